From an optimization exercise on the open Yosys and OpenROAD flow, aimed at small area and a short achievable clock period; shortcuts taken in it are not production practice.
Only simulation tests tie the RTL to the original design; equivalence was not proved.
The runs stand in the order in which they began. Some may have run side by side, so a run need not build on the results above it, and the first need not be the original design.
Some runs may be left out. An edit can pass the tests and still lose a function that they never use.
Power figures rest on the tool's default switching activity, not on a simulated workload.

==> flow/design.v <==
module processor_arm #(parameter N = 64)
					  (input logic CLOCK_50, reset,
					   input logic ExtIRQ,
					   output logic [N-1:0] IM_addr,
					   input logic [31:0] IM_readData,
					   input logic [N-1:0] DM_readData,
					   output logic [N-1:0] DM_writeData, DM_addr,
					   output logic DM_writeEnable, DM_readEnable,
					   output logic ExtIAck);
	logic [31:0] I;
	logic [10:0] op;
	assign I  = IM_readData;
	assign op = I[31:21];
	logic isLDUR, isSTUR, isADD, isSUB, isAND, isORR, isCBZ, isMRS, isERET, isBR;
	assign isLDUR = (op == 11'b11111000010);
	assign isSTUR = (op == 11'b11111000000);
	assign isADD  = (op == 11'b10001011000);
	assign isSUB  = (op == 11'b11001011000);
	assign isAND  = (op == 11'b10001010000);
	assign isORR  = (op == 11'b10101010000);
	assign isCBZ  = (op[10:3] == 8'b10110100);
	assign isMRS  = (op == 11'b11010101001);
	assign isERET = (op == 11'b11010110100);
	assign isBR   = (op == 11'b11010110000);
	logic valid, nai, regWrite, branch;
	assign valid    = isLDUR | isSTUR | isADD | isSUB | isAND | isORR | isCBZ | isMRS | isERET | isBR;
	assign nai      = ~valid;
	assign regWrite = (isLDUR | isADD | isSUB | isAND | isORR | isMRS) & ~reset;
	assign branch   = isCBZ | isERET | isBR;
	assign DM_readEnable  = isLDUR & ~reset;
	assign DM_writeEnable = isSTUR & ~reset;
	logic [63:0] X [0:30];
	logic [4:0] ra1, ra2, wa;
	assign ra1 = I[9:5];
	assign ra2 = I[25] ? I[20:16] : I[4:0];
	assign wa  = I[4:0];
	logic [63:0] wd, rd1, rd2;
	genvar gi;
	generate
		for (gi = 0; gi < 31; gi++) begin : g_reg
			always_ff @(posedge CLOCK_50)
				if (regWrite && wa == gi) X[gi] <= wd;
		end
	endgenerate
	logic [30:0] sel1, sel2;
	onehot31 D1 (.a(ra1), .y(sel1));
	onehot31 D2 (.a(ra2), .y(sel2));
	generate
		for (gi = 0; gi < 64; gi++) begin : g_rd
			logic [30:0] col;
			for (genvar r = 0; r < 31; r++) begin : g_c
				assign col[r] = X[r][gi];
			end
			rmux31 M1 (.d(col), .s(sel1), .y(rd1[gi]));
			rmux31 M2 (.d(col), .s(sel2), .y(rd2[gi]));
		end
	endgenerate
	addr_gen AG (.a(rd1), .imm(I[20:12]), .y(DM_addr));
	assign DM_writeData = rd2;
	logic [63:0] sum;
	alu_addsub AS (.a(rd1), .b(rd2), .sub(I[30]), .y(sum));
	logic [63:2] PC, ERR, ELR;
	logic [1:0]  ESR;
	logic [63:0] excData;
	always_comb
		case (I[13:12])
			2'b00: excData = {ERR, 2'b00};
			2'b01: excData = {ELR, 2'b00};
			2'b10: excData = {62'b0, ESR};
			default: excData = '0;
		endcase
	always_comb
		if (isLDUR)          wd = DM_readData;
		else if (isMRS)      wd = excData;
		else if (isAND)      wd = rd1 & rd2;
		else if (isORR)      wd = rd1 | rd2;
		else                 wd = sum;
	logic zero, taken, EProc;
	logic [63:2] pcPlus4, nextPC;
	assign zero     = ~|rd2;
	assign taken    = branch & zero;
	logic [63:2] pcBranch;
	assign pcPlus4  = PC + 62'd1;
	assign pcBranch = PC + (isCBZ ? {{43{I[23]}}, I[23:5]} : 62'd0);
	assign nextPC   = taken ? (isERET ? ERR : pcBranch) : pcPlus4;
	assign EProc    = (ExtIRQ | nai) & ~reset;
	always_ff @(posedge CLOCK_50, posedge reset)
		if (reset) PC <= '0;
		else if (EProc) PC <= 62'd54;    
		else PC <= nextPC;
	always_ff @(posedge CLOCK_50, posedge reset)
		if (reset) begin
			ERR <= '0;
			ELR <= '0;
			ESR <= '0;
		end else if (EProc) begin
			ERR <= nextPC;
			ELR <= PC;
			ESR <= nai ? 2'b10 : 2'b01;
		end
	assign IM_addr = {PC, 2'b00};
	assign ExtIAck = ExtIRQ & (PC == 62'd54);
endmodule
module onehot31 (input logic [4:0] a,
				 output logic [30:0] y);
	always_comb
		for (int i = 0; i < 31; i++) y[i] = (a == i);
endmodule
module rmux31 (input logic [30:0] d, s,
			   output logic y);
	logic [10:0] g;
	logic [2:0]  h;
	for (genvar k = 0; k < 10; k++) begin : g_aoi
		aoi222 A (.a1(d[3*k]), .a2(s[3*k]), .b1(d[3*k+1]), .b2(s[3*k+1]),
				  .c1(d[3*k+2]), .c2(s[3*k+2]), .y(g[k]));
	end
	nand2g N0 (.a(d[30]), .b(s[30]), .y(g[10]));
	nand4g N1 (.a(g[0]), .b(g[1]), .c(g[2]), .d(g[3]), .y(h[0]));
	nand4g N2 (.a(g[4]), .b(g[5]), .c(g[6]), .d(g[7]), .y(h[1]));
	nand3g N3 (.a(g[8]), .b(g[9]), .c(g[10]), .y(h[2]));
	or3g   O1 (.a(h[0]), .b(h[1]), .c(h[2]), .y(y));
endmodule
module aoi222 (input logic a1, a2, b1, b2, c1, c2, output logic y);
	assign y = ~((a1 & a2) | (b1 & b2) | (c1 & c2));
endmodule
module nand2g (input logic a, b, output logic y);
	assign y = ~(a & b);
endmodule
module nand3g (input logic a, b, c, output logic y);
	assign y = ~(a & b & c);
endmodule
module nand4g (input logic a, b, c, d, output logic y);
	assign y = ~(a & b & c & d);
endmodule
module or3g (input logic a, b, c, output logic y);
	assign y = a | b | c;
endmodule
module addr_gen (input logic [63:0] a,
				 input logic [8:0] imm,
				 output logic [63:0] y);
	logic [9:0] lo;
	logic inc, dec;
	logic [54:0] ones, zeros;    
	add9 L (.a(a[8:0]), .b(imm), .s(lo));
	assign inc = ~imm[8] & lo[9];
	assign dec = imm[8] & ~lo[9];
	prefix_and54 PA (.x(a[62:9]), .y(ones[54:1]));
	prefix_nor54 PZ (.x(a[62:9]), .y(zeros[54:1]));
	assign ones[0]  = 1'b1;
	assign zeros[0] = 1'b1;
	assign y[8:0] = lo[8:0];
	for (genvar j = 0; j < 55; j++) begin : g_hi
		addr_bit B (.a(a[9+j]), .p(ones[j]), .z(zeros[j]), .inc(inc), .dec(dec), .y(y[9+j]));
	end
endmodule
module add9 (input logic [8:0] a, b, output logic [9:0] s);
	assign s = {1'b0, a} + {1'b0, b};
endmodule
module addr_bit (input logic a, p, z, inc, dec, output logic y);
	assign y = a ^ ((inc & p) | (dec & z));
endmodule
module prefix_and54 (input logic [53:0] x, output logic [53:0] y);
	logic [53:0] t [0:6];
	assign t[0] = x;
	for (genvar lv = 0; lv < 6; lv++) begin : g_lv
		for (genvar i = 0; i < 54; i++) begin : g_i
			if ((i >> lv) & 1)
				assign t[lv+1][i] = t[lv][i] & t[lv][((i >> lv) << lv) - 1];
			else
				assign t[lv+1][i] = t[lv][i];
		end
	end
	assign y = t[6];
endmodule
module prefix_nor54 (input logic [53:0] x, output logic [53:0] y);
	logic [53:0] t [0:6];
	assign t[0] = ~x;
	for (genvar lv = 0; lv < 6; lv++) begin : g_lv
		for (genvar i = 0; i < 54; i++) begin : g_i
			if ((i >> lv) & 1)
				assign t[lv+1][i] = t[lv][i] & t[lv][((i >> lv) << lv) - 1];
			else
				assign t[lv+1][i] = t[lv][i];
		end
	end
	assign y = t[6];
endmodule
module alu_addsub (input logic [63:0] a, b,
				   input logic sub,
				   output logic [63:0] y);
	logic [64:0] t;
	assign t = {a, 1'b1} + {(sub ? ~b : b), sub};
	assign y = t[64:1];
endmodule
==> flow/run.sh <==
#!/bin/bash
# synth_recipe.tcl (not shown) runs the flow's synth.tcl, then flattens the netlist and writes it again
# the make line also repeats each setting of config.mk as NAME=value (left out here)
make -C /OpenROAD-flow-scripts/flow DESIGN_CONFIG=/design/flow/config.mk WORK_HOME=/design/flow/orfs CLKGATE_MAP_FILE= SYNTH_SCRIPT=/design/flow/synth_recipe.tcl finish
==> flow/config.mk <==
export PLATFORM = sky130hd
export DESIGN_NAME = processor_arm
export DESIGN_NICKNAME = processor_arm
export VERILOG_FILES = /design/flow/design.v
export SDC_FILE = /design/flow/constraint.sdc
export NUM_CORES = 4
export LEC_CHECK = 0
export CAP_MARGIN = 20
export CORE_MARGIN = 2
export CORE_UTILIZATION = 70
export PLACE_DENSITY = 0.85
export SETUP_SLACK_MARGIN = 5
export SLEW_MARGIN = 20
export SYNTH_HIERARCHICAL = 1
==> flow/constraint.sdc <==
create_clock -name core_clock -period 14.5 [get_ports {CLOCK_50}]
set_input_delay 2.9000 -clock core_clock [delete_from_list [all_inputs] [get_ports {CLOCK_50}]]
set_output_delay 2.9000 -clock core_clock [all_outputs]
set_load 0.01 [all_outputs]
==> run notes, run 1 <==
outcome stopped before the end; CTS buffer count 206; Die Y 383.7 µm; Compound-Gate Fraction of Synth Area 0.1884; Ports 294; GRT Resource Usage Total 0.8313; Mean Syn Cell Area 13.39 µm²; Clock Path Buffers 3; routability cong. 1.073; Port Buffers 291; clock sinks 2,172; Synth Flop Type edfxtp_1; number of core rows 139; DP Worst Slack 1604 ps; register area share after synthesis 0.6368; area share of fa/ha/maj cells after synthesis 0.01264; Die X 383.7 µm; Syn Inst Count 7,537; Yosys warning total 13; Max H-tree Level 4; Stopped at global routing (5_1_grt); Hold-fix buffers, CTS 0; Yosys cell types 117; XOR/XNOR share of the synthesized area 0.02429; Post-Synth Simple-Gate Area 0.1159; Clk Tree Root Cell clkbuf_16; mux share of post-synthesis cell area 0.009929; total grt overflow 269; fraction of registers with async set/reset 0.08656; flops & latches, synth 2,172; post-synthesis cell area 0.1009 mm²; placed cells 9,764; number of flops mapped to enable cells by yosys 1,984; main combinational cell family by area after synthesis compound AO/OA/AOI/OAI gates; largest net degree at the start of global routing 153; HPWL Detailed 294,100 µm; Initial Utilization 0.7044; GR repair worst EP DM_addr[63]; error message [ERROR GRT-0232] Routing congestion too high. Check the congestion heatmap in the GUI.; worst_ep kind top-level output
==> routing by layer <==
metal,track usage,GRT overflow
met5,0.5621,4
met2,0.9440,103
met1,0.8355,19
met4,0.8058,129
met3,0.7288,14
==> power by group through the flow <==
stage / Clock, µW / Sequential [µW] / Combinational (µW)
3_3_place_gp: 0 / 8600 / 4350
4_1_cts: 5400 / 8470 / 5060
2_1_floorplan: 0 / 8640 / 2250
3_5_place_dp: 0 / 8610 / 4540
==> metrics by stage <==
step	cell area, µm²	hold slack (ps)
detailed placement	109100	463.5
global placement	109000	457.7
CTS	119900	477.9
floorplan	102000	445.9
==> how the worst min path moves through the flow <==
stage | from | end | slack, ps | depth (start not counted)
floorplan | ELR[7]$_DFFE_PP0N_ | ELR[7]$_DFFE_PP0N_ | 450 | 2
global placement | ELR[54]$_DFFE_PP0N_ | ELR[54]$_DFFE_PP0N_ | 460 | 2
detailed placement | ELR[58]$_DFFE_PP0N_ | ELR[58]$_DFFE_PP0N_ | 460 | 2
CTS | ELR[58]$_DFFE_PP0N_ | ELR[58]$_DFFE_PP0N_ | 480 | 2
==> modules after synthesis, one instance, submodules excluded, excerpt <==
module | flops+latches | cells | area (µm²) | times used
addr_gen | 0 | 3 | 18.77 | 1
prefix_nor54 | 0 | 88 | 514.2 | 1
addr_bit | 0 | 2 | 21.27 | 55
nand2g | 0 | 1 | 3.754 | 128
processor_arm | 2172 | 4526 | 76930 | 1
alu_addsub | 0 | 646 | 4603 | 1
==> Yosys cell counts, drive strengths merged (60+ instances only) <==
cell,n,area (µm²)
xnor2,149,1305
nor2,586,2205
dfrtp,188,4705
nand2,552,2072
nor3,168,867.1
or3,164,1033
a222oi,1280,12810
nor4,107,703.2
and3,60,375.4
edfxtp,1984,59580
a21oi,436,2197
nand4,349,2190
nand3,221,1106
xor2,131,1147
o21ai,125,633.1
ha,98,1226
clkbuf,200,750.7
mux2i,84,844.6
==> cells by family after synthesis <==
group | Yosys count
AND/OR/NAND/NOR | 2358
AO/OA/AOI/OAI | 2223
buffers and inverters | 303
other | 2
adder cells (fa/ha/maj) | 101
XOR/XNOR | 280
flip-flops | 2172
multiplexers | 98
==> what timing repair did <==
action	4_1_cts
pin swaps	199
gates cloned	42
endpoints found under the setup margin	1757
buffers inserted	220
resized for setup	607
==> inputs of run 2 (changes only) <==
--- a/flow/design.v
+++ b/flow/design.v
@@ -36,3 +36,5 @@
 	assign wa  = I[4:0];
-	logic [63:0] wd, rd1, rd2;
+	logic [63:0] wd, rd1, rd2, rd1n, rd2n;
+	assign rd1 = ~rd1n;
+	assign rd2 = ~rd2n;
 	genvar gi;
@@ -53,10 +55,10 @@
 			end
-			rmux31 M1 (.d(col), .s(sel1), .y(rd1[gi]));
-			rmux31 M2 (.d(col), .s(sel2), .y(rd2[gi]));
+			rmux31 M1 (.d(col), .s(sel1), .yn(rd1n[gi]));
+			rmux31 M2 (.d(col), .s(sel2), .yn(rd2n[gi]));
 		end
 	endgenerate
-	addr_gen AG (.a(rd1), .imm(I[20:12]), .y(DM_addr));
+	addr_gen AG (.an(rd1n), .imm(I[20:12]), .y(DM_addr));
 	assign DM_writeData = rd2;
 	logic [63:0] sum;
-	alu_addsub AS (.a(rd1), .b(rd2), .sub(I[30]), .y(sum));
+	alu_addsub AS (.an(rd1n), .bn(rd2n), .sub(I[30]), .y(sum));
 	logic [63:2] PC, ERR, ELR;
@@ -109,3 +111,3 @@
 module rmux31 (input logic [30:0] d, s,
-			   output logic y);
+			   output logic yn);
 	logic [10:0] g;
@@ -120,3 +122,3 @@
 	nand3g N3 (.a(g[8]), .b(g[9]), .c(g[10]), .y(h[2]));
-	or3g   O1 (.a(h[0]), .b(h[1]), .c(h[2]), .y(y));
+	nor3g  O1 (.a(h[0]), .b(h[1]), .c(h[2]), .y(yn));
 endmodule
@@ -134,6 +136,46 @@
 endmodule
-module or3g (input logic a, b, c, output logic y);
-	assign y = a | b | c;
+module nor3g (input logic a, b, c, output logic y);
+	assign y = ~(a | b | c);
 endmodule
-module addr_gen (input logic [63:0] a,
+module alu_addsub (input logic [63:0] an, bn,
+				   input logic sub,
+				   output logic [63:0] y);
+	logic [63:0] a, b;
+	assign a = ~an;
+	assign b = ~bn;
+	logic [63:0] bb, g, p;
+	assign bb = b ^ {64{sub}};
+	assign g = a & bb;
+	assign p = a ^ bb;
+	logic [63:0] G [0:12];
+	logic [63:0] P [0:12];
+	logic [64:0] c;
+	logic [63:0] g0;
+	assign g0 = {g[63:1], g[0] | (p[0] & sub)};
+	assign G[0] = g0; assign P[0] = p;
+	for (genvar l = 0; l < 6; l++) begin : up
+		for (genvar i = 0; i < 64; i++) begin : b
+			if ((i % (2 << l)) == (2 << l) - 1) begin
+				assign G[l+1][i] = G[l][i] | (P[l][i] & G[l][i - (1 << l)]);
+				assign P[l+1][i] = P[l][i] & P[l][i - (1 << l)];
+			end else begin
+				assign G[l+1][i] = G[l][i];
+				assign P[l+1][i] = P[l][i];
+			end
+		end
+	end
+	for (genvar l = 5; l > 0; l--) begin : dn
+		for (genvar i = 0; i < 64; i++) begin : b
+			if ((i % (1 << l)) == (1 << (l-1)) - 1 && i >= (1 << l)) begin
+				assign G[12-l][i] = G[11-l][i] | (P[11-l][i] & G[11-l][i - (1 << (l-1))]);
+				assign P[12-l][i] = P[11-l][i] & P[11-l][i - (1 << (l-1))];
+			end else begin
+				assign G[12-l][i] = G[11-l][i];
+				assign P[12-l][i] = P[11-l][i];
+			end
+		end
+	end
+	assign y = p ^ {G[11][62:0], sub};
+endmodule
+module addr_gen (input logic [63:0] an,
 				 input logic [8:0] imm,
@@ -142,53 +184,876 @@
 	logic inc, dec;
-	logic [54:0] ones, zeros;    
-	add9 L (.a(a[8:0]), .b(imm), .s(lo));
+	add9 L (.an(an[8:0]), .b(imm), .s(lo));
 	assign inc = ~imm[8] & lo[9];
 	assign dec = imm[8] & ~lo[9];
-	prefix_and54 PA (.x(a[62:9]), .y(ones[54:1]));
-	prefix_nor54 PZ (.x(a[62:9]), .y(zeros[54:1]));
-	assign ones[0]  = 1'b1;
-	assign zeros[0] = 1'b1;
 	assign y[8:0] = lo[8:0];
-	for (genvar j = 0; j < 55; j++) begin : g_hi
-		addr_bit B (.a(a[9+j]), .p(ones[j]), .z(zeros[j]), .inc(inc), .dec(dec), .y(y[9+j]));
-	end
+	logic n1;
+	nor2g G1 (.a(an[10]), .b(an[9]), .y(n1));
+	logic n2;
+	nor2g G2 (.a(an[12]), .b(an[11]), .y(n2));
+	logic n3;
+	nor2g G3 (.a(an[14]), .b(an[13]), .y(n3));
+	logic n4;
+	nor2g G4 (.a(an[16]), .b(an[15]), .y(n4));
+	logic n5;
+	nor2g G5 (.a(an[18]), .b(an[17]), .y(n5));
+	logic n6;
+	nor2g G6 (.a(an[20]), .b(an[19]), .y(n6));
+	logic n7;
+	nor2g G7 (.a(an[22]), .b(an[21]), .y(n7));
+	logic n8;
+	nor2g G8 (.a(an[24]), .b(an[23]), .y(n8));
+	logic n9;
+	nor2g G9 (.a(an[26]), .b(an[25]), .y(n9));
+	logic n10;
+	nor2g G10 (.a(an[28]), .b(an[27]), .y(n10));
+	logic n11;
+	nor2g G11 (.a(an[30]), .b(an[29]), .y(n11));
+	logic n12;
+	nor2g G12 (.a(an[32]), .b(an[31]), .y(n12));
+	logic n13;
+	nor2g G13 (.a(an[34]), .b(an[33]), .y(n13));
+	logic n14;
+	nor2g G14 (.a(an[36]), .b(an[35]), .y(n14));
+	logic n15;
+	nor2g G15 (.a(an[38]), .b(an[37]), .y(n15));
+	logic n16;
+	nor2g G16 (.a(an[40]), .b(an[39]), .y(n16));
+	logic n17;
+	nor2g G17 (.a(an[42]), .b(an[41]), .y(n17));
+	logic n18;
+	nor2g G18 (.a(an[44]), .b(an[43]), .y(n18));
+	logic n19;
+	nor2g G19 (.a(an[46]), .b(an[45]), .y(n19));
+	logic n20;
+	nor2g G20 (.a(an[48]), .b(an[47]), .y(n20));
+	logic n21;
+	nor2g G21 (.a(an[50]), .b(an[49]), .y(n21));
+	logic n22;
+	nor2g G22 (.a(an[52]), .b(an[51]), .y(n22));
+	logic n23;
+	nor2g G23 (.a(an[54]), .b(an[53]), .y(n23));
+	logic n24;
+	nor2g G24 (.a(an[56]), .b(an[55]), .y(n24));
+	logic n25;
+	nor2g G25 (.a(an[58]), .b(an[57]), .y(n25));
+	logic n26;
+	nor2g G26 (.a(an[60]), .b(an[59]), .y(n26));
+	logic n27;
+	nor2g G27 (.a(an[62]), .b(an[61]), .y(n27));
+	logic n28;
+	logic n28i;
+	invg I28 (.a(n1), .y(n28i));
+	nor2g G28 (.a(n28i), .b(an[11]), .y(n28));
+	logic n29;
+	nand2g G29 (.a(n2), .b(n1), .y(n29));
+	logic n30;
+	logic n30i;
+	invg I30 (.a(n3), .y(n30i));
+	nor2g G30 (.a(n30i), .b(an[15]), .y(n30));
+	logic n31;
+	nand2g G31 (.a(n4), .b(n3), .y(n31));
+	logic n32;
+	logic n32i;
+	invg I32 (.a(n5), .y(n32i));
+	nor2g G32 (.a(n32i), .b(an[19]), .y(n32));
+	logic n33;
+	nand2g G33 (.a(n6), .b(n5), .y(n33));
+	logic n34;
+	logic n34i;
+	invg I34 (.a(n7), .y(n34i));
+	nor2g G34 (.a(n34i), .b(an[23]), .y(n34));
+	logic n35;
+	nand2g G35 (.a(n8), .b(n7), .y(n35));
+	logic n36;
+	logic n36i;
+	invg I36 (.a(n9), .y(n36i));
+	nor2g G36 (.a(n36i), .b(an[27]), .y(n36));
+	logic n37;
+	nand2g G37 (.a(n10), .b(n9), .y(n37));
+	logic n38;
+	logic n38i;
+	invg I38 (.a(n11), .y(n38i));
+	nor2g G38 (.a(n38i), .b(an[31]), .y(n38));
+	logic n39;
+	nand2g G39 (.a(n12), .b(n11), .y(n39));
+	logic n40;
+	logic n40i;
+	invg I40 (.a(n13), .y(n40i));
+	nor2g G40 (.a(n40i), .b(an[35]), .y(n40));
+	logic n41;
+	nand2g G41 (.a(n14), .b(n13), .y(n41));
+	logic n42;
+	logic n42i;
+	invg I42 (.a(n15), .y(n42i));
+	nor2g G42 (.a(n42i), .b(an[39]), .y(n42));
+	logic n43;
+	nand2g G43 (.a(n16), .b(n15), .y(n43));
+	logic n44;
+	logic n44i;
+	invg I44 (.a(n17), .y(n44i));
+	nor2g G44 (.a(n44i), .b(an[43]), .y(n44));
+	logic n45;
+	nand2g G45 (.a(n18), .b(n17), .y(n45));
+	logic n46;
+	logic n46i;
+	invg I46 (.a(n19), .y(n46i));
+	nor2g G46 (.a(n46i), .b(an[47]), .y(n46));
+	logic n47;
+	nand2g G47 (.a(n20), .b(n19), .y(n47));
+	logic n48;
+	logic n48i;
+	invg I48 (.a(n21), .y(n48i));
+	nor2g G48 (.a(n48i), .b(an[51]), .y(n48));
+	logic n49;
+	nand2g G49 (.a(n22), .b(n21), .y(n49));
+	logic n50;
+	logic n50i;
+	invg I50 (.a(n23), .y(n50i));
+	nor2g G50 (.a(n50i), .b(an[55]), .y(n50));
+	logic n51;
+	nand2g G51 (.a(n24), .b(n23), .y(n51));
+	logic n52;
+	logic n52i;
+	invg I52 (.a(n25), .y(n52i));
+	nor2g G52 (.a(n52i), .b(an[59]), .y(n52));
+	logic n53;
+	nand2g G53 (.a(n26), .b(n25), .y(n53));
+	logic n54;
+	nor2g G54 (.a(an[13]), .b(n29), .y(n54));
+	logic n55;
+	logic n55i;
+	invg I55 (.a(n3), .y(n55i));
+	nor2g G55 (.a(n55i), .b(n29), .y(n55));
+	logic n56;
+	logic n56i;
+	invg I56 (.a(n30), .y(n56i));
+	nor2g G56 (.a(n56i), .b(n29), .y(n56));
+	logic n57;
+	nor2g G57 (.a(n31), .b(n29), .y(n57));
+	logic n58;
+	nor2g G58 (.a(an[21]), .b(n33), .y(n58));
+	logic n59;
+	logic n59i;
+	invg I59 (.a(n7), .y(n59i));
+	nor2g G59 (.a(n59i), .b(n33), .y(n59));
+	logic n60;
+	logic n60i;
+	invg I60 (.a(n34), .y(n60i));
+	nor2g G60 (.a(n60i), .b(n33), .y(n60));
+	logic n61;
+	nor2g G61 (.a(n35), .b(n33), .y(n61));
+	logic n62;
+	nor2g G62 (.a(an[29]), .b(n37), .y(n62));
+	logic n63;
+	logic n63i;
+	invg I63 (.a(n11), .y(n63i));
+	nor2g G63 (.a(n63i), .b(n37), .y(n63));
+	logic n64;
+	logic n64i;
+	invg I64 (.a(n38), .y(n64i));
+	nor2g G64 (.a(n64i), .b(n37), .y(n64));
+	logic n65;
+	nor2g G65 (.a(n39), .b(n37), .y(n65));
+	logic n66;
+	nor2g G66 (.a(an[37]), .b(n41), .y(n66));
+	logic n67;
+	logic n67i;
+	invg I67 (.a(n15), .y(n67i));
+	nor2g G67 (.a(n67i), .b(n41), .y(n67));
+	logic n68;
+	logic n68i;
+	invg I68 (.a(n42), .y(n68i));
+	nor2g G68 (.a(n68i), .b(n41), .y(n68));
+	logic n69;
+	nor2g G69 (.a(n43), .b(n41), .y(n69));
+	logic n70;
+	nor2g G70 (.a(an[45]), .b(n45), .y(n70));
+	logic n71;
+	logic n71i;
+	invg I71 (.a(n19), .y(n71i));
+	nor2g G71 (.a(n71i), .b(n45), .y(n71));
+	logic n72;
+	logic n72i;
+	invg I72 (.a(n46), .y(n72i));
+	nor2g G72 (.a(n72i), .b(n45), .y(n72));
+	logic n73;
+	nor2g G73 (.a(n47), .b(n45), .y(n73));
+	logic n74;
+	nor2g G74 (.a(an[53]), .b(n49), .y(n74));
+	logic n75;
+	logic n75i;
+	invg I75 (.a(n23), .y(n75i));
+	nor2g G75 (.a(n75i), .b(n49), .y(n75));
+	logic n76;
+	logic n76i;
+	invg I76 (.a(n50), .y(n76i));
+	nor2g G76 (.a(n76i), .b(n49), .y(n76));
+	logic n77;
+	nor2g G77 (.a(n51), .b(n49), .y(n77));
+	logic n78;
+	nor2g G78 (.a(an[61]), .b(n53), .y(n78));
+	logic n79;
+	logic n79i;
+	invg I79 (.a(n27), .y(n79i));
+	nor2g G79 (.a(n79i), .b(n53), .y(n79));
+	logic n80;
+	logic n80i;
+	invg I80 (.a(n57), .y(n80i));
+	nor2g G80 (.a(n80i), .b(an[17]), .y(n80));
+	logic n81;
+	nand2g G81 (.a(n5), .b(n57), .y(n81));
+	logic n82;
+	nand2g G82 (.a(n32), .b(n57), .y(n82));
+	logic n83;
+	logic n83i;
+	invg I83 (.a(n57), .y(n83i));
+	nor2g G83 (.a(n83i), .b(n33), .y(n83));
+	logic n84;
+	nand2g G84 (.a(n58), .b(n57), .y(n84));
+	logic n85;
+	nand2g G85 (.a(n59), .b(n57), .y(n85));
+	logic n86;
+	nand2g G86 (.a(n60), .b(n57), .y(n86));
+	logic n87;
+	nand2g G87 (.a(n61), .b(n57), .y(n87));
+	logic n88;
+	logic n88i;
+	invg I88 (.a(n65), .y(n88i));
+	nor2g G88 (.a(n88i), .b(an[33]), .y(n88));
+	logic n89;
+	nand2g G89 (.a(n13), .b(n65), .y(n89));
+	logic n90;
+	nand2g G90 (.a(n40), .b(n65), .y(n90));
+	logic n91;
+	logic n91i;
+	invg I91 (.a(n65), .y(n91i));
+	nor2g G91 (.a(n91i), .b(n41), .y(n91));
+	logic n92;
+	nand2g G92 (.a(n66), .b(n65), .y(n92));
+	logic n93;
+	nand2g G93 (.a(n67), .b(n65), .y(n93));
+	logic n94;
+	nand2g G94 (.a(n68), .b(n65), .y(n94));
+	logic n95;
+	nand2g G95 (.a(n69), .b(n65), .y(n95));
+	logic n96;
+	logic n96i;
+	invg I96 (.a(n73), .y(n96i));
+	nor2g G96 (.a(n96i), .b(an[49]), .y(n96));
+	logic n97;
+	nand2g G97 (.a(n21), .b(n73), .y(n97));
+	logic n98;
+	nand2g G98 (.a(n48), .b(n73), .y(n98));
+	logic n99;
+	logic n99i;
+	invg I99 (.a(n73), .y(n99i));
+	nor2g G99 (.a(n99i), .b(n49), .y(n99));
+	logic n100;
+	nand2g G100 (.a(n74), .b(n73), .y(n100));
+	logic n101;
+	nand2g G101 (.a(n75), .b(n73), .y(n101));
+	logic n102;
+	nand2g G102 (.a(n76), .b(n73), .y(n102));
+	logic n103;
+	nand2g G103 (.a(n77), .b(n73), .y(n103));
+	logic n104;
+	nor2g G104 (.a(an[25]), .b(n87), .y(n104));
+	logic n105;
+	logic n105i;
+	invg I105 (.a(n9), .y(n105i));
+	nor2g G105 (.a(n105i), .b(n87), .y(n105));
+	logic n106;
+	logic n106i;
+	invg I106 (.a(n36), .y(n106i));
+	nor2g G106 (.a(n106i), .b(n87), .y(n106));
+	logic n107;
+	nor2g G107 (.a(n37), .b(n87), .y(n107));
+	logic n108;
+	logic n108i;
+	invg I108 (.a(n62), .y(n108i));
+	nor2g G108 (.a(n108i), .b(n87), .y(n108));
+	logic n109;
+	logic n109i;
+	invg I109 (.a(n63), .y(n109i));
+	nor2g G109 (.a(n109i), .b(n87), .y(n109));
+	logic n110;
+	logic n110i;
+	invg I110 (.a(n64), .y(n110i));
+	nor2g G110 (.a(n110i), .b(n87), .y(n110));
+	logic n111;
+	logic n111i;
+	invg I111 (.a(n65), .y(n111i));
+	nor2g G111 (.a(n111i), .b(n87), .y(n111));
+	logic n112;
+	logic n112i;
+	invg I112 (.a(n88), .y(n112i));
+	nor2g G112 (.a(n112i), .b(n87), .y(n112));
+	logic n113;
+	nor2g G113 (.a(n89), .b(n87), .y(n113));
+	logic n114;
+	nor2g G114 (.a(n90), .b(n87), .y(n114));
+	logic n115;
+	logic n115i;
+	invg I115 (.a(n91), .y(n115i));
+	nor2g G115 (.a(n115i), .b(n87), .y(n115));
+	logic n116;
+	nor2g G116 (.a(n92), .b(n87), .y(n116));
+	logic n117;
+	nor2g G117 (.a(n93), .b(n87), .y(n117));
+	logic n118;
+	nor2g G118 (.a(n94), .b(n87), .y(n118));
+	logic n119;
+	nor2g G119 (.a(n95), .b(n87), .y(n119));
+	logic n120;
+	nor2g G120 (.a(an[57]), .b(n103), .y(n120));
+	logic n121;
+	logic n121i;
+	invg I121 (.a(n25), .y(n121i));
+	nor2g G121 (.a(n121i), .b(n103), .y(n121));
+	logic n122;
+	logic n122i;
+	invg I122 (.a(n52), .y(n122i));
+	nor2g G122 (.a(n122i), .b(n103), .y(n122));
+	logic n123;
+	nor2g G123 (.a(n53), .b(n103), .y(n123));
+	logic n124;
+	logic n124i;
+	invg I124 (.a(n78), .y(n124i));
+	nor2g G124 (.a(n124i), .b(n103), .y(n124));
+	logic n125;
+	logic n125i;
+	invg I125 (.a(n79), .y(n125i));
+	nor2g G125 (.a(n125i), .b(n103), .y(n125));
+	logic n126;
+	logic n126i;
+	invg I126 (.a(n119), .y(n126i));
+	nor2g G126 (.a(n126i), .b(an[41]), .y(n126));
+	logic n127;
+	nand2g G127 (.a(n17), .b(n119), .y(n127));
+	logic n128;
+	nand2g G128 (.a(n44), .b(n119), .y(n128));
+	logic n129;
+	logic n129i;
+	invg I129 (.a(n119), .y(n129i));
+	nor2g G129 (.a(n129i), .b(n45), .y(n129));
+	logic n130;
+	nand2g G130 (.a(n70), .b(n119), .y(n130));
+	logic n131;
+	nand2g G131 (.a(n71), .b(n119), .y(n131));
+	logic n132;
+	nand2g G132 (.a(n72), .b(n119), .y(n132));
+	logic n133;
+	nand2g G133 (.a(n73), .b(n119), .y(n133));
+	logic n134;
+	nand2g G134 (.a(n96), .b(n119), .y(n134));
+	logic n135;
+	logic n135i;
+	invg I135 (.a(n119), .y(n135i));
+	nor2g G135 (.a(n135i), .b(n97), .y(n135));
+	logic n136;
+	logic n136i;
+	invg I136 (.a(n119), .y(n136i));
+	nor2g G136 (.a(n136i), .b(n98), .y(n136));
+	logic n137;
+	nand2g G137 (.a(n99), .b(n119), .y(n137));
+	logic n138;
+	logic n138i;
+	invg I138 (.a(n119), .y(n138i));
+	nor2g G138 (.a(n138i), .b(n100), .y(n138));
+	logic n139;
+	logic n139i;
+	invg I139 (.a(n119), .y(n139i));
+	nor2g G139 (.a(n139i), .b(n101), .y(n139));
+	logic n140;
+	logic n140i;
+	invg I140 (.a(n119), .y(n140i));
+	nor2g G140 (.a(n140i), .b(n102), .y(n140));
+	logic n141;
+	logic n141i;
+	invg I141 (.a(n119), .y(n141i));
+	nor2g G141 (.a(n141i), .b(n103), .y(n141));
+	logic n142;
+	nand2g G142 (.a(n120), .b(n119), .y(n142));
+	logic n143;
+	nand2g G143 (.a(n121), .b(n119), .y(n143));
+	logic n144;
+	nand2g G144 (.a(n122), .b(n119), .y(n144));
+	logic n145;
+	nand2g G145 (.a(n123), .b(n119), .y(n145));
+	logic n146;
+	nand2g G146 (.a(n124), .b(n119), .y(n146));
+	logic n147;
+	nand2g G147 (.a(n125), .b(n119), .y(n147));
+	logic n148;
+	nand2g G148 (.a(an[10]), .b(an[9]), .y(n148));
+	logic n149;
+	nand2g G149 (.a(an[12]), .b(an[11]), .y(n149));
+	logic n150;
+	nand2g G150 (.a(an[14]), .b(an[13]), .y(n150));
+	logic n151;
+	nand2g G151 (.a(an[16]), .b(an[15]), .y(n151));
+	logic n152;
+	nand2g G152 (.a(an[18]), .b(an[17]), .y(n152));
+	logic n153;
+	nand2g G153 (.a(an[20]), .b(an[19]), .y(n153));
+	logic n154;
+	nand2g G154 (.a(an[22]), .b(an[21]), .y(n154));
+	logic n155;
+	nand2g G155 (.a(an[24]), .b(an[23]), .y(n155));
+	logic n156;
+	nand2g G156 (.a(an[26]), .b(an[25]), .y(n156));
+	logic n157;
+	nand2g G157 (.a(an[28]), .b(an[27]), .y(n157));
+	logic n158;
+	nand2g G158 (.a(an[30]), .b(an[29]), .y(n158));
+	logic n159;
+	nand2g G159 (.a(an[32]), .b(an[31]), .y(n159));
+	logic n160;
+	nand2g G160 (.a(an[34]), .b(an[33]), .y(n160));
+	logic n161;
+	nand2g G161 (.a(an[36]), .b(an[35]), .y(n161));
+	logic n162;
+	nand2g G162 (.a(an[38]), .b(an[37]), .y(n162));
+	logic n163;
+	nand2g G163 (.a(an[40]), .b(an[39]), .y(n163));
+	logic n164;
+	nand2g G164 (.a(an[42]), .b(an[41]), .y(n164));
+	logic n165;
+	nand2g G165 (.a(an[44]), .b(an[43]), .y(n165));
+	logic n166;
+	nand2g G166 (.a(an[46]), .b(an[45]), .y(n166));
+	logic n167;
+	nand2g G167 (.a(an[48]), .b(an[47]), .y(n167));
+	logic n168;
+	nand2g G168 (.a(an[50]), .b(an[49]), .y(n168));
+	logic n169;
+	nand2g G169 (.a(an[52]), .b(an[51]), .y(n169));
+	logic n170;
+	nand2g G170 (.a(an[54]), .b(an[53]), .y(n170));
+	logic n171;
+	nand2g G171 (.a(an[56]), .b(an[55]), .y(n171));
+	logic n172;
+	nand2g G172 (.a(an[58]), .b(an[57]), .y(n172));
+	logic n173;
+	nand2g G173 (.a(an[60]), .b(an[59]), .y(n173));
+	logic n174;
+	nand2g G174 (.a(an[62]), .b(an[61]), .y(n174));
+	logic n175;
+	logic n175i;
+	invg I175 (.a(an[11]), .y(n175i));
+	nor2g G175 (.a(n175i), .b(n148), .y(n175));
+	logic n176;
+	nor2g G176 (.a(n149), .b(n148), .y(n176));
+	logic n177;
+	logic n177i;
+	invg I177 (.a(an[15]), .y(n177i));
+	nor2g G177 (.a(n177i), .b(n150), .y(n177));
+	logic n178;
+	nor2g G178 (.a(n151), .b(n150), .y(n178));
+	logic n179;
+	logic n179i;
+	invg I179 (.a(an[19]), .y(n179i));
+	nor2g G179 (.a(n179i), .b(n152), .y(n179));
+	logic n180;
+	nor2g G180 (.a(n153), .b(n152), .y(n180));
+	logic n181;
+	logic n181i;
+	invg I181 (.a(an[23]), .y(n181i));
+	nor2g G181 (.a(n181i), .b(n154), .y(n181));
+	logic n182;
+	nor2g G182 (.a(n155), .b(n154), .y(n182));
+	logic n183;
+	logic n183i;
+	invg I183 (.a(an[27]), .y(n183i));
+	nor2g G183 (.a(n183i), .b(n156), .y(n183));
+	logic n184;
+	nor2g G184 (.a(n157), .b(n156), .y(n184));
+	logic n185;
+	logic n185i;
+	invg I185 (.a(an[31]), .y(n185i));
+	nor2g G185 (.a(n185i), .b(n158), .y(n185));
+	logic n186;
+	nor2g G186 (.a(n159), .b(n158), .y(n186));
+	logic n187;
+	logic n187i;
+	invg I187 (.a(an[35]), .y(n187i));
+	nor2g G187 (.a(n187i), .b(n160), .y(n187));
+	logic n188;
+	nor2g G188 (.a(n161), .b(n160), .y(n188));
+	logic n189;
+	logic n189i;
+	invg I189 (.a(an[39]), .y(n189i));
+	nor2g G189 (.a(n189i), .b(n162), .y(n189));
+	logic n190;
+	nor2g G190 (.a(n163), .b(n162), .y(n190));
+	logic n191;
+	logic n191i;
+	invg I191 (.a(an[43]), .y(n191i));
+	nor2g G191 (.a(n191i), .b(n164), .y(n191));
+	logic n192;
+	nor2g G192 (.a(n165), .b(n164), .y(n192));
+	logic n193;
+	logic n193i;
+	invg I193 (.a(an[47]), .y(n193i));
+	nor2g G193 (.a(n193i), .b(n166), .y(n193));
+	logic n194;
+	nor2g G194 (.a(n167), .b(n166), .y(n194));
+	logic n195;
+	logic n195i;
+	invg I195 (.a(an[51]), .y(n195i));
+	nor2g G195 (.a(n195i), .b(n168), .y(n195));
+	logic n196;
+	nor2g G196 (.a(n169), .b(n168), .y(n196));
+	logic n197;
+	logic n197i;
+	invg I197 (.a(an[55]), .y(n197i));
+	nor2g G197 (.a(n197i), .b(n170), .y(n197));
+	logic n198;
+	nor2g G198 (.a(n171), .b(n170), .y(n198));
+	logic n199;
+	logic n199i;
+	invg I199 (.a(an[59]), .y(n199i));
+	nor2g G199 (.a(n199i), .b(n172), .y(n199));
+	logic n200;
+	nor2g G200 (.a(n173), .b(n172), .y(n200));
+	logic n201;
+	nand2g G201 (.a(an[13]), .b(n176), .y(n201));
+	logic n202;
+	logic n202i;
+	invg I202 (.a(n176), .y(n202i));
+	nor2g G202 (.a(n202i), .b(n150), .y(n202));
+	logic n203;
+	nand2g G203 (.a(n177), .b(n176), .y(n203));
+	logic n204;
+	nand2g G204 (.a(n178), .b(n176), .y(n204));
+	logic n205;
+	nand2g G205 (.a(an[21]), .b(n180), .y(n205));
+	logic n206;
+	logic n206i;
+	invg I206 (.a(n180), .y(n206i));
+	nor2g G206 (.a(n206i), .b(n154), .y(n206));
+	logic n207;
+	nand2g G207 (.a(n181), .b(n180), .y(n207));
+	logic n208;
+	nand2g G208 (.a(n182), .b(n180), .y(n208));
+	logic n209;
+	nand2g G209 (.a(an[29]), .b(n184), .y(n209));
+	logic n210;
+	logic n210i;
+	invg I210 (.a(n184), .y(n210i));
+	nor2g G210 (.a(n210i), .b(n158), .y(n210));
+	logic n211;
+	nand2g G211 (.a(n185), .b(n184), .y(n211));
+	logic n212;
+	nand2g G212 (.a(n186), .b(n184), .y(n212));
+	logic n213;
+	nand2g G213 (.a(an[37]), .b(n188), .y(n213));
+	logic n214;
+	logic n214i;
+	invg I214 (.a(n188), .y(n214i));
+	nor2g G214 (.a(n214i), .b(n162), .y(n214));
+	logic n215;
+	nand2g G215 (.a(n189), .b(n188), .y(n215));
+	logic n216;
+	nand2g G216 (.a(n190), .b(n188), .y(n216));
+	logic n217;
+	nand2g G217 (.a(an[45]), .b(n192), .y(n217));
+	logic n218;
+	logic n218i;
+	invg I218 (.a(n192), .y(n218i));
+	nor2g G218 (.a(n218i), .b(n166), .y(n218));
+	logic n219;
+	nand2g G219 (.a(n193), .b(n192), .y(n219));
+	logic n220;
+	nand2g G220 (.a(n194), .b(n192), .y(n220));
+	logic n221;
+	nand2g G221 (.a(an[53]), .b(n196), .y(n221));
+	logic n222;
+	logic n222i;
+	invg I222 (.a(n196), .y(n222i));
+	nor2g G222 (.a(n222i), .b(n170), .y(n222));
+	logic n223;
+	nand2g G223 (.a(n197), .b(n196), .y(n223));
+	logic n224;
+	nand2g G224 (.a(n198), .b(n196), .y(n224));
+	logic n225;
+	nand2g G225 (.a(an[61]), .b(n200), .y(n225));
+	logic n226;
+	logic n226i;
+	invg I226 (.a(n200), .y(n226i));
+	nor2g G226 (.a(n226i), .b(n174), .y(n226));
+	logic n227;
+	logic n227i;
+	invg I227 (.a(an[17]), .y(n227i));
+	nor2g G227 (.a(n227i), .b(n204), .y(n227));
+	logic n228;
+	nor2g G228 (.a(n152), .b(n204), .y(n228));
+	logic n229;
+	logic n229i;
+	invg I229 (.a(n179), .y(n229i));
+	nor2g G229 (.a(n229i), .b(n204), .y(n229));
+	logic n230;
+	logic n230i;
+	invg I230 (.a(n180), .y(n230i));
+	nor2g G230 (.a(n230i), .b(n204), .y(n230));
+	logic n231;
+	nor2g G231 (.a(n205), .b(n204), .y(n231));
+	logic n232;
+	logic n232i;
+	invg I232 (.a(n206), .y(n232i));
+	nor2g G232 (.a(n232i), .b(n204), .y(n232));
+	logic n233;
+	nor2g G233 (.a(n207), .b(n204), .y(n233));
+	logic n234;
+	nor2g G234 (.a(n208), .b(n204), .y(n234));
+	logic n235;
+	logic n235i;
+	invg I235 (.a(an[33]), .y(n235i));
+	nor2g G235 (.a(n235i), .b(n212), .y(n235));
+	logic n236;
+	nor2g G236 (.a(n160), .b(n212), .y(n236));
+	logic n237;
+	logic n237i;
+	invg I237 (.a(n187), .y(n237i));
+	nor2g G237 (.a(n237i), .b(n212), .y(n237));
+	logic n238;
+	logic n238i;
+	invg I238 (.a(n188), .y(n238i));
+	nor2g G238 (.a(n238i), .b(n212), .y(n238));
+	logic n239;
+	nor2g G239 (.a(n213), .b(n212), .y(n239));
+	logic n240;
+	logic n240i;
+	invg I240 (.a(n214), .y(n240i));
+	nor2g G240 (.a(n240i), .b(n212), .y(n240));
+	logic n241;
+	nor2g G241 (.a(n215), .b(n212), .y(n241));
+	logic n242;
+	nor2g G242 (.a(n216), .b(n212), .y(n242));
+	logic n243;
+	logic n243i;
+	invg I243 (.a(an[49]), .y(n243i));
+	nor2g G243 (.a(n243i), .b(n220), .y(n243));
+	logic n244;
+	nor2g G244 (.a(n168), .b(n220), .y(n244));
+	logic n245;
+	logic n245i;
+	invg I245 (.a(n195), .y(n245i));
+	nor2g G245 (.a(n245i), .b(n220), .y(n245));
+	logic n246;
+	logic n246i;
+	invg I246 (.a(n196), .y(n246i));
+	nor2g G246 (.a(n246i), .b(n220), .y(n246));
+	logic n247;
+	nor2g G247 (.a(n221), .b(n220), .y(n247));
+	logic n248;
+	logic n248i;
+	invg I248 (.a(n222), .y(n248i));
+	nor2g G248 (.a(n248i), .b(n220), .y(n248));
+	logic n249;
+	nor2g G249 (.a(n223), .b(n220), .y(n249));
+	logic n250;
+	nor2g G250 (.a(n224), .b(n220), .y(n250));
+	logic n251;
+	nand2g G251 (.a(an[25]), .b(n234), .y(n251));
+	logic n252;
+	logic n252i;
+	invg I252 (.a(n234), .y(n252i));
+	nor2g G252 (.a(n252i), .b(n156), .y(n252));
+	logic n253;
+	nand2g G253 (.a(n183), .b(n234), .y(n253));
+	logic n254;
+	nand2g G254 (.a(n184), .b(n234), .y(n254));
+	logic n255;
+	logic n255i;
+	invg I255 (.a(n234), .y(n255i));
+	nor2g G255 (.a(n255i), .b(n209), .y(n255));
+	logic n256;
+	nand2g G256 (.a(n210), .b(n234), .y(n256));
+	logic n257;
+	logic n257i;
+	invg I257 (.a(n234), .y(n257i));
+	nor2g G257 (.a(n257i), .b(n211), .y(n257));
+	logic n258;
+	logic n258i;
+	invg I258 (.a(n234), .y(n258i));
+	nor2g G258 (.a(n258i), .b(n212), .y(n258));
+	logic n259;
+	nand2g G259 (.a(n235), .b(n234), .y(n259));
+	logic n260;
+	nand2g G260 (.a(n236), .b(n234), .y(n260));
+	logic n261;
+	nand2g G261 (.a(n237), .b(n234), .y(n261));
+	logic n262;
+	nand2g G262 (.a(n238), .b(n234), .y(n262));
+	logic n263;
+	nand2g G263 (.a(n239), .b(n234), .y(n263));
+	logic n264;
+	nand2g G264 (.a(n240), .b(n234), .y(n264));
+	logic n265;
+	nand2g G265 (.a(n241), .b(n234), .y(n265));
+	logic n266;
+	nand2g G266 (.a(n242), .b(n234), .y(n266));
+	logic n267;
+	nand2g G267 (.a(an[57]), .b(n250), .y(n267));
+	logic n268;
+	logic n268i;
+	invg I268 (.a(n250), .y(n268i));
+	nor2g G268 (.a(n268i), .b(n172), .y(n268));
+	logic n269;
+	nand2g G269 (.a(n199), .b(n250), .y(n269));
+	logic n270;
+	nand2g G270 (.a(n200), .b(n250), .y(n270));
+	logic n271;
+	logic n271i;
+	invg I271 (.a(n250), .y(n271i));
+	nor2g G271 (.a(n271i), .b(n225), .y(n271));
+	logic n272;
+	nand2g G272 (.a(n226), .b(n250), .y(n272));
+	logic n273;
+	logic n273i;
+	invg I273 (.a(an[41]), .y(n273i));
+	nor2g G273 (.a(n273i), .b(n266), .y(n273));
+	logic n274;
+	nor2g G274 (.a(n164), .b(n266), .y(n274));
+	logic n275;
+	logic n275i;
+	invg I275 (.a(n191), .y(n275i));
+	nor2g G275 (.a(n275i), .b(n266), .y(n275));
+	logic n276;
+	logic n276i;
+	invg I276 (.a(n192), .y(n276i));
+	nor2g G276 (.a(n276i), .b(n266), .y(n276));
+	logic n277;
+	nor2g G277 (.a(n217), .b(n266), .y(n277));
+	logic n278;
+	logic n278i;
+	invg I278 (.a(n218), .y(n278i));
+	nor2g G278 (.a(n278i), .b(n266), .y(n278));
+	logic n279;
+	nor2g G279 (.a(n219), .b(n266), .y(n279));
+	logic n280;
+	nor2g G280 (.a(n220), .b(n266), .y(n280));
+	logic n281;
+	logic n281i;
+	invg I281 (.a(n243), .y(n281i));
+	nor2g G281 (.a(n281i), .b(n266), .y(n281));
+	logic n282;
+	logic n282i;
+	invg I282 (.a(n244), .y(n282i));
+	nor2g G282 (.a(n282i), .b(n266), .y(n282));
+	logic n283;
+	logic n283i;
+	invg I283 (.a(n245), .y(n283i));
+	nor2g G283 (.a(n283i), .b(n266), .y(n283));
+	logic n284;
+	logic n284i;
+	invg I284 (.a(n246), .y(n284i));
+	nor2g G284 (.a(n284i), .b(n266), .y(n284));
+	logic n285;
+	logic n285i;
+	invg I285 (.a(n247), .y(n285i));
+	nor2g G285 (.a(n285i), .b(n266), .y(n285));
+	logic n286;
+	logic n286i;
+	invg I286 (.a(n248), .y(n286i));
+	nor2g G286 (.a(n286i), .b(n266), .y(n286));
+	logic n287;
+	logic n287i;
+	invg I287 (.a(n249), .y(n287i));
+	nor2g G287 (.a(n287i), .b(n266), .y(n287));
+	logic n288;
+	logic n288i;
+	invg I288 (.a(n250), .y(n288i));
+	nor2g G288 (.a(n288i), .b(n266), .y(n288));
+	logic n289;
+	nor2g G289 (.a(n267), .b(n266), .y(n289));
+	logic n290;
+	logic n290i;
+	invg I290 (.a(n268), .y(n290i));
+	nor2g G290 (.a(n290i), .b(n266), .y(n290));
+	logic n291;
+	nor2g G291 (.a(n269), .b(n266), .y(n291));
+	logic n292;
+	nor2g G292 (.a(n270), .b(n266), .y(n292));
+	logic n293;
+	logic n293i;
+	invg I293 (.a(n271), .y(n293i));
+	nor2g G293 (.a(n293i), .b(n266), .y(n293));
+	logic n294;
+	nor2g G294 (.a(n272), .b(n266), .y(n294));
+	addr_bit0 B0 (.an(an[9]), .inc(inc), .dec(dec), .y(y[9]));
+	addr_bit #(.PP(1), .PZ(0)) B1 (.an(an[10]), .p(an[9]), .z(an[9]), .inc(inc), .dec(dec), .y(y[10]));
+	addr_bit #(.PP(0), .PZ(1)) B2 (.an(an[11]), .p(n1), .z(n148), .inc(inc), .dec(dec), .y(y[11]));
+	addr_bit #(.PP(0), .PZ(0)) B3 (.an(an[12]), .p(n28), .z(n175), .inc(inc), .dec(dec), .y(y[12]));
+	addr_bit #(.PP(1), .PZ(0)) B4 (.an(an[13]), .p(n29), .z(n176), .inc(inc), .dec(dec), .y(y[13]));
+	addr_bit #(.PP(0), .PZ(1)) B5 (.an(an[14]), .p(n54), .z(n201), .inc(inc), .dec(dec), .y(y[14]));
+	addr_bit #(.PP(0), .PZ(0)) B6 (.an(an[15]), .p(n55), .z(n202), .inc(inc), .dec(dec), .y(y[15]));
+	addr_bit #(.PP(0), .PZ(1)) B7 (.an(an[16]), .p(n56), .z(n203), .inc(inc), .dec(dec), .y(y[16]));
+	addr_bit #(.PP(0), .PZ(1)) B8 (.an(an[17]), .p(n57), .z(n204), .inc(inc), .dec(dec), .y(y[17]));
+	addr_bit #(.PP(0), .PZ(0)) B9 (.an(an[18]), .p(n80), .z(n227), .inc(inc), .dec(dec), .y(y[18]));
+	addr_bit #(.PP(1), .PZ(0)) B10 (.an(an[19]), .p(n81), .z(n228), .inc(inc), .dec(dec), .y(y[19]));
+	addr_bit #(.PP(1), .PZ(0)) B11 (.an(an[20]), .p(n82), .z(n229), .inc(inc), .dec(dec), .y(y[20]));
+	addr_bit #(.PP(0), .PZ(0)) B12 (.an(an[21]), .p(n83), .z(n230), .inc(inc), .dec(dec), .y(y[21]));
+	addr_bit #(.PP(1), .PZ(0)) B13 (.an(an[22]), .p(n84), .z(n231), .inc(inc), .dec(dec), .y(y[22]));
+	addr_bit #(.PP(1), .PZ(0)) B14 (.an(an[23]), .p(n85), .z(n232), .inc(inc), .dec(dec), .y(y[23]));
+	addr_bit #(.PP(1), .PZ(0)) B15 (.an(an[24]), .p(n86), .z(n233), .inc(inc), .dec(dec), .y(y[24]));
+	addr_bit #(.PP(1), .PZ(0)) B16 (.an(an[25]), .p(n87), .z(n234), .inc(inc), .dec(dec), .y(y[25]));
+	addr_bit #(.PP(0), .PZ(1)) B17 (.an(an[26]), .p(n104), .z(n251), .inc(inc), .dec(dec), .y(y[26]));
+	addr_bit #(.PP(0), .PZ(0)) B18 (.an(an[27]), .p(n105), .z(n252), .inc(inc), .dec(dec), .y(y[27]));
+	addr_bit #(.PP(0), .PZ(1)) B19 (.an(an[28]), .p(n106), .z(n253), .inc(inc), .dec(dec), .y(y[28]));
+	addr_bit #(.PP(0), .PZ(1)) B20 (.an(an[29]), .p(n107), .z(n254), .inc(inc), .dec(dec), .y(y[29]));
+	addr_bit #(.PP(0), .PZ(0)) B21 (.an(an[30]), .p(n108), .z(n255), .inc(inc), .dec(dec), .y(y[30]));
+	addr_bit #(.PP(0), .PZ(1)) B22 (.an(an[31]), .p(n109), .z(n256), .inc(inc), .dec(dec), .y(y[31]));
+	addr_bit #(.PP(0), .PZ(0)) B23 (.an(an[32]), .p(n110), .z(n257), .inc(inc), .dec(dec), .y(y[32]));
+	addr_bit #(.PP(0), .PZ(0)) B24 (.an(an[33]), .p(n111), .z(n258), .inc(inc), .dec(dec), .y(y[33]));
+	addr_bit #(.PP(0), .PZ(1)) B25 (.an(an[34]), .p(n112), .z(n259), .inc(inc), .dec(dec), .y(y[34]));
+	addr_bit #(.PP(0), .PZ(1)) B26 (.an(an[35]), .p(n113), .z(n260), .inc(inc), .dec(dec), .y(y[35]));
+	addr_bit #(.PP(0), .PZ(1)) B27 (.an(an[36]), .p(n114), .z(n261), .inc(inc), .dec(dec), .y(y[36]));
+	addr_bit #(.PP(0), .PZ(1)) B28 (.an(an[37]), .p(n115), .z(n262), .inc(inc), .dec(dec), .y(y[37]));
+	addr_bit #(.PP(0), .PZ(1)) B29 (.an(an[38]), .p(n116), .z(n263), .inc(inc), .dec(dec), .y(y[38]));
+	addr_bit #(.PP(0), .PZ(1)) B30 (.an(an[39]), .p(n117), .z(n264), .inc(inc), .dec(dec), .y(y[39]));
+	addr_bit #(.PP(0), .PZ(1)) B31 (.an(an[40]), .p(n118), .z(n265), .inc(inc), .dec(dec), .y(y[40]));
+	addr_bit #(.PP(0), .PZ(1)) B32 (.an(an[41]), .p(n119), .z(n266), .inc(inc), .dec(dec), .y(y[41]));
+	addr_bit #(.PP(0), .PZ(0)) B33 (.an(an[42]), .p(n126), .z(n273), .inc(inc), .dec(dec), .y(y[42]));
+	addr_bit #(.PP(1), .PZ(0)) B34 (.an(an[43]), .p(n127), .z(n274), .inc(inc), .dec(dec), .y(y[43]));
+	addr_bit #(.PP(1), .PZ(0)) B35 (.an(an[44]), .p(n128), .z(n275), .inc(inc), .dec(dec), .y(y[44]));
+	addr_bit #(.PP(0), .PZ(0)) B36 (.an(an[45]), .p(n129), .z(n276), .inc(inc), .dec(dec), .y(y[45]));
+	addr_bit #(.PP(1), .PZ(0)) B37 (.an(an[46]), .p(n130), .z(n277), .inc(inc), .dec(dec), .y(y[46]));
+	addr_bit #(.PP(1), .PZ(0)) B38 (.an(an[47]), .p(n131), .z(n278), .inc(inc), .dec(dec), .y(y[47]));
+	addr_bit #(.PP(1), .PZ(0)) B39 (.an(an[48]), .p(n132), .z(n279), .inc(inc), .dec(dec), .y(y[48]));
+	addr_bit #(.PP(1), .PZ(0)) B40 (.an(an[49]), .p(n133), .z(n280), .inc(inc), .dec(dec), .y(y[49]));
+	addr_bit #(.PP(1), .PZ(0)) B41 (.an(an[50]), .p(n134), .z(n281), .inc(inc), .dec(dec), .y(y[50]));
+	addr_bit #(.PP(0), .PZ(0)) B42 (.an(an[51]), .p(n135), .z(n282), .inc(inc), .dec(dec), .y(y[51]));
+	addr_bit #(.PP(0), .PZ(0)) B43 (.an(an[52]), .p(n136), .z(n283), .inc(inc), .dec(dec), .y(y[52]));
+	addr_bit #(.PP(1), .PZ(0)) B44 (.an(an[53]), .p(n137), .z(n284), .inc(inc), .dec(dec), .y(y[53]));
+	addr_bit #(.PP(0), .PZ(0)) B45 (.an(an[54]), .p(n138), .z(n285), .inc(inc), .dec(dec), .y(y[54]));
+	addr_bit #(.PP(0), .PZ(0)) B46 (.an(an[55]), .p(n139), .z(n286), .inc(inc), .dec(dec), .y(y[55]));
+	addr_bit #(.PP(0), .PZ(0)) B47 (.an(an[56]), .p(n140), .z(n287), .inc(inc), .dec(dec), .y(y[56]));
+	addr_bit #(.PP(0), .PZ(0)) B48 (.an(an[57]), .p(n141), .z(n288), .inc(inc), .dec(dec), .y(y[57]));
+	addr_bit #(.PP(1), .PZ(0)) B49 (.an(an[58]), .p(n142), .z(n289), .inc(inc), .dec(dec), .y(y[58]));
+	addr_bit #(.PP(1), .PZ(0)) B50 (.an(an[59]), .p(n143), .z(n290), .inc(inc), .dec(dec), .y(y[59]));
+	addr_bit #(.PP(1), .PZ(0)) B51 (.an(an[60]), .p(n144), .z(n291), .inc(inc), .dec(dec), .y(y[60]));
+	addr_bit #(.PP(1), .PZ(0)) B52 (.an(an[61]), .p(n145), .z(n292), .inc(inc), .dec(dec), .y(y[61]));
+	addr_bit #(.PP(1), .PZ(0)) B53 (.an(an[62]), .p(n146), .z(n293), .inc(inc), .dec(dec), .y(y[62]));
+	addr_bit #(.PP(1), .PZ(0)) B54 (.an(an[63]), .p(n147), .z(n294), .inc(inc), .dec(dec), .y(y[63]));
 endmodule
-module add9 (input logic [8:0] a, b, output logic [9:0] s);
-	assign s = {1'b0, a} + {1'b0, b};
+module add9 (input logic [8:0] an, b, output logic [9:0] s);
+	assign s = {1'b0, ~an} + {1'b0, b};
 endmodule
-module addr_bit (input logic a, p, z, inc, dec, output logic y);
-	assign y = a ^ ((inc & p) | (dec & z));
+module addr_bit #(parameter PP = 0, PZ = 0)
+				 (input logic an, p, z, inc, dec, output logic y);
+	logic pt, zt;
+	assign pt = PP ? ~p : p;
+	assign zt = PZ ? ~z : z;
+	assign y = ~an ^ ((inc & pt) | (dec & zt));
 endmodule
-module prefix_and54 (input logic [53:0] x, output logic [53:0] y);
-	logic [53:0] t [0:6];
-	assign t[0] = x;
-	for (genvar lv = 0; lv < 6; lv++) begin : g_lv
-		for (genvar i = 0; i < 54; i++) begin : g_i
-			if ((i >> lv) & 1)
-				assign t[lv+1][i] = t[lv][i] & t[lv][((i >> lv) << lv) - 1];
-			else
-				assign t[lv+1][i] = t[lv][i];
-		end
-	end
-	assign y = t[6];
+module addr_bit0 (input logic an, inc, dec, output logic y);
+	assign y = ~an ^ (inc | dec);
 endmodule
-module prefix_nor54 (input logic [53:0] x, output logic [53:0] y);
-	logic [53:0] t [0:6];
-	assign t[0] = ~x;
-	for (genvar lv = 0; lv < 6; lv++) begin : g_lv
-		for (genvar i = 0; i < 54; i++) begin : g_i
-			if ((i >> lv) & 1)
-				assign t[lv+1][i] = t[lv][i] & t[lv][((i >> lv) << lv) - 1];
-			else
-				assign t[lv+1][i] = t[lv][i];
-		end
-	end
-	assign y = t[6];
+module nor2g (input logic a, b, output logic y);
+	assign y = ~(a | b);
 endmodule
-module alu_addsub (input logic [63:0] a, b,
-				   input logic sub,
-				   output logic [63:0] y);
-	logic [64:0] t;
-	assign t = {a, 1'b1} + {(sub ? ~b : b), sub};
-	assign y = t[64:1];
+module invg (input logic a, output logic y);
+	assign y = ~a;
 endmodule
--- a/flow/config.mk
+++ b/flow/config.mk
@@ -9,4 +9,4 @@
 export CORE_MARGIN = 2
-export CORE_UTILIZATION = 70
-export PLACE_DENSITY = 0.85
+export CORE_UTILIZATION = 40
+export PLACE_DENSITY = 0.55
 export SETUP_SLACK_MARGIN = 5
==> run notes, run 2 <==
Reg with most FFs X; fillers 21,670; top cells by count, synth 1,984 x edfxtp_1, 1,280 x a222oi_1, 752 x nor2_1, 627 x nand2_1, 338 x inv_1 (was 1,984 x edfxtp_1, 1,280 x a222oi_1, 584 x nor2_1, 552 x nand2_1, 432 x a21oi_1); worst r2r src X[0][17]$_DFFE_PP_; DRC violations left 0; Synth Flop Type edfxtp_1 (unchanged); fin cells 12,310; max cap viols 0; Area contributors post-synth edfxtp_1 59%, a222oi_1 13%, dfrtp_1 4.6% (was edfxtp_1 59%, a222oi_1 13%, dfrtp_1 4.7%); Post-Synth Simple-Gate Area 0.1142 (was 0.1159); Largest delay share family, worst path simple AND/OR/NAND/NOR gates; hold slack 464.5 ps; total grt overflow 0; Worst Path Buf+Inv 8; VDD IR max 0.1345 mV; clock sinks 2,172 (unchanged); Syn Inst Count 7,619 (was 7,537); Worst R2R Setup Slack 8070 ps; Yosys top cell area share 0.5880 (was 0.5902); Hold WC Path Type register to register; initial drt markers 21,160; outcome finished clean (was stopped before the end); Final Critical Period 9987 ps; CP peak stage delay 390 ps; Worst Hold Path Cells 2; mux share of post-synthesis cell area 0.01032 (was 0.009929); CP Max Fanout 18; register area share after synthesis 0.6344 (was 0.6368); first-pass detailed-route iteration total 14; FF-to-FF End X[9][55]$_DFFE_PP_; Setup CP Type primary input to primary output; layout cells sized above 1 0.2002; critical path's most frequent cell buf_12; Max H-tree Level 4 (unchanged); Die X 507.3 µm (was 383.7 µm); Initial Utilization 0.4027 (was 0.7044); die area 0.2573 mm²; setup TNS 0 ps; routed vias 88,710; Largest register FFs 1,984; post-synthesis cell area 0.1013 mm² (was 0.1009 mm²); Port Buffers 291 (unchanged); Max-Slew Margin vs Limit 0.1674; critical path arrival 7090 ps; leak pwr 0.04334 µW; Slew @ Worst Pin 1239 ps; area delta synth->final 24.43%; Yosys cell types 114 (was 117); worst clock skew 71.26 ps; Worst Path Required 11,600 ps; Hold EP ELR[42]$_DFFE_PP0N_; largest net degree at the start of global routing 97; GRT Resource Usage Total 0.3750; WL per Instance 41.10 µm; first-pass GRT wire length 674,500 µm; Worst Setup End Kind primary output; antenna-violating nets left 0; Hold Fails Final Rpt 0; Via-to-Cell Ratio 7.209; Yosys warning total 12 (was 13); flops & latches, synth 2,172 (unchanged); commonest cells after routing, fill and taps aside 1,984 x edfxtp_1, 1,280 x a222oi_1, 622 x nor2_1; Die Y 507.3 µm (was 383.7 µm); reg2reg path depth 22; CTS tree built; Mean Syn Cell Area 13.30 µm² (was 13.39 µm²); placed cells 11,420 (was 9,764); # setup viols final 0; Worst-Skew Late Latency 920 ps; Worst-path clk slew 60 ps; main combinational cell family by area after synthesis compound AO/OA/AOI/OAI gates (unchanged); fraction of registers with async set/reset 0.08656 (unchanged); Hold-fix buffers, CTS 0 (unchanged); fin worst setup slack 4513 ps; Ports 294 (unchanged); area share of fa/ha/maj cells after synthesis 0.01771 (was 0.01264); CTS buffer count 230 (was 206); Clk Tree Root Cell clkbuf_16 (unchanged); Compound-Gate Fraction of Synth Area 0.1815 (was 0.1884); Worst path slowest cell nand4_1; number of global-route vias before repair 83,260; cell taking the most area after synthesis edfxtp_1 (unchanged); Core Area 0.2516 mm²; Hold Crit Start ELR[42]$_DFFE_PP0N_; most common cell in the synthesized netlist edfxtp_1 (unchanged); crit share post-route 0.6888; number of flops mapped to enable cells by yosys 1,984 (unchanged); Clock Path Buffers 3 (unchanged); DP Worst Slack 1834 ps (was 1604 ps); total routed wirelength 505,800 µm; routability cong. 0.9437 (was 1.073); Worst setup SP type primary input; most common cell after layout, fill and taps aside edfxtp_1; Max Freq 0.1001 GHz; crit path cell chain buf_6 -> or3b_4 -> nor2_4 -> buf_4 -> buf_16 -> a222oi_1 -> nand4_1 -> nor3_4 -> inv_2 -> ha_4 -> nand2_4 -> o31a_1 -> o21ai_4 -> and2b_4 -> buf_12 -> buf_12 -> buf_12 -> a22oi_2 -> xor2_2 -> buf_2; fin. max-slew vios 0; fin util 0.5010; number of core rows 184 (was 139); Layout Nets 8,940; power per cell area 152.6 mW/mm²; initial antenna violation count 38; RSZ-0062 raised after global routing true; XOR/XNOR share of the synthesized area 0.02031 (was 0.02429); HPWL Detailed 306,100 µm (was 294,100 µm)
## run 2: cell types whose count changed after synthesis, sizes merged, moves of 32 or more
cell and delta:
inv +284, nor2 +167, or3 -140, a21oi -132
nand2 +75, nor4 -68, a211oi +53, clkbuf -40
and3 -35, fa +32
## run 2: area by class of cell
| cell class | instances | area [µm²] | area share |
|---|---|---|---|
| tap | 3348 | 4189 | 0.03323 |
| inverter | 338 | 1306 | 0.01036 |
| multi-input combinational | 4920 | 37700 | 0.2990 |
| sequential | 2172 | 64280 | 0.5099 |
| timing repair buffer | 1056 | 11060 | 0.08772 |
| clock buffer | 282 | 6056 | 0.04803 |
| antenna | 40 | 100.1 | 0.0007939 |
| clock inverter | 149 | 1385 | 0.01099 |
## run 2: modules after synthesis, one instance, submodules excluded, a selection
module         cells inside  cell area, µm²  copies in the design  flops+latches
alu_addsub              434            3531                     1              0
nand2g                    1           3.754                   235              0
onehot31                 46           217.7                     2              0
nand4g                    1           6.256                   256              0
add9                     49           367.9                     1              0
invg                      1           3.754                   104              0
addr_gen                  2           15.01                     1              0
addr_bit0                 2           12.51                     1              0
nor3g                     1           10.01                   128              0
nor2g                     1           3.754                   187              0
processor_arm          4576           77360                     1           2172
aoi222                    1           10.01                  1280              0
nand3g                    1           5.005                   128              0
## run 2: cells by family after synthesis
kind of cell             count (synthesis)
AND/OR/NAND/NOR                       2332
flip-flops                            2172
AO/OA/AOI/OAI                         2099
buffers and inverters                  555
XOR/XNOR                               235
adder cells (fa/ha/maj)                123
multiplexers                           102
other                                    1
## run 2: stage by stage
step / power (µW) / cell area, µm²
final: 19240 / 126100
after global routing: 19610 / 126000
after CTS: 18840 / 124200
after detailed placement: 12780 / 112100
after global placement: 12660 / 112000
after floorplan: 10610 / 102200
## run 2: power by group
part	switching (µW)	total, µW	leakage [µW]	internal, µW
logic	3570	4900	0.0194	1330
clock network	2620	5920	0.00360	3300
registers	12.4	8420	0.0204	8400
## run 2: tightest hold or removal path, cell delays in order (launching register included)
cell	delay, ps
dfrtp_1	340
nand2_1	50
nand2_1	50
## run 2: what timing repair did
action / 4_1_cts / 5_1_grt
resized for setup: 600 / 181
setup endpoints to repair: 1922 / 1040
pin swaps: 203 / 170
setup buffers: 258 / 94
gates cloned: 43 / 18
## run 2: how the worst max path moves through the flow
stage | depth (start not counted) | from | end | slack [ps]
floorplan | 14 | IM_readData[8] | DM_addr[19] | 4600
global placement | 25 | IM_readData[25] | X[3][63]$_DFFE_PP_ | 1900
detailed placement | 16 | IM_readData[7] | DM_addr[38] | 1830
CTS | 22 | IM_readData[6] | DM_addr[38] | 4640
global route | 20 | IM_readData[6] | DM_addr[32] | 4480
finish | 20 | IM_readData[8] | DM_addr[32] | 4510
## run 2: layer usage
| metal | up-vias | global-route usage | part of all wire | wire length, µm |
|---|---|---|---|---|
| met1 | 44100 | 0.4719 | 0.34 | 172400 |
| met2 | 8201 | 0.5379 | 0.42 | 210900 |
| met3 | 1637 | 0.1457 | 0.16 | 82800 |
| met5 | - | 0.0009259 | 0.00051 | 259 |
| met4 | 24 | 0.2405 | 0.078 | 39350 |
| li1 | 34750 | - | - | - |
==> inputs of run 3 (changes only) <==
--- a/flow/design.v
+++ b/flow/design.v
@@ -183,6 +183,5 @@
 	logic [9:0] lo;
-	logic inc, dec;
+	logic c9;
 	add9 L (.an(an[8:0]), .b(imm), .s(lo));
-	assign inc = ~imm[8] & lo[9];
-	assign dec = imm[8] & ~lo[9];
+	carry9 C (.an(an[8:0]), .b(imm), .c(c9));
 	assign y[8:0] = lo[8:0];
@@ -984,57 +983,57 @@
 	nor2g G294 (.a(n272), .b(n266), .y(n294));
-	addr_bit0 B0 (.an(an[9]), .inc(inc), .dec(dec), .y(y[9]));
-	addr_bit #(.PP(1), .PZ(0)) B1 (.an(an[10]), .p(an[9]), .z(an[9]), .inc(inc), .dec(dec), .y(y[10]));
-	addr_bit #(.PP(0), .PZ(1)) B2 (.an(an[11]), .p(n1), .z(n148), .inc(inc), .dec(dec), .y(y[11]));
-	addr_bit #(.PP(0), .PZ(0)) B3 (.an(an[12]), .p(n28), .z(n175), .inc(inc), .dec(dec), .y(y[12]));
-	addr_bit #(.PP(1), .PZ(0)) B4 (.an(an[13]), .p(n29), .z(n176), .inc(inc), .dec(dec), .y(y[13]));
-	addr_bit #(.PP(0), .PZ(1)) B5 (.an(an[14]), .p(n54), .z(n201), .inc(inc), .dec(dec), .y(y[14]));
-	addr_bit #(.PP(0), .PZ(0)) B6 (.an(an[15]), .p(n55), .z(n202), .inc(inc), .dec(dec), .y(y[15]));
-	addr_bit #(.PP(0), .PZ(1)) B7 (.an(an[16]), .p(n56), .z(n203), .inc(inc), .dec(dec), .y(y[16]));
-	addr_bit #(.PP(0), .PZ(1)) B8 (.an(an[17]), .p(n57), .z(n204), .inc(inc), .dec(dec), .y(y[17]));
-	addr_bit #(.PP(0), .PZ(0)) B9 (.an(an[18]), .p(n80), .z(n227), .inc(inc), .dec(dec), .y(y[18]));
-	addr_bit #(.PP(1), .PZ(0)) B10 (.an(an[19]), .p(n81), .z(n228), .inc(inc), .dec(dec), .y(y[19]));
-	addr_bit #(.PP(1), .PZ(0)) B11 (.an(an[20]), .p(n82), .z(n229), .inc(inc), .dec(dec), .y(y[20]));
-	addr_bit #(.PP(0), .PZ(0)) B12 (.an(an[21]), .p(n83), .z(n230), .inc(inc), .dec(dec), .y(y[21]));
-	addr_bit #(.PP(1), .PZ(0)) B13 (.an(an[22]), .p(n84), .z(n231), .inc(inc), .dec(dec), .y(y[22]));
-	addr_bit #(.PP(1), .PZ(0)) B14 (.an(an[23]), .p(n85), .z(n232), .inc(inc), .dec(dec), .y(y[23]));
-	addr_bit #(.PP(1), .PZ(0)) B15 (.an(an[24]), .p(n86), .z(n233), .inc(inc), .dec(dec), .y(y[24]));
-	addr_bit #(.PP(1), .PZ(0)) B16 (.an(an[25]), .p(n87), .z(n234), .inc(inc), .dec(dec), .y(y[25]));
-	addr_bit #(.PP(0), .PZ(1)) B17 (.an(an[26]), .p(n104), .z(n251), .inc(inc), .dec(dec), .y(y[26]));
-	addr_bit #(.PP(0), .PZ(0)) B18 (.an(an[27]), .p(n105), .z(n252), .inc(inc), .dec(dec), .y(y[27]));
-	addr_bit #(.PP(0), .PZ(1)) B19 (.an(an[28]), .p(n106), .z(n253), .inc(inc), .dec(dec), .y(y[28]));
-	addr_bit #(.PP(0), .PZ(1)) B20 (.an(an[29]), .p(n107), .z(n254), .inc(inc), .dec(dec), .y(y[29]));
-	addr_bit #(.PP(0), .PZ(0)) B21 (.an(an[30]), .p(n108), .z(n255), .inc(inc), .dec(dec), .y(y[30]));
-	addr_bit #(.PP(0), .PZ(1)) B22 (.an(an[31]), .p(n109), .z(n256), .inc(inc), .dec(dec), .y(y[31]));
-	addr_bit #(.PP(0), .PZ(0)) B23 (.an(an[32]), .p(n110), .z(n257), .inc(inc), .dec(dec), .y(y[32]));
-	addr_bit #(.PP(0), .PZ(0)) B24 (.an(an[33]), .p(n111), .z(n258), .inc(inc), .dec(dec), .y(y[33]));
-	addr_bit #(.PP(0), .PZ(1)) B25 (.an(an[34]), .p(n112), .z(n259), .inc(inc), .dec(dec), .y(y[34]));
-	addr_bit #(.PP(0), .PZ(1)) B26 (.an(an[35]), .p(n113), .z(n260), .inc(inc), .dec(dec), .y(y[35]));
-	addr_bit #(.PP(0), .PZ(1)) B27 (.an(an[36]), .p(n114), .z(n261), .inc(inc), .dec(dec), .y(y[36]));
-	addr_bit #(.PP(0), .PZ(1)) B28 (.an(an[37]), .p(n115), .z(n262), .inc(inc), .dec(dec), .y(y[37]));
-	addr_bit #(.PP(0), .PZ(1)) B29 (.an(an[38]), .p(n116), .z(n263), .inc(inc), .dec(dec), .y(y[38]));
-	addr_bit #(.PP(0), .PZ(1)) B30 (.an(an[39]), .p(n117), .z(n264), .inc(inc), .dec(dec), .y(y[39]));
-	addr_bit #(.PP(0), .PZ(1)) B31 (.an(an[40]), .p(n118), .z(n265), .inc(inc), .dec(dec), .y(y[40]));
-	addr_bit #(.PP(0), .PZ(1)) B32 (.an(an[41]), .p(n119), .z(n266), .inc(inc), .dec(dec), .y(y[41]));
-	addr_bit #(.PP(0), .PZ(0)) B33 (.an(an[42]), .p(n126), .z(n273), .inc(inc), .dec(dec), .y(y[42]));
-	addr_bit #(.PP(1), .PZ(0)) B34 (.an(an[43]), .p(n127), .z(n274), .inc(inc), .dec(dec), .y(y[43]));
-	addr_bit #(.PP(1), .PZ(0)) B35 (.an(an[44]), .p(n128), .z(n275), .inc(inc), .dec(dec), .y(y[44]));
-	addr_bit #(.PP(0), .PZ(0)) B36 (.an(an[45]), .p(n129), .z(n276), .inc(inc), .dec(dec), .y(y[45]));
-	addr_bit #(.PP(1), .PZ(0)) B37 (.an(an[46]), .p(n130), .z(n277), .inc(inc), .dec(dec), .y(y[46]));
-	addr_bit #(.PP(1), .PZ(0)) B38 (.an(an[47]), .p(n131), .z(n278), .inc(inc), .dec(dec), .y(y[47]));
-	addr_bit #(.PP(1), .PZ(0)) B39 (.an(an[48]), .p(n132), .z(n279), .inc(inc), .dec(dec), .y(y[48]));
-	addr_bit #(.PP(1), .PZ(0)) B40 (.an(an[49]), .p(n133), .z(n280), .inc(inc), .dec(dec), .y(y[49]));
-	addr_bit #(.PP(1), .PZ(0)) B41 (.an(an[50]), .p(n134), .z(n281), .inc(inc), .dec(dec), .y(y[50]));
-	addr_bit #(.PP(0), .PZ(0)) B42 (.an(an[51]), .p(n135), .z(n282), .inc(inc), .dec(dec), .y(y[51]));
-	addr_bit #(.PP(0), .PZ(0)) B43 (.an(an[52]), .p(n136), .z(n283), .inc(inc), .dec(dec), .y(y[52]));
-	addr_bit #(.PP(1), .PZ(0)) B44 (.an(an[53]), .p(n137), .z(n284), .inc(inc), .dec(dec), .y(y[53]));
-	addr_bit #(.PP(0), .PZ(0)) B45 (.an(an[54]), .p(n138), .z(n285), .inc(inc), .dec(dec), .y(y[54]));
-	addr_bit #(.PP(0), .PZ(0)) B46 (.an(an[55]), .p(n139), .z(n286), .inc(inc), .dec(dec), .y(y[55]));
-	addr_bit #(.PP(0), .PZ(0)) B47 (.an(an[56]), .p(n140), .z(n287), .inc(inc), .dec(dec), .y(y[56]));
-	addr_bit #(.PP(0), .PZ(0)) B48 (.an(an[57]), .p(n141), .z(n288), .inc(inc), .dec(dec), .y(y[57]));
-	addr_bit #(.PP(1), .PZ(0)) B49 (.an(an[58]), .p(n142), .z(n289), .inc(inc), .dec(dec), .y(y[58]));
-	addr_bit #(.PP(1), .PZ(0)) B50 (.an(an[59]), .p(n143), .z(n290), .inc(inc), .dec(dec), .y(y[59]));
-	addr_bit #(.PP(1), .PZ(0)) B51 (.an(an[60]), .p(n144), .z(n291), .inc(inc), .dec(dec), .y(y[60]));
-	addr_bit #(.PP(1), .PZ(0)) B52 (.an(an[61]), .p(n145), .z(n292), .inc(inc), .dec(dec), .y(y[61]));
-	addr_bit #(.PP(1), .PZ(0)) B53 (.an(an[62]), .p(n146), .z(n293), .inc(inc), .dec(dec), .y(y[62]));
-	addr_bit #(.PP(1), .PZ(0)) B54 (.an(an[63]), .p(n147), .z(n294), .inc(inc), .dec(dec), .y(y[63]));
+	addr_bit0 B0 (.an(an[9]), .s(imm[8]), .c(c9), .y(y[9]));
+	addr_bit #(.PP(1), .PZ(0)) B1 (.an(an[10]), .p(an[9]), .z(an[9]), .s(imm[8]), .c(c9), .y(y[10]));
+	addr_bit #(.PP(0), .PZ(1)) B2 (.an(an[11]), .p(n1), .z(n148), .s(imm[8]), .c(c9), .y(y[11]));
+	addr_bit #(.PP(0), .PZ(0)) B3 (.an(an[12]), .p(n28), .z(n175), .s(imm[8]), .c(c9), .y(y[12]));
+	addr_bit #(.PP(1), .PZ(0)) B4 (.an(an[13]), .p(n29), .z(n176), .s(imm[8]), .c(c9), .y(y[13]));
+	addr_bit #(.PP(0), .PZ(1)) B5 (.an(an[14]), .p(n54), .z(n201), .s(imm[8]), .c(c9), .y(y[14]));
+	addr_bit #(.PP(0), .PZ(0)) B6 (.an(an[15]), .p(n55), .z(n202), .s(imm[8]), .c(c9), .y(y[15]));
+	addr_bit #(.PP(0), .PZ(1)) B7 (.an(an[16]), .p(n56), .z(n203), .s(imm[8]), .c(c9), .y(y[16]));
+	addr_bit #(.PP(0), .PZ(1)) B8 (.an(an[17]), .p(n57), .z(n204), .s(imm[8]), .c(c9), .y(y[17]));
+	addr_bit #(.PP(0), .PZ(0)) B9 (.an(an[18]), .p(n80), .z(n227), .s(imm[8]), .c(c9), .y(y[18]));
+	addr_bit #(.PP(1), .PZ(0)) B10 (.an(an[19]), .p(n81), .z(n228), .s(imm[8]), .c(c9), .y(y[19]));
+	addr_bit #(.PP(1), .PZ(0)) B11 (.an(an[20]), .p(n82), .z(n229), .s(imm[8]), .c(c9), .y(y[20]));
+	addr_bit #(.PP(0), .PZ(0)) B12 (.an(an[21]), .p(n83), .z(n230), .s(imm[8]), .c(c9), .y(y[21]));
+	addr_bit #(.PP(1), .PZ(0)) B13 (.an(an[22]), .p(n84), .z(n231), .s(imm[8]), .c(c9), .y(y[22]));
+	addr_bit #(.PP(1), .PZ(0)) B14 (.an(an[23]), .p(n85), .z(n232), .s(imm[8]), .c(c9), .y(y[23]));
+	addr_bit #(.PP(1), .PZ(0)) B15 (.an(an[24]), .p(n86), .z(n233), .s(imm[8]), .c(c9), .y(y[24]));
+	addr_bit #(.PP(1), .PZ(0)) B16 (.an(an[25]), .p(n87), .z(n234), .s(imm[8]), .c(c9), .y(y[25]));
+	addr_bit #(.PP(0), .PZ(1)) B17 (.an(an[26]), .p(n104), .z(n251), .s(imm[8]), .c(c9), .y(y[26]));
+	addr_bit #(.PP(0), .PZ(0)) B18 (.an(an[27]), .p(n105), .z(n252), .s(imm[8]), .c(c9), .y(y[27]));
+	addr_bit #(.PP(0), .PZ(1)) B19 (.an(an[28]), .p(n106), .z(n253), .s(imm[8]), .c(c9), .y(y[28]));
+	addr_bit #(.PP(0), .PZ(1)) B20 (.an(an[29]), .p(n107), .z(n254), .s(imm[8]), .c(c9), .y(y[29]));
+	addr_bit #(.PP(0), .PZ(0)) B21 (.an(an[30]), .p(n108), .z(n255), .s(imm[8]), .c(c9), .y(y[30]));
+	addr_bit #(.PP(0), .PZ(1)) B22 (.an(an[31]), .p(n109), .z(n256), .s(imm[8]), .c(c9), .y(y[31]));
+	addr_bit #(.PP(0), .PZ(0)) B23 (.an(an[32]), .p(n110), .z(n257), .s(imm[8]), .c(c9), .y(y[32]));
+	addr_bit #(.PP(0), .PZ(0)) B24 (.an(an[33]), .p(n111), .z(n258), .s(imm[8]), .c(c9), .y(y[33]));
+	addr_bit #(.PP(0), .PZ(1)) B25 (.an(an[34]), .p(n112), .z(n259), .s(imm[8]), .c(c9), .y(y[34]));
+	addr_bit #(.PP(0), .PZ(1)) B26 (.an(an[35]), .p(n113), .z(n260), .s(imm[8]), .c(c9), .y(y[35]));
+	addr_bit #(.PP(0), .PZ(1)) B27 (.an(an[36]), .p(n114), .z(n261), .s(imm[8]), .c(c9), .y(y[36]));
+	addr_bit #(.PP(0), .PZ(1)) B28 (.an(an[37]), .p(n115), .z(n262), .s(imm[8]), .c(c9), .y(y[37]));
+	addr_bit #(.PP(0), .PZ(1)) B29 (.an(an[38]), .p(n116), .z(n263), .s(imm[8]), .c(c9), .y(y[38]));
+	addr_bit #(.PP(0), .PZ(1)) B30 (.an(an[39]), .p(n117), .z(n264), .s(imm[8]), .c(c9), .y(y[39]));
+	addr_bit #(.PP(0), .PZ(1)) B31 (.an(an[40]), .p(n118), .z(n265), .s(imm[8]), .c(c9), .y(y[40]));
+	addr_bit #(.PP(0), .PZ(1)) B32 (.an(an[41]), .p(n119), .z(n266), .s(imm[8]), .c(c9), .y(y[41]));
+	addr_bit #(.PP(0), .PZ(0)) B33 (.an(an[42]), .p(n126), .z(n273), .s(imm[8]), .c(c9), .y(y[42]));
+	addr_bit #(.PP(1), .PZ(0)) B34 (.an(an[43]), .p(n127), .z(n274), .s(imm[8]), .c(c9), .y(y[43]));
+	addr_bit #(.PP(1), .PZ(0)) B35 (.an(an[44]), .p(n128), .z(n275), .s(imm[8]), .c(c9), .y(y[44]));
+	addr_bit #(.PP(0), .PZ(0)) B36 (.an(an[45]), .p(n129), .z(n276), .s(imm[8]), .c(c9), .y(y[45]));
+	addr_bit #(.PP(1), .PZ(0)) B37 (.an(an[46]), .p(n130), .z(n277), .s(imm[8]), .c(c9), .y(y[46]));
+	addr_bit #(.PP(1), .PZ(0)) B38 (.an(an[47]), .p(n131), .z(n278), .s(imm[8]), .c(c9), .y(y[47]));
+	addr_bit #(.PP(1), .PZ(0)) B39 (.an(an[48]), .p(n132), .z(n279), .s(imm[8]), .c(c9), .y(y[48]));
+	addr_bit #(.PP(1), .PZ(0)) B40 (.an(an[49]), .p(n133), .z(n280), .s(imm[8]), .c(c9), .y(y[49]));
+	addr_bit #(.PP(1), .PZ(0)) B41 (.an(an[50]), .p(n134), .z(n281), .s(imm[8]), .c(c9), .y(y[50]));
+	addr_bit #(.PP(0), .PZ(0)) B42 (.an(an[51]), .p(n135), .z(n282), .s(imm[8]), .c(c9), .y(y[51]));
+	addr_bit #(.PP(0), .PZ(0)) B43 (.an(an[52]), .p(n136), .z(n283), .s(imm[8]), .c(c9), .y(y[52]));
+	addr_bit #(.PP(1), .PZ(0)) B44 (.an(an[53]), .p(n137), .z(n284), .s(imm[8]), .c(c9), .y(y[53]));
+	addr_bit #(.PP(0), .PZ(0)) B45 (.an(an[54]), .p(n138), .z(n285), .s(imm[8]), .c(c9), .y(y[54]));
+	addr_bit #(.PP(0), .PZ(0)) B46 (.an(an[55]), .p(n139), .z(n286), .s(imm[8]), .c(c9), .y(y[55]));
+	addr_bit #(.PP(0), .PZ(0)) B47 (.an(an[56]), .p(n140), .z(n287), .s(imm[8]), .c(c9), .y(y[56]));
+	addr_bit #(.PP(0), .PZ(0)) B48 (.an(an[57]), .p(n141), .z(n288), .s(imm[8]), .c(c9), .y(y[57]));
+	addr_bit #(.PP(1), .PZ(0)) B49 (.an(an[58]), .p(n142), .z(n289), .s(imm[8]), .c(c9), .y(y[58]));
+	addr_bit #(.PP(1), .PZ(0)) B50 (.an(an[59]), .p(n143), .z(n290), .s(imm[8]), .c(c9), .y(y[59]));
+	addr_bit #(.PP(1), .PZ(0)) B51 (.an(an[60]), .p(n144), .z(n291), .s(imm[8]), .c(c9), .y(y[60]));
+	addr_bit #(.PP(1), .PZ(0)) B52 (.an(an[61]), .p(n145), .z(n292), .s(imm[8]), .c(c9), .y(y[61]));
+	addr_bit #(.PP(1), .PZ(0)) B53 (.an(an[62]), .p(n146), .z(n293), .s(imm[8]), .c(c9), .y(y[62]));
+	addr_bit #(.PP(1), .PZ(0)) B54 (.an(an[63]), .p(n147), .z(n294), .s(imm[8]), .c(c9), .y(y[63]));
 endmodule
@@ -1043,4 +1042,31 @@
 endmodule
+module carry9 (input logic [8:0] an, b, output logic c);
+	logic [8:0] g, p;
+	assign g = ~an & b;
+	assign p = ~an | b;
+	logic [3:0] g1n, p1n;       
+	for (genvar k = 0; k < 4; k++) begin : l1
+		aoi21g A (.a(g[2*k+2]), .b(p[2*k+2]), .c(g[2*k+1]), .y(g1n[k]));
+		nand2g N (.a(p[2*k+2]), .b(p[2*k+1]), .y(p1n[k]));
+	end
+	logic [1:0] g2, p2;         
+	for (genvar k = 0; k < 2; k++) begin : l2
+		oai21g O (.a(g1n[2*k+1]), .b(p1n[2*k+1]), .c(g1n[2*k]), .y(g2[k]));
+		nor2g  R (.a(p1n[2*k+1]), .b(p1n[2*k]), .y(p2[k]));
+	end
+	logic g3n, p3n;             
+	aoi21g A3 (.a(g2[1]), .b(p2[1]), .c(g2[0]), .y(g3n));
+	nand2g N3 (.a(p2[1]), .b(p2[0]), .y(p3n));
+	logic g0n;
+	assign g0n = an[0] | ~b[0];
+	oai21g O4 (.a(g3n), .b(p3n), .c(g0n), .y(c));
+endmodule
+module aoi21g (input logic a, b, c, output logic y);
+	assign y = ~(a | (b & c));
+endmodule
+module oai21g (input logic a, b, c, output logic y);
+	assign y = ~(a & (b | c));
+endmodule
 module addr_bit #(parameter PP = 0, PZ = 0)
-				 (input logic an, p, z, inc, dec, output logic y);
+				 (input logic an, p, z, s, c, output logic y);
 	logic pt, zt;
@@ -1048,6 +1074,6 @@
 	assign zt = PZ ? ~z : z;
-	assign y = ~an ^ ((inc & pt) | (dec & zt));
+	assign y = ~an ^ (c ? (~s & pt) : (s & zt));
 endmodule
-module addr_bit0 (input logic an, inc, dec, output logic y);
-	assign y = ~an ^ (inc | dec);
+module addr_bit0 (input logic an, s, c, output logic y);
+	assign y = ~an ^ (c ^ s);
 endmodule
--- a/flow/config.mk
+++ b/flow/config.mk
@@ -10,2 +10,4 @@
 export CORE_UTILIZATION = 40
+export CTS_CLUSTER_DIAMETER = 60
+export CTS_CLUSTER_SIZE = 30
 export PLACE_DENSITY = 0.55
==> run notes, run 3 <==
outcome finished clean (unchanged); layout cells sized above 1 0.2062 (was 0.2002); Layout Nets 9,030 (was 8,940); total grt overflow 0 (unchanged); first-pass detailed-route iteration total 15 (was 14); routability cong. 0.9516 (was 0.9437); setup TNS 0 ps (unchanged); antenna-violating nets left 0 (unchanged); Syn Inst Count 7,715 (was 7,619); Worst setup SP type primary input (unchanged); Mean Syn Cell Area 13.19 µm² (was 13.30 µm²); CP Max Fanout 40 (was 18); Reg with most FFs X (unchanged); # setup viols final 0 (unchanged); VDD IR max 0.1355 mV (was 0.1345 mV); Clk Tree Root Cell clkbuf_16 (unchanged); Worst R2R Setup Slack 7830 ps (was 8070 ps); Worst Setup End Kind primary output (unchanged); Worst Path Required 11,600 ps (about the same); Core Area 0.2535 mm² (was 0.2516 mm²); RSZ-0062 raised after global routing true (unchanged); Largest register FFs 1,984 (unchanged); fin cells 12,320 (was 12,310); FF-to-FF End X[27][53]$_DFFE_PP_ (was X[9][55]$_DFFE_PP_); first-pass GRT wire length 675,700 µm (was 674,500 µm); largest net degree at the start of global routing 176 (was 97); HPWL Detailed 300,200 µm (was 306,100 µm); Pwr Total 18,530 µW (was 19,240 µW); initial drt markers 22,550 (was 21,160); Max-Slew Margin vs Limit 0.03670 (was 0.1674); die area 0.2585 mm² (was 0.2573 mm²); leak pwr 0.04301 µW (was 0.04334 µW); clock sinks 2,172 (unchanged); crit share post-route 0.6867 (was 0.6888); Hold Crit Start ELR[30]$_DFFE_PP0N_ (was ELR[42]$_DFFE_PP0N_); total routed wirelength 511,000 µm (was 505,800 µm); Slew @ Worst Pin 1440 ps (was 1239 ps); number of global-route vias before repair 83,210 (was 83,260); WL per Instance 41.46 µm (was 41.10 µm); CTS tree built (unchanged); Die Y 508.4 µm (was 507.3 µm); commonest cells after routing, fill and taps aside 1,984 x edfxtp_1, 1,280 x a222oi_1, 653 x nand2_1 (was 1,984 x edfxtp_1, 1,280 x a222oi_1, 622 x nor2_1); Worst-path clk slew 70 ps (was 60 ps); register area 0.06428 mm² (unchanged); routed vias 90,180 (was 88,710); initial antenna violation count 29 (was 38); Final Critical Period 9957 ps (was 9987 ps); Worst-Skew Late Latency 910 ps (was 920 ps); most common cell after layout, fill and taps aside edfxtp_1 (unchanged); Initial Utilization 0.4015 (was 0.4027); Hold Fails Final Rpt 0 (unchanged); fillers 21,830 (was 21,670); Clock Path Buffers 3 (unchanged); worst r2r src X[15][9]$_DFFE_PP_ (was X[0][17]$_DFFE_PP_); Via-to-Cell Ratio 7.317 (was 7.209); worst clock skew 61.78 ps (was 71.26 ps); Worst Hold Path Cells 2 (unchanged); Port Buffers 291 (unchanged); Max Freq 0.1004 GHz (was 0.1001 GHz); Yosys warning total 12 (unchanged); critical path arrival 7060 ps (was 7090 ps); CTS buffer count 156 (was 230); placed cells 11,510 (was 11,420); area delta synth->final 23.79% (was 24.43%); Setup CP Type primary input to primary output (unchanged); max cap viols 0 (unchanged); GRT Resource Usage Total 0.3757 (was 0.3750); area of the multi-input gates 0.03868 mm² (was 0.03770 mm²); power per cell area 147.1 mW/mm² (was 152.6 mW/mm²); Max H-tree Level 4 (unchanged); Die X 508.4 µm (was 507.3 µm); post-synthesis cell area 0.1018 mm² (was 0.1013 mm²); fin. max-slew vios 0 (unchanged); Hold WC Path Type register to register (unchanged); Hold EP ELR[30]$_DFFE_PP0N_ (was ELR[42]$_DFFE_PP0N_); Ports 294 (unchanged); DRC violations left 0 (unchanged); number of core rows 185 (was 184); reg2reg path depth 21 (was 22)
## run 3: layer usage
layer  share of wire  up-vias  GRT usage  wire [µm]
li1                -    35100          -          -
met1            0.34    44580     0.4787     175200
met2            0.41     8670     0.5278     208600
met3            0.17     1798     0.1605      88640
met4           0.075       34     0.2247      38290
met5         0.00058        -          0        297
## run 3: through the flow
stage	hold WS (ps)	util	setup WS, ps	area (µm²)
2_1_floorplan	438.5	-	4331	102200
3_3_place_gp	448.6	0.4426	2022	112200
3_5_place_dp	455.9	0.4430	2030	112300
4_1_cts	469.6	0.4887	4803	123900
5_1_grt	481.5	0.4969	4551	125900
6_report	467.6	0.4971	4543	126000
## run 3: cell type report
| type | count | area share |
|---|---|---|
| tap | 3366 | 0.03343 |
| antenna | 15 | 0.0002979 |
| timing repair buffer | 1126 | 0.09435 |
| multi-input combinational | 5052 | 0.3071 |
| clock inverter | 126 | 0.01394 |
| inverter | 300 | 0.009028 |
| sequential | 2172 | 0.5102 |
| clock buffer | 167 | 0.03165 |
## run 3: worst max-delay path, cell delays in order
cell      delay (ps)
buf_12           110
nand2b_4         170
buf_4            130
buf_4            130
nor2_4            70
buf_12           200
a222oi_1         470
nand4_1          400
nor3_4           410
nand2_2          110
nor2_4           250
nand2_2          100
nor2_4           210
buf_6            190
nand2_8           70
buf_12           150
buf_16           180
nor2_4           100
nand2_1           60
o22ai_2          140
xnor2_1          140
buf_2            150
## run 3: where the power goes
| part | total (µW) | internal, µW | switching (µW) | leakage, µW |
|---|---|---|---|---|
| Clock | 5010 | 2340 | 2680 | 0.00277 |
| Combinational | 5100 | 1350 | 3750 | 0.0199 |
| Sequential | 8420 | 8400 | 12.9 | 0.0204 |
## run 3: repair_timing
action | in CTS | in global routing
endpoints found under the setup margin | 1808 | 881
pin swaps | 259 | 189
setup buffers | 367 | 81
gates resized for setup | 591 | 265
gates cloned | 40 | 23
hold buffers | 0 | 0
## run 3: how the worst max path moves through the flow
stage	start	endpoint	depth (start not counted)
finish	IM_readData[9]	DM_addr[59]	22
global route	IM_readData[9]	DM_addr[59]	25
CTS	IM_readData[8]	DM_addr[44]	22
detailed placement	IM_readData[9]	DM_addr[57]	19
global placement	IM_readData[9]	DM_addr[62]	19
floorplan	IM_readData[9]	DM_addr[26]	14
==> inputs of run 4 (changes only) <==
--- a/flow/design.v
+++ b/flow/design.v
@@ -36,5 +36,4 @@
 	assign wa  = I[4:0];
-	logic [63:0] wd, rd1, rd2, rd1n, rd2n;
+	logic [63:0] wd, rd1, rd2, rd1n;
 	assign rd1 = ~rd1n;
-	assign rd2 = ~rd2n;
 	genvar gi;
@@ -56,3 +55,3 @@
 			rmux31 M1 (.d(col), .s(sel1), .yn(rd1n[gi]));
-			rmux31 M2 (.d(col), .s(sel2), .yn(rd2n[gi]));
+			rmux31p M2 (.d(col), .s(sel2), .y(rd2[gi]));
 		end
@@ -62,3 +61,3 @@
 	logic [63:0] sum;
-	alu_addsub AS (.an(rd1n), .bn(rd2n), .sub(I[30]), .y(sum));
+	alu_addsub AS (.an(rd1n), .b(rd2), .sub(I[30]), .y(sum));
 	logic [63:2] PC, ERR, ELR;
@@ -73,8 +72,5 @@
 		endcase
-	always_comb
-		if (isLDUR)          wd = DM_readData;
-		else if (isMRS)      wd = excData;
-		else if (isAND)      wd = rd1 & rd2;
-		else if (isORR)      wd = rd1 | rd2;
-		else                 wd = sum;
+	wb_mux WB (.ld(DM_readData), .exc(excData), .an(rd1n), .b(rd2), .sum(sum),
+			   .sLD(I[28] & I[27]), .sMRS(I[28] & ~I[27]), .sAS(~I[28] & I[24]),
+			   .sLG(~I[28] & ~I[24]), .sORR(I[29]), .y(wd));
 	logic zero, taken, EProc;
@@ -84,4 +80,3 @@
 	logic [63:2] pcBranch;
-	assign pcPlus4  = PC + 62'd1;
-	assign pcBranch = PC + (isCBZ ? {{43{I[23]}}, I[23:5]} : 62'd0);
+	pc_adders PA (.pc(PC), .off(isCBZ ? I[23:5] : 19'd0), .plus1(pcPlus4), .branch(pcBranch));
 	assign nextPC   = taken ? (isERET ? ERR : pcBranch) : pcPlus4;
@@ -124,2 +119,19 @@
 endmodule
+module rmux31p (input logic [30:0] d, s,
+				output logic y);
+	logic [10:0] g;
+	logic [2:0]  h;
+	for (genvar k = 0; k < 10; k++) begin : g_aoi
+		aoi222 A (.a1(d[3*k]), .a2(s[3*k]), .b1(d[3*k+1]), .b2(s[3*k+1]),
+				  .c1(d[3*k+2]), .c2(s[3*k+2]), .y(g[k]));
+	end
+	nand2g N0 (.a(d[30]), .b(s[30]), .y(g[10]));
+	nand4g N1 (.a(g[0]), .b(g[1]), .c(g[2]), .d(g[3]), .y(h[0]));
+	nand4g N2 (.a(g[4]), .b(g[5]), .c(g[6]), .d(g[7]), .y(h[1]));
+	nand3g N3 (.a(g[8]), .b(g[9]), .c(g[10]), .y(h[2]));
+	or3g   O1 (.a(h[0]), .b(h[1]), .c(h[2]), .y(y));
+endmodule
+module or3g (input logic a, b, c, output logic y);
+	assign y = a | b | c;
+endmodule
 module aoi222 (input logic a1, a2, b1, b2, c1, c2, output logic y);
@@ -139,8 +151,7 @@
 endmodule
-module alu_addsub (input logic [63:0] an, bn,
+module alu_addsub (input logic [63:0] an, b,
 				   input logic sub,
 				   output logic [63:0] y);
-	logic [63:0] a, b;
+	logic [63:0] a;
 	assign a = ~an;
-	assign b = ~bn;
 	logic [63:0] bb, g, p;
@@ -179,2 +190,23 @@
 endmodule
+module wb_mux (input logic [63:0] ld, exc, an, b, sum,
+			   input logic sLD, sMRS, sAS, sLG, sORR,
+			   output logic [63:0] y);
+	logic [63:0] a, lg;
+	assign a  = ~an;
+	assign lg = (a & b) | (a & {64{sORR}}) | (b & {64{sORR}});
+	assign y = ({64{sLD}} & ld) | ({64{sMRS}} & exc) | ({64{sAS}} & sum) | ({64{sLG}} & lg);
+endmodule
+module pc_adders (input logic [63:2] pc,
+				  input logic [18:0] off,
+				  output logic [63:2] plus1, branch);
+	logic [19:0] lo1, loB;
+	logic [63:21] hi, hiInc, hiDec;
+	assign lo1   = {1'b0, pc[20:2]} + 20'd1;
+	assign loB   = {1'b0, pc[20:2]} + {1'b0, off};
+	assign hi    = pc[63:21];
+	assign hiInc = hi + 43'd1;
+	assign hiDec = hi - 43'd1;
+	assign plus1  = {lo1[19] ? hiInc : hi, lo1[18:0]};
+	assign branch = {(loB[19] & ~off[18]) ? hiInc : ((~loB[19] & off[18]) ? hiDec : hi), loB[18:0]};
+endmodule
 module addr_gen (input logic [63:0] an,
@@ -983,57 +1015,57 @@
 	nor2g G294 (.a(n272), .b(n266), .y(n294));
-	addr_bit0 B0 (.an(an[9]), .s(imm[8]), .c(c9), .y(y[9]));
-	addr_bit #(.PP(1), .PZ(0)) B1 (.an(an[10]), .p(an[9]), .z(an[9]), .s(imm[8]), .c(c9), .y(y[10]));
-	addr_bit #(.PP(0), .PZ(1)) B2 (.an(an[11]), .p(n1), .z(n148), .s(imm[8]), .c(c9), .y(y[11]));
-	addr_bit #(.PP(0), .PZ(0)) B3 (.an(an[12]), .p(n28), .z(n175), .s(imm[8]), .c(c9), .y(y[12]));
-	addr_bit #(.PP(1), .PZ(0)) B4 (.an(an[13]), .p(n29), .z(n176), .s(imm[8]), .c(c9), .y(y[13]));
-	addr_bit #(.PP(0), .PZ(1)) B5 (.an(an[14]), .p(n54), .z(n201), .s(imm[8]), .c(c9), .y(y[14]));
-	addr_bit #(.PP(0), .PZ(0)) B6 (.an(an[15]), .p(n55), .z(n202), .s(imm[8]), .c(c9), .y(y[15]));
-	addr_bit #(.PP(0), .PZ(1)) B7 (.an(an[16]), .p(n56), .z(n203), .s(imm[8]), .c(c9), .y(y[16]));
-	addr_bit #(.PP(0), .PZ(1)) B8 (.an(an[17]), .p(n57), .z(n204), .s(imm[8]), .c(c9), .y(y[17]));
-	addr_bit #(.PP(0), .PZ(0)) B9 (.an(an[18]), .p(n80), .z(n227), .s(imm[8]), .c(c9), .y(y[18]));
-	addr_bit #(.PP(1), .PZ(0)) B10 (.an(an[19]), .p(n81), .z(n228), .s(imm[8]), .c(c9), .y(y[19]));
-	addr_bit #(.PP(1), .PZ(0)) B11 (.an(an[20]), .p(n82), .z(n229), .s(imm[8]), .c(c9), .y(y[20]));
-	addr_bit #(.PP(0), .PZ(0)) B12 (.an(an[21]), .p(n83), .z(n230), .s(imm[8]), .c(c9), .y(y[21]));
-	addr_bit #(.PP(1), .PZ(0)) B13 (.an(an[22]), .p(n84), .z(n231), .s(imm[8]), .c(c9), .y(y[22]));
-	addr_bit #(.PP(1), .PZ(0)) B14 (.an(an[23]), .p(n85), .z(n232), .s(imm[8]), .c(c9), .y(y[23]));
-	addr_bit #(.PP(1), .PZ(0)) B15 (.an(an[24]), .p(n86), .z(n233), .s(imm[8]), .c(c9), .y(y[24]));
-	addr_bit #(.PP(1), .PZ(0)) B16 (.an(an[25]), .p(n87), .z(n234), .s(imm[8]), .c(c9), .y(y[25]));
-	addr_bit #(.PP(0), .PZ(1)) B17 (.an(an[26]), .p(n104), .z(n251), .s(imm[8]), .c(c9), .y(y[26]));
-	addr_bit #(.PP(0), .PZ(0)) B18 (.an(an[27]), .p(n105), .z(n252), .s(imm[8]), .c(c9), .y(y[27]));
-	addr_bit #(.PP(0), .PZ(1)) B19 (.an(an[28]), .p(n106), .z(n253), .s(imm[8]), .c(c9), .y(y[28]));
-	addr_bit #(.PP(0), .PZ(1)) B20 (.an(an[29]), .p(n107), .z(n254), .s(imm[8]), .c(c9), .y(y[29]));
-	addr_bit #(.PP(0), .PZ(0)) B21 (.an(an[30]), .p(n108), .z(n255), .s(imm[8]), .c(c9), .y(y[30]));
-	addr_bit #(.PP(0), .PZ(1)) B22 (.an(an[31]), .p(n109), .z(n256), .s(imm[8]), .c(c9), .y(y[31]));
-	addr_bit #(.PP(0), .PZ(0)) B23 (.an(an[32]), .p(n110), .z(n257), .s(imm[8]), .c(c9), .y(y[32]));
-	addr_bit #(.PP(0), .PZ(0)) B24 (.an(an[33]), .p(n111), .z(n258), .s(imm[8]), .c(c9), .y(y[33]));
-	addr_bit #(.PP(0), .PZ(1)) B25 (.an(an[34]), .p(n112), .z(n259), .s(imm[8]), .c(c9), .y(y[34]));
-	addr_bit #(.PP(0), .PZ(1)) B26 (.an(an[35]), .p(n113), .z(n260), .s(imm[8]), .c(c9), .y(y[35]));
-	addr_bit #(.PP(0), .PZ(1)) B27 (.an(an[36]), .p(n114), .z(n261), .s(imm[8]), .c(c9), .y(y[36]));
-	addr_bit #(.PP(0), .PZ(1)) B28 (.an(an[37]), .p(n115), .z(n262), .s(imm[8]), .c(c9), .y(y[37]));
-	addr_bit #(.PP(0), .PZ(1)) B29 (.an(an[38]), .p(n116), .z(n263), .s(imm[8]), .c(c9), .y(y[38]));
-	addr_bit #(.PP(0), .PZ(1)) B30 (.an(an[39]), .p(n117), .z(n264), .s(imm[8]), .c(c9), .y(y[39]));
-	addr_bit #(.PP(0), .PZ(1)) B31 (.an(an[40]), .p(n118), .z(n265), .s(imm[8]), .c(c9), .y(y[40]));
-	addr_bit #(.PP(0), .PZ(1)) B32 (.an(an[41]), .p(n119), .z(n266), .s(imm[8]), .c(c9), .y(y[41]));
-	addr_bit #(.PP(0), .PZ(0)) B33 (.an(an[42]), .p(n126), .z(n273), .s(imm[8]), .c(c9), .y(y[42]));
-	addr_bit #(.PP(1), .PZ(0)) B34 (.an(an[43]), .p(n127), .z(n274), .s(imm[8]), .c(c9), .y(y[43]));
-	addr_bit #(.PP(1), .PZ(0)) B35 (.an(an[44]), .p(n128), .z(n275), .s(imm[8]), .c(c9), .y(y[44]));
-	addr_bit #(.PP(0), .PZ(0)) B36 (.an(an[45]), .p(n129), .z(n276), .s(imm[8]), .c(c9), .y(y[45]));
-	addr_bit #(.PP(1), .PZ(0)) B37 (.an(an[46]), .p(n130), .z(n277), .s(imm[8]), .c(c9), .y(y[46]));
-	addr_bit #(.PP(1), .PZ(0)) B38 (.an(an[47]), .p(n131), .z(n278), .s(imm[8]), .c(c9), .y(y[47]));
-	addr_bit #(.PP(1), .PZ(0)) B39 (.an(an[48]), .p(n132), .z(n279), .s(imm[8]), .c(c9), .y(y[48]));
-	addr_bit #(.PP(1), .PZ(0)) B40 (.an(an[49]), .p(n133), .z(n280), .s(imm[8]), .c(c9), .y(y[49]));
-	addr_bit #(.PP(1), .PZ(0)) B41 (.an(an[50]), .p(n134), .z(n281), .s(imm[8]), .c(c9), .y(y[50]));
-	addr_bit #(.PP(0), .PZ(0)) B42 (.an(an[51]), .p(n135), .z(n282), .s(imm[8]), .c(c9), .y(y[51]));
-	addr_bit #(.PP(0), .PZ(0)) B43 (.an(an[52]), .p(n136), .z(n283), .s(imm[8]), .c(c9), .y(y[52]));
-	addr_bit #(.PP(1), .PZ(0)) B44 (.an(an[53]), .p(n137), .z(n284), .s(imm[8]), .c(c9), .y(y[53]));
-	addr_bit #(.PP(0), .PZ(0)) B45 (.an(an[54]), .p(n138), .z(n285), .s(imm[8]), .c(c9), .y(y[54]));
-	addr_bit #(.PP(0), .PZ(0)) B46 (.an(an[55]), .p(n139), .z(n286), .s(imm[8]), .c(c9), .y(y[55]));
-	addr_bit #(.PP(0), .PZ(0)) B47 (.an(an[56]), .p(n140), .z(n287), .s(imm[8]), .c(c9), .y(y[56]));
-	addr_bit #(.PP(0), .PZ(0)) B48 (.an(an[57]), .p(n141), .z(n288), .s(imm[8]), .c(c9), .y(y[57]));
-	addr_bit #(.PP(1), .PZ(0)) B49 (.an(an[58]), .p(n142), .z(n289), .s(imm[8]), .c(c9), .y(y[58]));
-	addr_bit #(.PP(1), .PZ(0)) B50 (.an(an[59]), .p(n143), .z(n290), .s(imm[8]), .c(c9), .y(y[59]));
-	addr_bit #(.PP(1), .PZ(0)) B51 (.an(an[60]), .p(n144), .z(n291), .s(imm[8]), .c(c9), .y(y[60]));
-	addr_bit #(.PP(1), .PZ(0)) B52 (.an(an[61]), .p(n145), .z(n292), .s(imm[8]), .c(c9), .y(y[61]));
-	addr_bit #(.PP(1), .PZ(0)) B53 (.an(an[62]), .p(n146), .z(n293), .s(imm[8]), .c(c9), .y(y[62]));
-	addr_bit #(.PP(1), .PZ(0)) B54 (.an(an[63]), .p(n147), .z(n294), .s(imm[8]), .c(c9), .y(y[63]));
+	assign y[9] = ~an[9] ^ c9 ^ imm[8];
+	assign y[10] = ~an[10] ^ (c9 ? (~imm[8] & ~an[9]) : (imm[8] & an[9]));
+	assign y[11] = ~an[11] ^ (c9 ? (~imm[8] & n1) : (imm[8] & ~n148));
+	assign y[12] = ~an[12] ^ (c9 ? (~imm[8] & n28) : (imm[8] & n175));
+	assign y[13] = ~an[13] ^ (c9 ? (~imm[8] & ~n29) : (imm[8] & n176));
+	assign y[14] = ~an[14] ^ (c9 ? (~imm[8] & n54) : (imm[8] & ~n201));
+	assign y[15] = ~an[15] ^ (c9 ? (~imm[8] & n55) : (imm[8] & n202));
+	assign y[16] = ~an[16] ^ (c9 ? (~imm[8] & n56) : (imm[8] & ~n203));
+	assign y[17] = ~an[17] ^ (c9 ? (~imm[8] & n57) : (imm[8] & ~n204));
+	assign y[18] = ~an[18] ^ (c9 ? (~imm[8] & n80) : (imm[8] & n227));
+	assign y[19] = ~an[19] ^ (c9 ? (~imm[8] & ~n81) : (imm[8] & n228));
+	assign y[20] = ~an[20] ^ (c9 ? (~imm[8] & ~n82) : (imm[8] & n229));
+	assign y[21] = ~an[21] ^ (c9 ? (~imm[8] & n83) : (imm[8] & n230));
+	assign y[22] = ~an[22] ^ (c9 ? (~imm[8] & ~n84) : (imm[8] & n231));
+	assign y[23] = ~an[23] ^ (c9 ? (~imm[8] & ~n85) : (imm[8] & n232));
+	assign y[24] = ~an[24] ^ (c9 ? (~imm[8] & ~n86) : (imm[8] & n233));
+	assign y[25] = ~an[25] ^ (c9 ? (~imm[8] & ~n87) : (imm[8] & n234));
+	assign y[26] = ~an[26] ^ (c9 ? (~imm[8] & n104) : (imm[8] & ~n251));
+	assign y[27] = ~an[27] ^ (c9 ? (~imm[8] & n105) : (imm[8] & n252));
+	assign y[28] = ~an[28] ^ (c9 ? (~imm[8] & n106) : (imm[8] & ~n253));
+	assign y[29] = ~an[29] ^ (c9 ? (~imm[8] & n107) : (imm[8] & ~n254));
+	assign y[30] = ~an[30] ^ (c9 ? (~imm[8] & n108) : (imm[8] & n255));
+	assign y[31] = ~an[31] ^ (c9 ? (~imm[8] & n109) : (imm[8] & ~n256));
+	assign y[32] = ~an[32] ^ (c9 ? (~imm[8] & n110) : (imm[8] & n257));
+	assign y[33] = ~an[33] ^ (c9 ? (~imm[8] & n111) : (imm[8] & n258));
+	assign y[34] = ~an[34] ^ (c9 ? (~imm[8] & n112) : (imm[8] & ~n259));
+	assign y[35] = ~an[35] ^ (c9 ? (~imm[8] & n113) : (imm[8] & ~n260));
+	assign y[36] = ~an[36] ^ (c9 ? (~imm[8] & n114) : (imm[8] & ~n261));
+	assign y[37] = ~an[37] ^ (c9 ? (~imm[8] & n115) : (imm[8] & ~n262));
+	assign y[38] = ~an[38] ^ (c9 ? (~imm[8] & n116) : (imm[8] & ~n263));
+	assign y[39] = ~an[39] ^ (c9 ? (~imm[8] & n117) : (imm[8] & ~n264));
+	assign y[40] = ~an[40] ^ (c9 ? (~imm[8] & n118) : (imm[8] & ~n265));
+	assign y[41] = ~an[41] ^ (c9 ? (~imm[8] & n119) : (imm[8] & ~n266));
+	assign y[42] = ~an[42] ^ (c9 ? (~imm[8] & n126) : (imm[8] & n273));
+	assign y[43] = ~an[43] ^ (c9 ? (~imm[8] & ~n127) : (imm[8] & n274));
+	assign y[44] = ~an[44] ^ (c9 ? (~imm[8] & ~n128) : (imm[8] & n275));
+	assign y[45] = ~an[45] ^ (c9 ? (~imm[8] & n129) : (imm[8] & n276));
+	assign y[46] = ~an[46] ^ (c9 ? (~imm[8] & ~n130) : (imm[8] & n277));
+	assign y[47] = ~an[47] ^ (c9 ? (~imm[8] & ~n131) : (imm[8] & n278));
+	assign y[48] = ~an[48] ^ (c9 ? (~imm[8] & ~n132) : (imm[8] & n279));
+	assign y[49] = ~an[49] ^ (c9 ? (~imm[8] & ~n133) : (imm[8] & n280));
+	assign y[50] = ~an[50] ^ (c9 ? (~imm[8] & ~n134) : (imm[8] & n281));
+	assign y[51] = ~an[51] ^ (c9 ? (~imm[8] & n135) : (imm[8] & n282));
+	assign y[52] = ~an[52] ^ (c9 ? (~imm[8] & n136) : (imm[8] & n283));
+	assign y[53] = ~an[53] ^ (c9 ? (~imm[8] & ~n137) : (imm[8] & n284));
+	assign y[54] = ~an[54] ^ (c9 ? (~imm[8] & n138) : (imm[8] & n285));
+	assign y[55] = ~an[55] ^ (c9 ? (~imm[8] & n139) : (imm[8] & n286));
+	assign y[56] = ~an[56] ^ (c9 ? (~imm[8] & n140) : (imm[8] & n287));
+	assign y[57] = ~an[57] ^ (c9 ? (~imm[8] & n141) : (imm[8] & n288));
+	assign y[58] = ~an[58] ^ (c9 ? (~imm[8] & ~n142) : (imm[8] & n289));
+	assign y[59] = ~an[59] ^ (c9 ? (~imm[8] & ~n143) : (imm[8] & n290));
+	assign y[60] = ~an[60] ^ (c9 ? (~imm[8] & ~n144) : (imm[8] & n291));
+	assign y[61] = ~an[61] ^ (c9 ? (~imm[8] & ~n145) : (imm[8] & n292));
+	assign y[62] = ~an[62] ^ (c9 ? (~imm[8] & ~n146) : (imm[8] & n293));
+	assign y[63] = ~an[63] ^ (c9 ? (~imm[8] & ~n147) : (imm[8] & n294));
 endmodule
@@ -1069,12 +1101,2 @@
 endmodule
-module addr_bit #(parameter PP = 0, PZ = 0)
-				 (input logic an, p, z, s, c, output logic y);
-	logic pt, zt;
-	assign pt = PP ? ~p : p;
-	assign zt = PZ ? ~z : z;
-	assign y = ~an ^ (c ? (~s & pt) : (s & zt));
-endmodule
-module addr_bit0 (input logic an, s, c, output logic y);
-	assign y = ~an ^ (c ^ s);
-endmodule
 module nor2g (input logic a, b, output logic y);
--- a/flow/config.mk
+++ b/flow/config.mk
@@ -9,6 +9,6 @@
 export CORE_MARGIN = 2
-export CORE_UTILIZATION = 40
+export CORE_UTILIZATION = 45
 export CTS_CLUSTER_DIAMETER = 60
 export CTS_CLUSTER_SIZE = 30
-export PLACE_DENSITY = 0.55
+export PLACE_DENSITY = 0.58
 export SETUP_SLACK_MARGIN = 5
==> run notes, run 4 <==
outcome finished clean (unchanged); Clock Path Buffers 3 (unchanged); Mean Syn Cell Area 14.21 µm² (was 13.19 µm²); fin. max-slew vios 0 (unchanged); number of global-route vias before repair 78,700 (was 83,210); routability cong. 0.9918 (was 0.9516); Syn Inst Count 7,010 (was 7,715); Worst setup SP type primary input (unchanged); Setup CP Type primary input to primary output (unchanged); Die X 474.6 µm (was 508.4 µm); layout cells sized above 1 0.1985 (was 0.2062); area of the multi-input gates 0.03608 mm² (was 0.03868 mm²); initial antenna violation count 45 (was 29); Hold-fix buffers, CTS 0 (unchanged); Port Buffers 291 (unchanged); Slew @ Worst Pin 1432 ps (was 1440 ps); Max Freq 0.1006 GHz (was 0.1004 GHz); CP Max Fanout 15 (was 40); WL per Instance 42.08 µm (was 41.46 µm); antenna-violating nets left 0 (unchanged); Clk Tree Root Cell clkbuf_16 (unchanged); VDD IR max 0.09201 mV (was 0.1355 mV); total routed wirelength 469,000 µm (was 511,000 µm); Core Area 0.2199 mm² (was 0.2535 mm²); fillers 17,790 (was 21,830); Final Critical Period 9942 ps (was 9957 ps); CTS tree built (unchanged); fin worst setup slack 4558 ps (was 4543 ps); Hold WC Path Type register to register (unchanged); routed vias 85,490 (was 90,180); commonest cells after routing, fill and taps aside 1,984 x edfxtp_1, 1,343 x a222oi_1, 611 x nand2_1 (was 1,984 x edfxtp_1, 1,280 x a222oi_1, 653 x nand2_1); worst clock skew 51.56 ps (was 61.78 ps); number of core rows 172 (was 185); Reg with most FFs X (unchanged); area delta synth->final 21.29% (was 23.79%); Worst Path Required 11,600 ps (about the same); Hold Fails Final Rpt 0 (unchanged); post-synthesis cell area 0.09964 mm² (was 0.1018 mm²); power per cell area 126.1 mW/mm² (was 147.1 mW/mm²); Ports 294 (unchanged); CTS buffer count 153 (was 156); crit share post-route 0.6856 (was 0.6867); DP Worst Slack 1343 ps (was 2030 ps); # setup viols final 0 (unchanged); most common cell after layout, fill and taps aside edfxtp_1 (unchanged); largest net degree at the start of global routing 184 (was 176); HPWL Detailed 279,900 µm (was 300,200 µm); fin cells 11,140 (was 12,320); Via-to-Cell Ratio 7.671 (was 7.317); max cap viols 0 (unchanged); RSZ-0062 raised after global routing true (unchanged); first-pass detailed-route iteration total 22 (was 15); Initial Utilization 0.4530 (was 0.4015); total grt overflow 0 (unchanged); critical path arrival 7040 ps (was 7060 ps); Yosys warning total 12 (unchanged); GRT Resource Usage Total 0.4000 (was 0.3757); DRC violations left 0 (unchanged); Worst-path clk slew 60 ps (was 70 ps); die area 0.2252 mm² (was 0.2585 mm²); first-pass GRT wire length 629,700 µm (was 675,700 µm); setup TNS 0 ps (unchanged); leak pwr 0.04095 µW (was 0.04301 µW); register area 0.06428 mm² (unchanged); Worst-Skew Late Latency 870 ps (was 910 ps); Worst Setup End Kind primary output (unchanged); placed cells 10,400 (was 11,510); Die Y 474.6 µm (was 508.4 µm); Largest register FFs 1,984 (unchanged); initial drt markers 23,320 (was 22,550); Max-Slew Margin vs Limit 0.03632 (was 0.03670); Layout Nets 8,262 (was 9,030); clock sinks 2,172 (unchanged); Max H-tree Level 4 (unchanged)
[run 4: worst max-delay path, cell delays in order]
cell and delay, ps:
buf_12 140, or3b_4 320, nor2_4 100, buf_4 200, a222oi_1 410, nand4_1 490, nor3_4 380, buf_4 150
nor2b_2 30, a21oi_2 100, o21ai_1 90, a21oi_2 170, o21ai_4 80, buf_12 150, nand2b_4 220, buf_12 250
o2bb2ai_4 190, xnor2_4 400, buf_6 170
[run 4: final timing paths]
kind,start,end,slack [ps],depth (start not counted)
max in group asynchronous,reset,ELR[49]$_DFFE_PP0P_,10450,4
hold / removal,ELR[23]$_DFFE_PP0P_,ELR[23]$_DFFE_PP0P_,480,2
setup reg to reg,X[0][0]$_DFFE_PP_,X[26][39]$_DFFE_PP_,7740,23
min in group asynchronous,reset,PC[23]$_DFF_PP0_,2820,3
setup / recovery,IM_readData[6],DM_addr[63],4560,19
hold reg to reg,ELR[23]$_DFFE_PP0P_,ELR[23]$_DFFE_PP0P_,480,2
[run 4: layer usage]
metal | global-route usage | vias to the layer above | share of wire
li1 | - | 32820 | -
met3 | 0.1780 | 1830 | 0.18
met4 | 0.2360 | 42 | 0.073
met2 | 0.5680 | 8557 | 0.42
met5 | 0.01622 | - | 0.0016
met1 | 0.5009 | 42240 | 0.33
[run 4: through the flow]
step                      total power [µW]  hold slack (ps)  instance area (µm²)    util
after global routing                 15530            499.7               120800  0.5494
after detailed placement             10090            463.2               108700  0.4944
after global placement               10050            458.3               108700  0.4941
final                                15240            478.5               120900  0.5495
after CTS                            14930            480.5               118900  0.5406
after floorplan                       8786            441.9               100000       -
[run 4: repair_timing]
action | CTS | global route
gates resized for setup | 567 | 312
setup endpoints to repair | 1654 | 509
pin swaps | 228 | 154
buffers inserted | 297 | 103
cloned | 31 | 6
[run 4: layout make-up]
class,count,share of cell area
Sequential cell,2172,0.5319
Timing Repair Buffer,1055,0.08677
Inverter,232,0.007237
Antenna cell,18,0.0003727
Clock inverter,117,0.01140
Clock buffer,168,0.03319
Multi-Input combinational cell,4424,0.2985
Tap cell,2958,0.03062
[run 4: report_power, final]
group          internal [µW]  switching, µW  leakage, µW
Sequential              7290           18.1       0.0205
Combinational           1010           2150       0.0179
Clock                   2220           2550      0.00261
==> inputs of run 5 (changes only) <==
--- a/flow/config.mk
+++ b/flow/config.mk
@@ -7,8 +7,8 @@
 export LEC_CHECK = 0
-export CAP_MARGIN = 20
+export CAP_MARGIN = 30
 export CORE_MARGIN = 2
-export CORE_UTILIZATION = 45
+export CORE_UTILIZATION = 40
 export CTS_CLUSTER_DIAMETER = 60
 export CTS_CLUSTER_SIZE = 30
-export PLACE_DENSITY = 0.58
+export PLACE_DENSITY = 0.55
 export SETUP_SLACK_MARGIN = 5
==> run notes, run 5 <==
Clk Tree Root Cell clkbuf_16 (unchanged); CP Max Fanout 16 (was 15); Worst Path Required 11,600 ps (about the same); Worst setup SP type primary input (unchanged); commonest cells after routing, fill and taps aside 1,984 x edfxtp_1, 1,343 x a222oi_1, 609 x nand2_1 (was 1,984 x edfxtp_1, 1,343 x a222oi_1, 611 x nand2_1); Die Y 503.1 µm (was 474.6 µm); total routed wirelength 481,500 µm (was 469,000 µm); area of the multi-input gates 0.03603 mm² (was 0.03608 mm²); clock sinks 2,172 (unchanged); Max Freq 0.09909 GHz (was 0.1006 GHz); Yosys warning total 12 (unchanged); Syn Inst Count 7,010 (unchanged); VDD IR max 0.1055 mV (was 0.09201 mV); # setup viols final 0 (unchanged); leak pwr 0.04173 µW (was 0.04095 µW); Hold Fails Final Rpt 0 (unchanged); crit share post-route 0.6960 (was 0.6856); Worst R2R Setup Slack 7880 ps (was 7740 ps); fillers 21,140 (was 17,790); total grt overflow 0 (unchanged); power per cell area 125.5 mW/mm² (was 126.1 mW/mm²); outcome finished clean (unchanged); DRC violations left 0 (unchanged); register area 0.06428 mm² (unchanged); post-synthesis cell area 0.09964 mm² (unchanged); first-pass detailed-route iteration total 15 (was 22); fin cells 11,580 (was 11,140); Ports 294 (unchanged); Mean Syn Cell Area 14.21 µm² (unchanged); first-pass GRT wire length 636,100 µm (was 629,700 µm); Slew @ Worst Pin 1306 ps (was 1432 ps); routability cong. 0.9901 (was 0.9918); RSZ-0062 raised after global routing true (unchanged); Max H-tree Level 4 (unchanged); Hold WC Path Type register to register (unchanged); Core Area 0.2482 mm² (was 0.2199 mm²); die area 0.2531 mm² (was 0.2252 mm²); Reg with most FFs X (unchanged); setup TNS 0 ps (unchanged); routed vias 84,830 (was 85,490); placed cells 10,810 (was 10,400); antenna-violating nets left 0 (unchanged); Clock Path Buffers 3 (unchanged); Initial Utilization 0.4014 (was 0.4530); number of core rows 183 (was 172); Worst-path clk slew 60 ps (about the same); HPWL Detailed 287,800 µm (was 279,900 µm); Hold-fix buffers, CTS 0 (unchanged); number of global-route vias before repair 77,890 (was 78,700); Largest register FFs 1,984 (unchanged); most common cell after layout, fill and taps aside edfxtp_1 (unchanged); CTS buffer count 157 (was 153); GRT Resource Usage Total 0.3596 (was 0.4000); Die X 503.1 µm (was 474.6 µm); area delta synth->final 23.29% (was 21.29%); initial antenna violation count 40 (was 45); Setup CP Type primary input to primary output (unchanged); CTS tree built (unchanged); initial drt markers 21,300 (was 23,320); Worst-Skew Late Latency 890 ps (was 870 ps); Layout Nets 8,304 (was 8,262); worst clock skew 81.83 ps (was 51.56 ps); fin util 0.4950 (was 0.5495); WL per Instance 41.59 µm (was 42.08 µm); Worst Setup End Kind primary output (unchanged); Via-to-Cell Ratio 7.328 (was 7.671); layout cells sized above 1 0.2057 (was 0.1985); Max-Slew Margin vs Limit 0.1293 (was 0.03632); critical path arrival 7190 ps (was 7040 ps); fin. max-slew vios 0 (unchanged); Port Buffers 291 (unchanged); max cap viols 0 (unchanged); Final Critical Period 10,090 ps (was 9942 ps); largest net degree at the start of global routing 92 (was 184)
run 5: stage by stage:
stage	instance area [µm²]	power [µW]	hold WS, ps	setup slack, ps
2_1_floorplan	100000	8786	441.9	5012
3_3_place_gp	109200	10040	457.5	1537
3_5_place_dp	109500	10100	463.5	1641
4_1_cts	120000	15110	479.5	4746
5_1_grt	122800	15720	500.2	4583
6_report	122900	15410	474.0	4408
run 5: routing by layer:
layer  track usage  vias to the layer above  routed length [µm]
met2        0.5239                     7804              202400
met4        0.2147                       30               37750
met1        0.4614                    42410              166200
li1              -                    32920                   -
met3        0.1220                     1662               74260
met5       0.02455                        -                 850
run 5: power by group:
| group | switching (µW) | leakage, µW | internal [µW] |
|---|---|---|---|
| clock | 2640 | 0.00274 | 2310 |
| combinational | 2110 | 0.0185 | 1040 |
| sequential | 18.5 | 0.0205 | 7290 |
| total | 4770 | 0.0417 | 10600 |
run 5: worst paths after layout:
check,end,from,cells after the start
max in group asynchronous,ELR[38]$_DFFE_PP0P_,reset,5
min in group asynchronous,PC[29]$_DFF_PP0_,reset,3
min reg2reg,ELR[13]$_DFFE_PP0P_,ELR[13]$_DFFE_PP0P_,2
max,DM_writeData[20],IM_readData[20],14
min,ELR[13]$_DFFE_PP0P_,ELR[13]$_DFFE_PP0P_,2
max reg2reg,X[28][44]$_DFFE_PP_,X[6][20]$_DFFE_PP_,18
run 5: critical path, cell delays in order:
cell	delay [ps]
clkdlybuf4s50_1	510
buf_12	180
mux2_4	230
nand2b_4	210
buf_12	120
buf_12	100
nor2_4	60
buf_4	170
buf_4	240
a222oi_1	1030
nand4_1	250
or3_4	500
buf_12	160
clkdlybuf4s50_1	480
run 5: final cells by class:
type                    count  area share
flip-flops and latches   2172      0.5233
multi-input cells        4408      0.2933
repair buffers           1109     0.09535
well taps                3330     0.03392
clock buffers             170     0.03359
clock inverters           123     0.01282
inverters                 232    0.007150
diodes                     32   0.0006518
run 5: timing repair:
action,4_1_cts,5_1_grt
hold endpoints to repair,0,0
buffers inserted,249,145
endpoints found under the setup margin,1670,675
cloned,25,18
pin swaps,171,214
gates resized for setup,612,290
==> inputs of run 6 (changes only) <==
==> flow/flow/run.sh (new file) <==
#!/bin/bash
# The standard layout (standard.sh, all ORFS steps from its standard
# synthesis to the routed layout), with one change: the ports get plain
# sky130_fd_sc_hd__buf_2 buffers instead of ORFS's default delay buffers.
# The whole output of the make run goes to standard.log in the work folder;
# each ORFS step also keeps its own log under orfs/logs/.
set -euo pipefail
export BUFFER_PORTS_ARGS="-buffer_cell sky130_fd_sc_hd__buf_2"
bash standard.sh > standard.log 2>&1
==> flow/standard.sh (new file) <==
#!/bin/bash
# synth_recipe.tcl (not shown) runs the flow's synth.tcl, then flattens the netlist and writes it again
# the make line also repeats each setting of config.mk as NAME=value (left out here)
make -C /OpenROAD-flow-scripts/flow DESIGN_CONFIG=/design/flow/config.mk WORK_HOME=/design/flow/orfs CLKGATE_MAP_FILE= SYNTH_SCRIPT=/design/flow/synth_recipe.tcl "${@:-finish}"
removed: flow/run.sh
==> run notes, run 6 <==
outcome finished clean (unchanged); Max Freq 0.1013 GHz (was 0.09909 GHz); total routed wirelength 480,200 µm (was 481,500 µm); HPWL Detailed 289,700 µm (was 287,800 µm); Largest delay share family, worst path simple AND/OR/NAND/NOR gates (was buffers and inverters); worst r2r src X[6][0]$_DFFE_PP_ (was X[6][20]$_DFFE_PP_); area delta synth->final 20.23% (was 23.29%); fin worst setup slack 4631 ps (was 4408 ps); CP peak stage delay 450 ps (was 1030 ps); power per cell area 127.6 mW/mm² (was 125.5 mW/mm²); setup TNS 0 ps (unchanged); Mean Syn Cell Area 14.21 µm² (unchanged); Max-Slew Margin vs Limit 0.2455 (was 0.1293); first-pass detailed-route iteration total 17 (was 15); Max H-tree Level 4 (unchanged); Hold Fails Final Rpt 0 (unchanged); largest net degree at the start of global routing 89 (was 92); CTS tree built (unchanged); Port Buffers 291 (unchanged); placed cells 10,800 (was 10,810); post-synthesis cell area 0.09964 mm² (unchanged); fin. max-slew vios 0 (unchanged); Setup CP Type primary input to primary output (unchanged); number of global-route vias before repair 77,620 (was 77,890); hold slack 476.2 ps (was 474.0 ps); Worst Hold Path Cells 2 (unchanged); Worst Path Buf+Inv 7 (was 8); max cap viols 0 (unchanged); Core Area 0.2482 mm² (unchanged); Setup crit start IM_readData[5] (was IM_readData[20]); RSZ-0062 raised after global routing true (unchanged); FF-to-FF End X[17][47]$_DFFE_PP_ (was X[28][44]$_DFFE_PP_); routed vias 84,530 (was 84,830); Final Critical Period 9869 ps (was 10,090 ps); Hold Crit Start ELR[25]$_DFFE_PP0P_ (was ELR[13]$_DFFE_PP0P_); Layout Nets 8,163 (was 8,304); Syn Inst Count 7,010 (unchanged); Worst setup SP type primary input (unchanged); Worst Path Required 11,600 ps (about the same); worst clock skew 95.97 ps (was 81.83 ps); GRT Resource Usage Total 0.3648 (was 0.3596); CP Max Fanout 14 (was 16); Hold WC Path Type register to register (unchanged); crit share post-route 0.6806 (was 0.6960); Hold EP ELR[25]$_DFFE_PP0P_ (was ELR[13]$_DFFE_PP0P_); Ports 294 (unchanged); layout cells sized above 1 0.2100 (was 0.2057); DRC violations left 0 (unchanged); Worst Setup End Kind primary output (unchanged); most common cell after layout, fill and taps aside edfxtp_1 (unchanged); VDD IR max 0.1438 mV (was 0.1055 mV); Die X 503.1 µm (unchanged); fin cells 11,430 (was 11,580); WL per Instance 42.01 µm (was 41.59 µm); Worst-path clk slew 60 ps (about the same); Yosys warning total 12 (unchanged); first-pass GRT wire length 640,800 µm (was 636,100 µm); Clk Tree Root Cell clkbuf_16 (unchanged); die area 0.2531 mm² (unchanged); leak pwr 0.04091 µW (was 0.04173 µW); initial antenna violation count 37 (was 40); # setup viols final 0 (unchanged); routability cong. 1.008 (was 0.9901); Via-to-Cell Ratio 7.395 (was 7.328); Clock Path Buffers 3 (unchanged); CTS buffer count 156 (was 157); Worst path slowest cell nand4_1 (was a222oi_1); Slew @ Worst Pin 1132 ps (was 1306 ps); commonest cells after routing, fill and taps aside 1,984 x edfxtp_1, 1,343 x a222oi_1, 614 x nand2_1 (was 1,984 x edfxtp_1, 1,343 x a222oi_1, 609 x nand2_1); critical path depth in cells 20 (was 14); Reg with most FFs X (unchanged); critical path arrival 6970 ps (was 7190 ps); reg2reg path depth 21 (was 18); Largest register FFs 1,984 (unchanged); DP Worst Slack 2382 ps (was 1641 ps); antenna-violating nets left 0 (unchanged); crit path cell chain buf_12 -> nand3b_1 -> nor2_4 -> buf_12 -> buf_16 -> a222oi_1 -> nand4_1 -> nor3_4 -> buf_4 -> nor2b_2 -> a21oi_2 -> o21ai_2 -> a21oi_2 -> o21ai_4 -> buf_12 -> nand2b_4 -> buf_6 -> o2bb2ai_4 -> xnor2_4 -> buf_6 (was clkdlybuf4s50_1 -> buf_12 -> mux2_4 -> nand2b_4 -> buf_12 -> buf_12 -> nor2_4 -> buf_4 -> buf_4 -> a222oi_1 -> nand4_1 -> or3_4 -> buf_12 -> clkdlybuf4s50_1); Worst-Skew Late Latency 890 ps (about the same); Initial Utilization 0.4014 (unchanged); Pwr Total 15,290 µW (was 15,410 µW); clock sinks 2,172 (unchanged); Worst R2R Setup Slack 8020 ps (was 7880 ps); total grt overflow 0 (unchanged); initial drt markers 22,650 (was 21,300); Die Y 503.1 µm (unchanged); critical path's most frequent cell buf_12 (unchanged); number of core rows 183 (unchanged)
## run 6: worst reg2reg max path: stages (launching register included)
cell	delay (ps)
edfxtp_1	430
a222oi_1	650
nand4_1	320
nor3_2	210
buf_4	200
buf_4	170
a21oi_1	90
fa_1	470
a211o_1	330
a211o_1	370
nand3_2	160
a211oi_4	90
buf_12	150
o211ai_2	200
o21ai_2	160
a21o_1	270
a31o_1	230
fa_1	370
xor2_1	170
a222oi_1	650
o211ai_1	180
buf_4	290
## run 6: worst max-delay path by stage
stage | end
finish | DM_addr[63]
global route | DM_addr[51]
CTS | DM_addr[63]
detailed placement | DM_addr[63]
global placement | DM_addr[63]
floorplan | X[0][63]$_DFFE_PP_
## run 6: cell type report
| cell class | count | area, µm² |
|---|---|---|
| antenna | 30 | 75.07 |
| clock buffer | 169 | 4068 |
| clock inverter | 121 | 1768 |
| fill | 21400 | 128400 |
| inverter | 232 | 874.6 |
| multi-input combinational | 4409 | 35600 |
| sequential | 2172 | 64280 |
| tap | 3330 | 4167 |
| timing repair buffer | 968 | 8961 |
## run 6: routing by layer
| layer | global-route usage | wire [µm] | up-vias |
|---|---|---|---|
| li1 | - | - | 32630 |
| met1 | 0.4650 | 164500 | 42200 |
| met2 | 0.5215 | 199700 | 8132 |
| met3 | 0.1378 | 79400 | 1555 |
| met4 | 0.2269 | 36070 | 20 |
| met5 | 0.01180 | 474 | - |
## run 6: through the flow
stage          area (µm²)  utilization
4_1_cts            118300       0.4765
3_3_place_gp       107800       0.4343
6_report           119800       0.4826
5_1_grt            119700       0.4824
3_5_place_dp       108000       0.4353
2_1_floorplan      100000            -
## run 6: report_power, final
part           internal (µW)  switching [µW]  leakage [µW]
Sequential              7290            18.4        0.0205
Clock                   2370            2670       0.00283
Combinational            887            2050        0.0176
## run 6: repair_timing
action | 4_1_cts | 5_1_grt
hold endpoints to repair | 0 | 0
pin swaps | 149 | 103
endpoints found under the setup margin | 1005 | 176
setup buffers | 233 | 41
resized for setup | 321 | 116
cloned | 21 | 11
hold buffers | 0 | 0

## afterwards: timing with drivers on the ports
In the flow no input, the clock included, has a driving cell. The finished layouts below were timed again as built, in two steps.
Step 1 assumes that a clkbuf_16 drives the clock port and a buf_2 every other input.
Step 2 moves the port delays by t, midway between the first and last clock arrival at a register: inputs arrive t later, outputs are due t later. That takes back most of the time a late clock gives input paths.
Slacks: no drivers / after step 1 / after step 2; pairs: no drivers / after step 1.
run | t (ns) | setup WS [ns] | latest minus earliest clock arrival (ns) | slew at the worst register clock pin (ns)
run 2 | 0.995 | 4.513 / 4.367 / 3.647 | 0.072 / 0.072 | 0.07 / 0.07
run 3 | 0.990 | 4.543 / 4.387 / 3.837 | 0.062 / 0.062 | 0.11 / 0.11
run 4 | 0.936 | 4.558 / 4.328 / 4.002 | 0.052 / 0.051 | 0.11 / 0.11
run 5 | 0.949 | 4.408 / 4.381 / 3.603 | 0.082 / 0.082 | 0.11 / 0.11
run 6 | 0.954 | 4.631 / 4.475 / 4.100 | 0.096 / 0.096 | 0.11 / 0.11
After both steps every run listed still meets setup and hold. For run 2, which loses most, drivers alone change the setup slack by -0.146 ns; drivers and shift together by -0.866 ns.
